What follows belongs to an exercise in optimizing a design on an open flow for small area; a production flow would make more cautious choices. RTL that was checked went through simulation tests only; none was proved equivalent to the original. The runs stand in the order in which they began. Some may have run side by side, so a run need not build on the results above it, and the first need not be the original design. The series may have gaps, and a smaller design here may also do less where the tests do not look. For run 2, only the layout was checked, not whether the RTL still works. Power is estimated from default activity; no workload was simulated.

[flow/config.mk]
export PLATFORM = sky130hd
export DESIGN_NAME = MIPScore
export DESIGN_NICKNAME = MIPScore
export VERILOG_FILES = /design/flow/design.v
export SDC_FILE = /design/flow/constraint.sdc
export NUM_CORES = 4
export LEC_CHECK = 0
export CAP_MARGIN = 20
export CORE_MARGIN = 2
export CORE_UTILIZATION = 40
export PLACE_DENSITY = 0.6
export SLEW_MARGIN = 20
[flow/constraint.sdc]
create_clock -name core_clock -period 11.0 [get_ports {clk}]
set_input_delay 2.2000 -clock core_clock [delete_from_list [all_inputs] [get_ports {clk}]]
set_output_delay 2.2000 -clock core_clock [all_outputs]
set_load 0.01 [all_outputs]
[flow/design.v]
module Decoder(
	input     [31:0] instr,       
	input            zero,        
	output reg       memtoreg,    
	output reg       memwrite,    
	output reg       dobranch,    
	output reg       alusrcbimm,  
	output reg [4:0] destreg,     
	output reg       regwrite,    
	output reg       dojump,      
	output reg [2:0] alucontrol   
);
	wire [5:0] op = instr[31:26];
	wire [5:0] funct = instr[5:0];
	always @*
	begin
		case (op)
			6'b000000:  
				begin
					regwrite = 1;
					destreg = instr[15:11];
					alusrcbimm = 0;
					dobranch = 0;
					memwrite = 0;
					memtoreg = 0;
					dojump = 0;
					case (funct)
						6'b100001: alucontrol = 3'b101;  
						6'b100011: alucontrol = 3'b001;  
						6'b100100: alucontrol = 3'b111;  
						6'b100101: alucontrol = 3'b110;  
						6'b101011: alucontrol = 3'b000;  
						default:   alucontrol = 3'b010;  
					endcase
				end
			6'b100011,  
			6'b101011:  
				begin
					regwrite = ~op[3];
					destreg = instr[20:16];
					alusrcbimm = 1;
					dobranch = 0;
					memwrite = op[3];
					memtoreg = 1;
					dojump = 0;
					alucontrol = 3'b101;  
				end
			6'b000100:  
				begin
					regwrite = 0;
					destreg = 5'b00000;
					alusrcbimm = 0;
					dobranch = zero;  
					memwrite = 0;
					memtoreg = 0;
					dojump = 0;
					alucontrol = 3'b001;  
				end
			6'b001001:  
				begin
					regwrite = 1;
					destreg = instr[20:16];
					alusrcbimm = 1;
					dobranch = 0;
					memwrite = 0;
					memtoreg = 0;
					dojump = 0;
					alucontrol = 3'b101;  
				end
			6'b000010:  
				begin
					regwrite = 0;
					destreg = 5'b00000;
					alusrcbimm = 0;
					dobranch = 0;
					memwrite = 0;
					memtoreg = 0;
					dojump = 1;
					alucontrol = 3'b010;
				end
			default:  
				begin
					regwrite = 1'b0;
					destreg = 5'b00000;
					alusrcbimm = 1'b0;
					dobranch = 1'b0;
					memwrite = 1'b0;
					memtoreg = 1'b0;
					dojump = 1'b0;
					alucontrol = 3'b010;
				end
		endcase
	end
endmodule
module Datapath(
	input         clk, reset,
	input         memtoreg,
	input         dobranch,
	input         alusrcbimm,
	input  [4:0]  destreg,
	input         regwrite,
	input         jump,
	input  [2:0]  alucontrol,
	output        zero,
	output [31:0] pc,
	input  [31:0] instr,
	output [31:0] aluout,
	output [31:0] writedata,
	input  [31:0] readdata
);
	wire [31:0] signimm;
	wire [31:0] srca, srcb, srcbimm;
	wire [31:0] result;
	ProgramCounter pcenv(clk, reset, dobranch, signimm, jump, instr[25:0], pc);
	SignExtension se(instr[15:0], signimm);
	assign srcbimm = alusrcbimm ? signimm : srcb;
	ArithmeticLogicUnit alu(srca, srcbimm, alucontrol, aluout, zero);
	assign result = memtoreg ? readdata : aluout;
	assign writedata = srcb;
	RegisterFile gpr(clk, regwrite & ~reset, instr[25:21], instr[20:16],
				   destreg, result, srca, srcb);
endmodule
module ProgramCounter(
	input         clk,
	input         reset,
	input         dobranch,
	input  [31:0] branchoffset,
	input         dojump,
	input  [25:0] jumptarget,
	output [31:0] progcounter
);
	reg  [31:0] pc;
	wire [31:0] incpc, branchpc, nextpc;
	Adder pcinc(.a(pc), .b(32'b100), .cin(1'b0), .y(incpc));
	Adder pcbranch(.a(incpc), .b({branchoffset[29:0], 2'b00}), .cin(1'b0), .y(branchpc));
	assign nextpc = dojump   ? {incpc[31:28], jumptarget, 2'b00} :
					dobranch ? branchpc :
							   incpc;
	always @(posedge clk)
	begin
		if (reset) begin  
			pc <= 'h00400000;
		end else begin
			pc <= nextpc;
		end
	end
	assign progcounter = pc;
endmodule
module RegisterFile(
	input         clk,
	input         we3,
	input  [4:0]  ra1, ra2, wa3,
	input  [31:0] wd3,
	output [31:0] rd1, rd2
);
	reg [31:0] registers[31:0];
	always @(posedge clk)
		if (we3) begin
			registers[wa3] <= wd3;
		end
	assign rd1 = (ra1 != 0) ? registers[ra1] : 0;
	assign rd2 = (ra2 != 0) ? registers[ra2] : 0;
endmodule
module Adder(
	input  [31:0] a, b,
	input         cin,
	output [31:0] y,
	output        cout
);
	assign {cout, y} = a + b + cin;
endmodule
module SignExtension(
	input  [15:0] a,
	output [31:0] y
);
	assign y = {{16{a[15]}}, a};
endmodule
module ArithmeticLogicUnit(
	input  [31:0] a, b,
	input  [2:0]  alucontrol,
	output reg [31:0] result,
	output reg        zero
);
always @ *
begin
	case (alucontrol)
		3'b000:  
			result = (a < b) ? 32'd1 : 32'd0;
		3'b001:  
			result = a - b;
		3'b101:  
			result = a + b;
		3'b110:  
			result = a | b;
		3'b111:  
			result = a & b;
		default:
			result = 32'b0;
	endcase
	zero = (alucontrol == 3'b010 || alucontrol == 3'b011 || alucontrol == 3'b100) ? 1'b0 : (result == 32'b0);
end
endmodule
module MIPScore(
	input clk,
	input reset,
	output [31:0] pc,
	input  [31:0] instr,
	output        memwrite,
	output [31:0] aluout, writedata,
	input  [31:0] readdata
);
	wire       memtoreg, alusrcbimm, regwrite, dojump, dobranch, zero;
	wire [4:0] destreg;
	wire [2:0] alucontrol;
	Decoder decoder(instr, zero, memtoreg, memwrite,
					dobranch, alusrcbimm, destreg,
					regwrite, dojump, alucontrol);
	Datapath dp(clk, reset, memtoreg, dobranch,
				alusrcbimm, destreg, regwrite, dojump,
				alucontrol,
				zero, pc, instr,
				aluout, writedata, readdata);
endmodule
[flow/run.sh]
#!/bin/bash
# synth_recipe.tcl (not shown) runs the flow's synth.tcl, then flattens the netlist and writes it again
# the make line also repeats each setting of config.mk as NAME=value (left out here)
make -C /OpenROAD-flow-scripts/flow DESIGN_CONFIG=/design/flow/config.mk WORK_HOME=/design/flow/orfs CLKGATE_MAP_FILE= SYNTH_SCRIPT=/design/flow/synth_recipe.tcl finish
==> flow_results.org, run 1 <==
** Hold path
- Instance count along the most critical hold path :: 3
- The min-delay analysis places its worst path in the category reg -> reg.
- Hold path start :: dp.pcenv.pc[21]
- Worst Hold Path EP :: dp.pcenv.pc[21]

** Critical path
- Cell depth of the worst flop-to-flop path :: 23
- The worst register-to-register path ends at dp.pcenv.pc[31].
- At the worst endpoint, the arrival time is between 8 and 9 ns.
- Worst Setup Start Kind :: input port
- RR Startpoint :: dp.gpr.registers[23][1]
- CP Class :: in -> out
- At the worst endpoint, the required time is approximately 8.8 ns.
- For flop-to-flop paths, the worst setup slack is between 3 and 4 ns.
- Max FO, Critical Path :: 27
- STA classifies the critical path endpoint as an output pin.

** Yosys
- Average size of a mapped cell :: about 16 µm²
- Largest cells by area after synthesis :: sky130_fd_sc_hd__edfxtp_1 54%, sky130_fd_sc_hd__mux4_2 22%, sky130_fd_sc_hd__ha_1 2.8%
- Among all flip-flop cells after synthesis, the most frequent one is sky130_fd_sc_hd__edfxtp_1.
- Cell accounting for the most synthesized area :: sky130_fd_sc_hd__edfxtp_1
- Number of flops mapped to enable cells by yosys :: a little over 1k
- Post-synth ARST share :: 0%
- Counting distinct cell types in the post-synthesis netlist gives between 100 and 150.
- Share of the synthesized area in the top cell type :: a little over half
- The cell area that synthesis handed to floorplanning was roughly 0.056 mm².
- Share of synthesized area occupied by flip-flops and latches :: around 55%
- Yosys warnings :: 4
- Counting flops and latches in the post-synthesis netlist gives about 1.1k.
- Number of cells produced by synthesis :: roughly 3.6k

** Timing
- The hold violation total from the final report came to 0.
- Final critical delay including setup and external delays :: around 11 ns
- After layout, the worst path uses between 90% and 100% of the clock period.
- At the pin with the least slew margin, the transition time is roughly 1.2 ns.
- Max-slew violation total from the final report :: 0
- Final setup TNS :: 0 ns
- Unrepaired setup endpoints after global routing :: no
- Slew headroom :: ~20%
- Setup skew after layout :: around 0.028 ns
- Setup violations remaining at the end of the flow were counted as 0.
- For this run, the top clock speed supported by timing is around 0.094 GHz.

** Clocking
- The number of gates resized after CTS was 0.
- Buffers inserted to repair hold after CTS numbered 0.
- The H-tree was split into 3 levels.
- CTS saw 1054 sinks.
- Clk pin slew, worst setup/hold paths :: 0.06 ns
- Clock Path Buffers :: 3
- The number of clock buffers added by TritonCTS is around 110.
- Clock tree from TritonCTS :: done
- The number of setup buffers added after CTS is 0.
- Clock latency on the worst-skew pair :: ~0.7 ns
- Clock tree root driver cell :: sky130_fd_sc_hd__clkbuf_16

** Placed design
- Number of port buffers :: 160
- Post-detail-place hpwl :: around 120 mm
- Routability congestion estimate :: between 0.9 and 1

** Detailed routing
- The routed layout has about 37k vias.
- The first detailed-routing pass ran for 5 iterations.
- For this run, design rule violations remaining after detail routing come to 0.
- Post-route ant nets :: 0
- Drt total wl :: approximately 190 mm
- In this run, the number of DRC markers left after iteration 0 of detailed routing was ~4.7k.
- In the final routed layout, each cell accounts on average for approximately 33 µm.
- Via-per-instance ratio :: roughly 6.4

** Layout
- FF/Latch Area :: 0.03135 mm²
- Total of fill cells in the finished design :: approximately 12k
- Relative to the synthesized area, the layout overhead comes to 15.08%.
- In the final layout, the multi-input gates occupy roughly 0.024 mm².
- Share of final-layout standard cells stronger than drive strength 1 :: between 20% and 30%
- Cells fill 46.48% of the core in the end.
- At the end of the flow, the number of nets in the layout was 4023.

** Pwr
- The worst-case IR drop observed on VDD is 0.1160 mV.
- For this design the static power due to leakage is roughly 22 nW.
- Power density normalized to cell area :: 154.0 mW/mm²

** Floorplanning
- I/O pin count :: around 160
- Initial Util :: between 40% and 50%
- Die Outline Area :: 0.1443 mm²
- Count of standard-cell rows :: 137
- Floorplan Core Area :: approximately 0.14 mm²
- Die height :: around 380 µm
- Chip width :: approximately 380 µm

** Global route
- The initial antenna violation count is 9.
- Entering global routing, the biggest net connects slightly above 90 pins.
- Global-route wire length before repair :: approximately 270 mm
- Grt ovf :: 0
- The number of global-route vias before repair was approximately 37k.
- GRT Total Usage :: between 20% and 30%

** Status
- The run finished with no timing, DRC or antenna violations.

** Run
- MaxCap Viol Count :: 0
==> metal layers <==
| metal | wire length, µm | up-vias | global-route usage [%] | part of all wire (%) |
|---|---|---|---|---|
| li1 | - | 15240 | - | - |
| met1 | 77810 | 19550 | 37.11 | 41 |
| met2 | 86760 | 1987 | 40.33 | 45 |
| met3 | 20400 | 293 | 5.816 | 11 |
| met4 | 6153 | 6 | 8.267 | 3.2 |
| met5 | 42 | - | 0 | 0.022 |
==> cell usage after synthesis (59+ instances only) <==
master and count:
sky130_fd_sc_hd__ha_1 126, sky130_fd_sc_hd__mux2i_1 135, sky130_fd_sc_hd__edfxtp_1 1024, sky130_fd_sc_hd__inv_1 110, sky130_fd_sc_hd__nor2_1 284, sky130_fd_sc_hd__nand2_1 122
sky130_fd_sc_hd__mux4_2 550, sky130_fd_sc_hd__nor3_1 85, sky130_fd_sc_hd__clkbuf_1 167, sky130_fd_sc_hd__a21oi_1 150, sky130_fd_sc_hd__nand3_1 64, sky130_fd_sc_hd__buf_1 59
==> worst max path at each step <==
stage	from	end	depth (start not counted)
2_1_floorplan	instr[21]	aluout[26]	21
3_3_place_gp	instr[16]	aluout[29]	19
3_5_place_dp	instr[16]	aluout[29]	19
4_1_cts	instr[16]	aluout[29]	19
5_1_grt	instr[16]	aluout[29]	19
6_report	instr[16]	aluout[29]	19
==> cell type report <==
cell class,instances,share of cell area [%]
well taps,1876,3.610
flip-flops and latches,1054,48.22
clock inverters,61,0.6794
repair buffers,368,5.210
clock buffers,151,4.650
multi-input cells,2181,36.97
diodes,2,0.007698
inverters,111,0.6486
==> power by group <==
part	internal [mW]	total, mW	switching, mW
logic	0.672	1.82	1.15
clock network	2.02	3.61	1.59
registers	4.58	4.58	0.00342
==> cells in the final DEF, fill, tap and decap left out, drive strengths merged, types with 9 or more instances in the layout <==
| cell | netlist | layout |
|---|---|---|
| buf | 96 | 217 |
| a211oi | 9 | 9 |
| a221oi | 30 | 30 |
| nor2 | 287 | 287 |
| a22o | 20 | 20 |
| a311o | 13 | 13 |
| clkbuf | 167 | 151 |
| edfxtp | 1024 | 1024 |
| a21o | 32 | 32 |
| nor4 | 15 | 15 |
| nor2b | 27 | 27 |
| nand2b | 11 | 11 |
| o21ai | 52 | 52 |
| nor3 | 86 | 86 |
| nand4 | 13 | 13 |
| o22ai | 29 | 29 |
| a21oi | 151 | 151 |
| clkinv | 1 | 55 |
| a211o | 17 | 17 |
| xor2 | 25 | 25 |
| xnor2 | 42 | 42 |
| o31ai | 16 | 16 |
| and3 | 24 | 24 |
| clkdlybuf4s50 | 0 | 151 |
| ha | 126 | 126 |
| nand3 | 64 | 64 |
| mux2 | 43 | 43 |
| o221ai | 35 | 35 |
| and2 | 13 | 13 |
| mux2i | 135 | 135 |
| o21bai | 9 | 9 |
| or2 | 14 | 14 |
| mux4 | 550 | 550 |
| dfxtp | 30 | 30 |
| or3 | 9 | 9 |
| a31oi | 14 | 14 |
| nand2 | 122 | 122 |
| o211ai | 23 | 23 |
| inv | 110 | 113 |
==> flip-flops by register name (all words and copies together), names as in the netlist <==
signal and count:
dp.pcenv.pc 30, dp.gpr.registers 1024
==> metrics by stage <==
| step | setup slack, ns | instances | cell area, µm² | hold WS, ns | total power [mW] |
|---|---|---|---|---|---|
| final | 0.3885 | 5804 | 65010 | 0.6452 | 10.01 |
| after detailed placement | 0.2012 | 5589 | 61490 | 0.6353 | 6.443 |
| after CTS | 0.1819 | 5801 | 64960 | 0.6507 | 10.01 |
| after global placement | 0.2614 | 5589 | 61480 | 0.6203 | 6.448 |
| after global routing | 0.01076 | 5802 | 65010 | 0.6969 | 10.33 |
| after floorplan | 1.163 | 3609 | 56500 | 0.6512 | 5.728 |
==> worst max-delay path, cell delays in order <==
cell	delay [ns]
sky130_fd_sc_hd__buf_8	0.24
sky130_fd_sc_hd__buf_12	0.32
sky130_fd_sc_hd__buf_4	0.34
sky130_fd_sc_hd__mux4_2	0.55
sky130_fd_sc_hd__mux4_2	0.48
sky130_fd_sc_hd__mux2i_2	0.32
sky130_fd_sc_hd__buf_4	0.22
sky130_fd_sc_hd__nor3_1	0.05
sky130_fd_sc_hd__a21oi_1	0.27
sky130_fd_sc_hd__ha_1	0.38
sky130_fd_sc_hd__nand3_1	0.23
sky130_fd_sc_hd__o31ai_4	0.46
sky130_fd_sc_hd__o31a_2	0.31
sky130_fd_sc_hd__a21oi_1	0.13
sky130_fd_sc_hd__or3_1	0.40
sky130_fd_sc_hd__o41ai_1	0.36
sky130_fd_sc_hd__xnor2_1	0.10
sky130_fd_sc_hd__o211ai_1	0.34
sky130_fd_sc_hd__clkdlybuf4s50_1	0.62
==> cell families (layout without fill, tap and decap cells) <==
family	count (synthesis)	after routing	synth area share, %
AOI/OAI and AO/OA	527	527	6.535
xor gates and xnor gates	67	67	1.039
adders and majority gates	129	129	2.897
buffers and inverters	374	691	2.653
DFF	1054	1054	55.49
muxes	728	728	25.17
other	1	4	0.006638
and+or+nand+nor	728	728	6.205
==> inputs of run 2 (changes only) <==
==> flow/design.v (replaced) <==
module Decoder(
	input     [31:0] instr,
	output           memtoreg,    
	output           memwrite,    
	output           isbeq,       
	output           alusrcbimm,  
	output    [4:0]  destreg,     
	output           regwrite,    
	output           dojump,      
	output           alusub,      
	output    [1:0]  alusel       
);
	wire [5:0] op = instr[31:26];
	wire [5:0] funct = instr[5:0];
	assign memwrite   = op[5] & op[3];
	assign memtoreg   = op[5];
	assign isbeq      = op[2];
	assign dojump     = op[1] & ~op[0];
	assign alusrcbimm = op[0];
	assign regwrite   = (~op[2] & ~op[1]) | (op[5] & ~op[3]);
	assign destreg    = op[0] ? instr[20:16] : instr[15:11];
	assign alusub     = ~op[0] & (funct[1] | op[2]);
	assign alusel[1]  = ~op[0] & funct[2];
	assign alusel[0]  = ~op[0] & (funct[2] ? funct[0] : funct[3]);
endmodule
module Datapath(
	input         clk, reset,
	input         memtoreg,
	input         isbeq,
	input         alusrcbimm,
	input  [4:0]  destreg,
	input         regwrite,
	input         jump,
	input         alusub,
	input  [1:0]  alusel,
	output [31:0] pc,
	input  [31:0] instr,
	output [31:0] aluout,
	output [31:0] writedata,
	input  [31:0] readdata
);
	wire [31:0] srca, srcb, result;
	wire [31:0] signimm = {{16{instr[15]}}, instr[15:0]};
	wire [31:0] opb = alusrcbimm ? signimm : srcb;
	wire [31:0] bx = opb ^ {32{alusub}};
	wire [31:0] p = srca ^ bx;
	wire [31:0] g = srca & bx;
	wire [32:0] c;
	BlockCarry #(.N(32)) ac(.p(p), .g(g), .cin(alusub), .c(c));
	wire [31:0] sum = p ^ c[31:0];
	wire [31:0] lres = g | (p & {32{alusel[0]}});
	assign aluout = alusel[1] ? lres :
	                alusel[0] ? {31'b0, ~c[32]} : sum;
	assign writedata = srcb;
	assign result = memtoreg ? readdata : aluout;
	wire eq = &p;
	reg  [31:2] pcr;
	wire [31:2] pcinc = pcr + 30'd1;
	wire [29:0] bp = pcr ^ signimm[29:0];
	wire [29:0] bg = pcr & signimm[29:0];
	wire [30:0] bc;
	BlockCarry #(.N(30)) bcy(.p(bp), .g(bg), .cin(1'b1), .c(bc));
	wire [31:2] pcbranch = bp ^ bc[29:0];
	wire [31:2] nextpc = jump ? {pcinc[31:28], instr[25:0]} :
	                     (isbeq & eq) ? pcbranch : pcinc;
	always @(posedge clk)
		if (reset) pcr <= 30'h00100000;
		else       pcr <= nextpc;
	assign pc = {pcr, 2'b00};
	wire regwrite2 = ~isbeq & ~jump & ~(memtoreg & instr[29]);
	RegisterFile gpr(.clk(clk), .we(regwrite & ~reset), .we2(regwrite2 & ~reset), .ra1(instr[25:21]),
	                 .ra2(instr[20:16]), .wa(destreg), .wd(result),
	                 .rd1(srca), .rd2(srcb));
endmodule
module BlockCarry #(parameter N = 32) (
	input  [N-1:0] p, g,
	input          cin,
	output [N:0]   c
);
	wire [N-1:0] G, P;
	assign c[0] = cin;
	genvar i;
	generate
		for (i = 0; i < N; i = i + 1) begin : b
			if (i % 4 == 0) begin : s
				assign G[i] = g[i];
				assign P[i] = p[i];
			end else begin : r
				assign G[i] = g[i] | (p[i] & G[i-1]);
				assign P[i] = p[i] & P[i-1];
			end
			assign c[i+1] = G[i] | (P[i] & c[i - i % 4]);
		end
	endgenerate
endmodule
module RegisterFile(
	input         clk,
	input         we,
	input         we2,
	input  [4:0]  ra1, ra2, wa,
	input  [31:0] wd,
	output [31:0] rd1, rd2
);
	reg  [31:0] r [1:31];
	wire [31:0] d [1:31];
	wire [31:1] s1, s2;
	genvar i, b;
	generate
		for (i = 1; i < 32; i = i + 1) begin : g
			wire wen = we & (wa == i);
			wire hold = ~(we2 & (wa == i));
			assign s1[i] = (ra1 == i);
			assign s2[i] = (ra2 == i);
			for (b = 0; b < 32; b = b + 1) begin : h
				RfAo22 u(.a1(r[i][b]), .a2(hold), .b1(wd[b]), .b2(wen), .y(d[i][b]));
			end
			always @(posedge clk)
				r[i] <= d[i];
		end
	endgenerate
	generate
		for (b = 0; b < 32; b = b + 1) begin : m
			wire [30:0] q;
			for (i = 1; i < 32; i = i + 1) begin : c
				assign q[i-1] = r[i][b];
			end
			RfMux31 p1(.q(q), .s(s1), .y(rd1[b]));
			RfMux31 p2(.q(q), .s(s2), .y(rd2[b]));
		end
	endgenerate
endmodule
module RfMux31(
	input  [30:0] q,
	input  [30:0] s,
	output        y
);
	wire [10:0] n;
	genvar k;
	generate
		for (k = 0; k < 10; k = k + 1) begin : a
			RfAoi222 u(.a1(q[3*k]), .a2(s[3*k]), .b1(q[3*k+1]), .b2(s[3*k+1]),
			           .c1(q[3*k+2]), .c2(s[3*k+2]), .y(n[k]));
		end
	endgenerate
	RfNand2 u10(.a(q[30]), .b(s[30]), .y(n[10]));
	wire p0, p1, p2;
	RfNand4 v0(.a(n[0]), .b(n[1]), .c(n[2]), .d(n[3]), .y(p0));
	RfNand4 v1(.a(n[4]), .b(n[5]), .c(n[6]), .d(n[7]), .y(p1));
	RfNand3 v2(.a(n[8]), .b(n[9]), .c(n[10]), .y(p2));
	RfOr3   w(.a(p0), .b(p1), .c(p2), .y(y));
endmodule
module RfAo22(input a1, a2, b1, b2, output y);
	assign y = (a1 & a2) | (b1 & b2);
endmodule
module RfAoi222(input a1, a2, b1, b2, c1, c2, output y);
	assign y = ~((a1 & a2) | (b1 & b2) | (c1 & c2));
endmodule
module RfNand2(input a, b, output y);
	assign y = ~(a & b);
endmodule
module RfNand3(input a, b, c, output y);
	assign y = ~(a & b & c);
endmodule
module RfNand4(input a, b, c, d, output y);
	assign y = ~(a & b & c & d);
endmodule
module RfOr3(input a, b, c, output y);
	assign y = a | b | c;
endmodule
module MIPScore(
	input clk,
	input reset,
	output [31:0] pc,
	input  [31:0] instr,
	output        memwrite,
	output [31:0] aluout, writedata,
	input  [31:0] readdata
);
	wire       memtoreg, alusrcbimm, regwrite, isbeq, dojump, alusub;
	wire [1:0] alusel;
	wire [4:0] destreg;
	Decoder decoder(.instr(instr), .memtoreg(memtoreg), .memwrite(memwrite),
	                .isbeq(isbeq), .alusrcbimm(alusrcbimm), .destreg(destreg),
	                .regwrite(regwrite), .dojump(dojump), .alusub(alusub),
	                .alusel(alusel));
	Datapath dp(.clk(clk), .reset(reset), .memtoreg(memtoreg), .isbeq(isbeq),
	            .alusrcbimm(alusrcbimm), .destreg(destreg), .regwrite(regwrite),
	            .jump(dojump), .alusub(alusub), .alusel(alusel),
	            .pc(pc), .instr(instr), .aluout(aluout),
	            .writedata(writedata), .readdata(readdata));
endmodule
--- a/flow/config.mk
+++ b/flow/config.mk
@@ -7,6 +7,8 @@
 export LEC_CHECK = 0
 export CAP_MARGIN = 20
 export CORE_MARGIN = 2
-export CORE_UTILIZATION = 40
+export CORE_UTILIZATION = 45
+export CTS_BUF_LIST = sky130_fd_sc_hd__clkbuf_8
 export PLACE_DENSITY = 0.6
 export SLEW_MARGIN = 20
+export SYNTH_HIERARCHICAL = 1
==> flow_results.org, run 2 <==
** Status
- Result of the run :: failed layout checks (was finished clean)
- The layout checks failed on setup timing.

** Clocking
- The clock sink count was 1022 (was 1054).
- Clock tree from TritonCTS :: done (unchanged)
- The root buffer cell is sky130_fd_sc_hd__clkbuf_8 (was sky130_fd_sc_hd__clkbuf_16).
- Hold_buf cts :: 0 (unchanged)
- Clock Path Buffers :: 3 (unchanged)
- Number of buffers created by CTS :: 174 (was 112)
- The clock slew at the register clock pins of the worst setup and hold paths is 0.06 ns (about the same).
- Clock latency on the worst-skew pair :: 0.89 ns (was 0.71 ns)
- Total number of H-tree levels :: 4 (was 3)

** Layout
- The most common cell after layout, fill and taps aside was sky130_fd_sc_hd__dfxtp_1 (was sky130_fd_sc_hd__edfxtp_1).
- Registers with the highest flip-flop counts: dp.gpr.r x992, dp.pcr x30 (was dp.gpr.registers x1024, dp.pcenv.pc x30).
- Final Net Count :: 4473 (was 4023)
- The register ranked first by flip-flop count is dp.gpr.r (was dp.gpr.registers).
- Share of final-layout standard cells stronger than drive strength 1 :: 14.43% (was 27.23%)
- Number of flip-flops under the largest register name :: 992 (was 1024)
- Final core area utilization :: 54.41% (was 46.48%)
- Commonest cells after routing, fill and taps aside: 1022 x sky130_fd_sc_hd__dfxtp_1, 992 x sky130_fd_sc_hd__a22o_1, 640 x sky130_fd_sc_hd__a222oi_1 (was 1024 x sky130_fd_sc_hd__edfxtp_1, 550 x sky130_fd_sc_hd__mux4_2, 239 x sky130_fd_sc_hd__nor2_1).
- The signed area change from the synthesized netlist to the final layout was 19.96% (was 15.08%).

** Critical path
- The capturing element type of the critical path is an output pin (unchanged).
- The data required time at the worst endpoint was 8.80 ns (about the same).
- The kind of critical path was in -> out (unchanged).
- The startpoint type of the worst setup path was an input port (unchanged).
- Max FO, Critical Path :: 11 (was 27)
- Arr. time, crit path :: 8.84 ns (was 8.41 ns)

** Floorplanning
- I/O pin count :: 163 (unchanged)
- The x dimension of the die was 316.0 µm (was 379.8 µm).
- Die Outline Area :: 0.09984 mm² (was 0.1443 mm²)
- Floorplan Core Area :: 0.09657 mm² (was 0.1399 mm²)
- Count of standard-cell rows :: 114 (was 137)
- The die outline height came to 316.0 µm (was 379.8 µm).
- The starting density of the core is 45.36% (was 40.39%).

** Yosys
- The synthesized instance count was 3893 (was 3608).
- Cell area after synthesis :: 0.04380 mm² (was 0.05650 mm²)
- Average size of a mapped cell :: 11.25 µm² (was 15.66 µm²)
- Yosys warnings :: 10 (was 4)

** Detailed routing
- Via-per-instance ratio :: 7.713 (was 6.387)
- The average wire length per cell after detail routing is 35.46 µm (was 32.94 µm).
- The count of vias placed by the detailed router was 44.36k (was 37.07k).
- The number of nets still failing antenna checks after routing is 0 (unchanged).
- The total wirelength of the detailed-routed design is 203.9 mm (was 191.2 mm).
- Number of detailed-route iterations in the first pass :: 14 (was 5)
- The residual DRC count came to 0 (unchanged).
- The DRC violation total after the first TritonRoute iteration is 10.01k (was 4733).

** Timing
- The final worst slack came to -0.04373 ns (was 0.3885 ns).
- Hold Violations, Final :: 0 (unchanged)
- Slew headroom :: 15.80% (was 20.55%)
- Unrepaired setup endpoints after global routing: no (unchanged).
- Count of final setup violators :: 1 (was 0)
- The max-slew violation count is 0 (unchanged).
- The ratio of final minimum period to clock period is 100.4% (was 96.47%).
- The minimum period implied by the final worst setup slack was 11.04 ns (was 10.61 ns).
- The transition at the pin with the smallest max-transition slack came to 1.260 ns (was 1.185 ns).
- The timing-limited maximum frequency is 0.09055 GHz (was 0.09424 GHz).
- Setup skew after layout :: 0.03810 ns (was 0.02807 ns)

** Pwr
- The net switching power of the design came to 3.315 mW (was 2.744 mW).
- The total internal power is 7.256 mW (was 7.268 mW).
- Logic gate share of total power :: 20.5% (was 18.2%)
- The power per cell area was 201.2 mW/mm² (was 154.0 mW/mm²).
- Leakage power total :: 20.00 nW (was 22.14 nW)
- The highest ir drop seen on vdd came to 0.1556 mV (was 0.1160 mV).
- Clock Power Share :: 33.1% (was 36.1%)
- Share of total power in sequential cells :: 46.4% (was 45.7%)
- The switching share of total power was 31.36% (was 27.41%).

** Hold path
- The type of the tightest min-delay check is reg -> reg (unchanged).

** Global route
- Via count of the first global-routing pass :: 41.13k (was 36.61k)
- Antenna violations before repair :: 11 (was 9)
- The global-route wire length before repair was 287.4 mm (was 272.3 mm).
- The global routing met3 resource utilization came to 11.58% (was 5.816%).
- Maximum number of pins on one net before global-route repair :: 55 (was 92)
- Global-route met2 utilization :: 53.62% (was 40.33%)
- The global-route layer with the greatest usage was met2 (unchanged).
- Grt ovf :: 0 (unchanged)
- The met1 global-route usage is 52.78% (was 37.11%).
- The combined global-route utilization of all metal layers came to 39.00% (was 26.19%).

** Placed design
- The quantity of I/O buffers inserted on ports was 159 (was 160).
- Routability congestion estimate :: 0.9912 (was 0.9488)
- Worst setup slack after placement :: 0.08816 ns (was 0.2012 ns)
- The HPWL reported at the end of detailed placement is 124.6 mm (was 119.1 mm).

** Run
- MaxCap Viol Count :: 0 (unchanged)
[run 2: power groups by stage]
| stage | sequential (mW) | combinational, mW | clock (mW) |
|---|---|---|---|
| global route | 4.99 | 2.27 | 3.70 |
| detailed placement | 4.95 | 2.09 | 0 |
| floorplan | 4.83 | 1.35 | 0 |
| CTS | 4.88 | 2.10 | 3.52 |
| finish | 4.91 | 2.16 | 3.50 |
| global placement | 4.94 | 2.07 | 0 |
[run 2: what timing repair did]
action,CTS,global route
endpoints found under the setup margin,0,12
setup buffers,0,4
resized for setup,0,10
[run 2: cell type report]
type | instances | area (µm²)
clock inverters | 83 | 515.5
clock buffers | 218 | 3000
inverters | 8 | 30.03
fillers | 8597 | 44020
well taps | 1276 | 1597
repair buffers | 335 | 3143
diodes | 6 | 15.01
multi-input cells | 2803 | 23780
flip-flops and latches | 1022 | 20460
[run 2: stage by stage]
step                hold slack [ns]  power [mW]  instance area [µm²]  setup TNS (ns)  std cells
floorplan                    0.4769       6.179                43810               0       3896
global placement             0.4873       7.003                48610               0       5424
detailed placement           0.4924       7.044                48770               0       5430
CTS                          0.5080       10.51                52280               0       5731
global route                 0.5220       10.95                52530               0       5746
finish                       0.5082       10.57                52540        -0.04373       5751
[run 2: worst max-delay path, stage by stage]
cell	delay, ns
sky130_fd_sc_hd__clkdlybuf4s50_1	0.63
sky130_fd_sc_hd__nand3b_1	0.34
sky130_fd_sc_hd__buf_4	0.22
sky130_fd_sc_hd__buf_12	0.15
sky130_fd_sc_hd__nor2_2	0.88
sky130_fd_sc_hd__a222oi_1	0.17
sky130_fd_sc_hd__nand4_1	0.30
sky130_fd_sc_hd__or3_1	0.20
sky130_fd_sc_hd__mux2i_1	0.10
sky130_fd_sc_hd__xnor2_1	0.17
sky130_fd_sc_hd__ha_1	0.44
sky130_fd_sc_hd__nand2_1	0.08
sky130_fd_sc_hd__nor4_1	0.24
sky130_fd_sc_hd__o21ai_2	0.18
sky130_fd_sc_hd__a31oi_2	0.44
sky130_fd_sc_hd__a32oi_2	0.13
sky130_fd_sc_hd__o31ai_2	0.33
sky130_fd_sc_hd__a31o_2	0.26
sky130_fd_sc_hd__a31o_1	0.33
sky130_fd_sc_hd__o21ai_0	0.13
sky130_fd_sc_hd__a221o_1	0.38
sky130_fd_sc_hd__clkdlybuf4s50_1	0.50
[run 2: path summary, 6_finish.rpt]
path / from / to / slack [ns] / cells after the start
setup / recovery: instr[16] / aluout[0] / -0.04 / 22
hold / removal: dp.gpr.r[31][7] / dp.gpr.r[31][7] / 0.51 / 1
setup reg to reg: dp.gpr.r[16][8] / dp.gpr.r[15][0] / 4.89 / 18
hold reg to reg: dp.gpr.r[31][7] / dp.gpr.r[31][7] / 0.51 / 1
[run 2: layer usage]
layer	up-vias	routed length (µm)
met5	-	236
met4	8	13910
met3	631	28860
met2	3697	81210
met1	21620	79730
li1	18400	-
==> inputs of run 3 (changes only) <==
--- a/flow/design.v
+++ b/flow/design.v
@@ -55,14 +55,14 @@
 	assign result = memtoreg ? readdata : aluout;
 	wire eq = &p;
 	reg  [31:2] pcr;
-	wire [31:2] pcinc = pcr + 30'd1;
-	wire [29:0] bp = pcr ^ signimm[29:0];
-	wire [29:0] bg = pcr & signimm[29:0];
+	wire        taken = isbeq & eq;
+	wire [29:0] boff = signimm[29:0] & {30{taken}};
+	wire [29:0] bp = pcr ^ boff;
+	wire [29:0] bg = pcr & boff;
 	wire [30:0] bc;
 	BlockCarry #(.N(30)) bcy(.p(bp), .g(bg), .cin(1'b1), .c(bc));
-	wire [31:2] pcbranch = bp ^ bc[29:0];
-	wire [31:2] nextpc = jump ? {pcinc[31:28], instr[25:0]} :
-	                     (isbeq & eq) ? pcbranch : pcinc;
+	wire [31:2] pcadd = bp ^ bc[29:0];
+	wire [31:2] nextpc = jump ? {pcadd[31:28], instr[25:0]} : pcadd;
 	always @(posedge clk)
 		if (reset) pcr <= 30'h00100000;
 		else       pcr <= nextpc;
@@ -101,8 +101,7 @@
 	input  [31:0] wd,
 	output [31:0] rd1, rd2
 );
-	reg  [31:0] r [1:31];
-	wire [31:0] d [1:31];
+	wire [31:0] r [1:31];
 	wire [31:1] s1, s2;
 	genvar i, b;
 	generate
@@ -111,11 +110,14 @@
 			wire hold = ~(we2 & (wa == i));
 			assign s1[i] = (ra1 == i);
 			assign s2[i] = (ra2 == i);
+			reg  [31:0] q;
+			wire [31:0] d;
 			for (b = 0; b < 32; b = b + 1) begin : h
-				RfAo22 u(.a1(r[i][b]), .a2(hold), .b1(wd[b]), .b2(wen), .y(d[i][b]));
+				RfAo22 u(.a1(q[b]), .a2(hold), .b1(wd[b]), .b2(wen), .y(d[b]));
 			end
 			always @(posedge clk)
-				r[i] <= d[i];
+				q <= d;
+			assign r[i] = q;
 		end
 	endgenerate
 	generate
==> flow/flow/run.sh (new file) <==
#!/bin/bash
set -euo pipefail
bash standard.sh \
  "CTS_ARGS=-sink_clustering_enable -repair_clock_nets -sink_clustering_size 16 -sink_clustering_max_diameter 60 -buf_list sky130_fd_sc_hd__clkbuf_8 -dont_use_dummy_load" \
  "BUFFER_PORTS_ARGS=-buffer_cell sky130_fd_sc_hd__buf_1" \
  finish > flow_make.log 2>&1
==> flow/standard.sh (new file) <==
#!/bin/bash
# synth_recipe.tcl (not shown) runs the flow's synth.tcl, then flattens the netlist and writes it again
# the make line also repeats each setting of config.mk as NAME=value (left out here)
make -C /OpenROAD-flow-scripts/flow DESIGN_CONFIG=/design/flow/config.mk WORK_HOME=/design/flow/orfs CLKGATE_MAP_FILE= SYNTH_SCRIPT=/design/flow/synth_recipe.tcl "${@:-finish}"
--- a/flow/config.mk
+++ b/flow/config.mk
@@ -7,8 +7,11 @@
 export LEC_CHECK = 0
 export CAP_MARGIN = 20
 export CORE_MARGIN = 2
-export CORE_UTILIZATION = 45
+export CORE_UTILIZATION = 40
 export CTS_BUF_LIST = sky130_fd_sc_hd__clkbuf_8
-export PLACE_DENSITY = 0.6
+export CTS_CLUSTER_DIAMETER = 60
+export CTS_CLUSTER_SIZE = 16
+export PLACE_DENSITY = 0.5
+export SETUP_SLACK_MARGIN = 0.25
 export SLEW_MARGIN = 20
 export SYNTH_HIERARCHICAL = 1
removed: flow/run.sh
==> flow_results.org, run 3 <==
** Timing
- The ratio of final minimum period to clock period came to 95.49% (was 100.4%).
- Setup skew after layout :: 0.08144 ns (was 0.03810 ns)
- Worst Hold Slack :: 0.5112 ns (was 0.5082 ns)
- The max-slew violation count came to 0 (unchanged).
- The final worst slack was 0.4956 ns (was -0.04373 ns).
- Slew headroom :: 18.38% (was 15.80%)
- Transition time at the pin with the least slew margin :: 1.220 ns (was 1.260 ns)
- The timing-limited maximum frequency came to 0.09520 GHz (was 0.09055 GHz).
- Final critical delay including setup and external delays :: 10.50 ns (was 11.04 ns)
- Count of final setup violators :: 0 (was 1)
- Final setup TNS :: 0 ns (was -0.04373 ns)
- Unrepaired setup endpoints after global routing: no (unchanged).
- Hold Violations, Final :: 0 (unchanged)

** Placed design
- Post-detail-place hpwl :: 132.6 mm (was 124.6 mm)
- The setup slack at placement is 0.6642 ns (was 0.08816 ns).
- The quantity of I/O buffers inserted on ports came to 159 (unchanged).
- The placer's final routability congestion estimate is 0.9695 (was 0.9912).

** Detailed routing
- The number of nets still failing antenna checks after routing came to 0 (unchanged).
- The count of vias placed by the detailed router is 42.87k (was 44.36k).
- The DRC violation total after the first TritonRoute iteration came to 8928 (was 10.01k).
- Number of detailed-route iterations in the first pass :: 13 (was 14)
- The via density per instance is 7.600 (was 7.713).
- Drt total wl :: 215.1 mm (was 203.9 mm)
- The residual DRC count was 0 (unchanged).
- The average wire length per cell after detail routing is 38.13 µm (was 35.46 µm).

** Run
- The number of max-capacitance violations reported came to 0 (unchanged).

** Critical path
- Arr. time, crit path :: 8.30 ns (was 8.84 ns)
- The data required time at the worst endpoint was 8.80 ns (about the same).
- Cell chain of the critical path: buf_1 -> or3b_2 -> nor2_4 -> buf_12 -> a222oi_1 -> nand4_1 -> or3_1 -> mux2i_1 -> xnor2_1 -> ha_1 -> a21oi_1 -> o21ai_0 -> nand2_1 -> a31oi_2 -> a32oi_2 -> o31ai_2 -> a31o_2 -> a31o_1 -> nor2b_1 -> o31ai_1 -> nand2_1 -> buf_1 (was clkdlybuf4s50_1 -> nand3b_1 -> buf_4 -> buf_12 -> nor2_2 -> a222oi_1 -> nand4_1 -> or3_1 -> mux2i_1 -> xnor2_1 -> ha_1 -> nand2_1 -> nor4_1 -> o21ai_2 -> a31oi_2 -> a32oi_2 -> o31ai_2 -> a31o_2 -> a31o_1 -> o21ai_0 -> a221o_1 -> clkdlybuf4s50_1).
- Max FO, Critical Path :: 25 (was 11)
- The worst-path cell with the longest stage delay was sky130_fd_sc_hd__or3_1 (was sky130_fd_sc_hd__nor2_2).
- CP Class :: in -> out (unchanged)
- Crit-path leading delay family :: compound AO/OA/AOI/OAI gates (unchanged)
- CP Buf/Inv Count :: 3 (was 4)
- Worst Setup Start Kind :: input port (unchanged)
- The critical path's largest stage delay came to 0.52 ns (was 0.88 ns).
- The capturing element type of the critical path was an output pin (unchanged).

** Pwr
- Power density normalized to cell area :: 187.7 mW/mm² (was 201.2 mW/mm²)
- The leakage power figure came to 18.53 nW (was 20.00 nW).
- The highest ir drop seen on vdd is 0.1324 mV (was 0.1556 mV).
- Final Total Pwr :: 9.237 mW (was 10.57 mW)

** Yosys
- The number of warnings reported in the yosys synthesis log came to 8 (was 10).
- Cell area after synthesis :: 0.04305 mm² (was 0.04380 mm²)
- Number of cells produced by synthesis :: 3843 (was 3893)
- Average size of a mapped cell :: 11.20 µm² (was 11.25 µm²)

** Layout
- The signed area change from the synthesized netlist to the final layout is 14.30% (was 19.96%).
- Commonest cells after routing, fill and taps aside :: 1022 x sky130_fd_sc_hd__dfxtp_1, 992 x sky130_fd_sc_hd__a22o_1, 640 x sky130_fd_sc_hd__a222oi_1 (unchanged)
- The most common cell after layout, fill and taps aside is sky130_fd_sc_hd__dfxtp_1 (unchanged).
- Share of final-layout standard cells stronger than drive strength 1 :: 11.75% (was 14.43%)
- Registers with the highest flip-flop counts :: dp.gpr.g.q x992, dp.pcr x30 (was dp.gpr.r x992, dp.pcr x30)
- Final Net Count :: 4361 (was 4473)
- Final core area utilization :: 46.03% (was 54.41%)
- The register ranked first by flip-flop count is dp.gpr.g.q (was dp.gpr.r).
- Number of flip-flops under the largest register name :: 992 (unchanged)

** Clocking
- Clock latency on the worst-skew pair :: 0.82 ns (was 0.89 ns)
- The number of buffers created by CTS is 99 (was 174).
- Hold_buf cts :: 0 (unchanged)
- The TritonCTS clock tree is done (unchanged).
- The depth of the CTS H-tree was 3 (was 4).
- Clk pin slew, worst setup/hold paths :: 0.07 ns (was 0.06 ns)
- The deepest clock path buffer count came to 3 (unchanged).
- TritonCTS sink count :: 1022 (unchanged)
- Clock tree root driver cell :: sky130_fd_sc_hd__clkbuf_8 (unchanged)

** Hold path
- The type of the tightest min-delay check is reg -> reg (unchanged).

** Global route
- Global-route wire length before repair :: 298.9 mm (was 287.4 mm)
- The initial antenna violation count came to 6 (was 11).
- The number of global-route vias before repair is 39.54k (was 41.13k).
- The combined global-route utilization of all metal layers was 36.98% (was 39.00%).
- The overall overflow remaining after global route is 0 (unchanged).
- Maximum number of pins on one net before global-route repair :: 44 (was 55)

** Floorplanning
- Die height :: 332.1 µm (was 316.0 µm)
- Die Outline Area :: 0.1103 mm² (was 0.09984 mm²)
- The placeable core region came to 0.1069 mm² (was 0.09657 mm²).
- Count of standard-cell rows :: 120 (was 114)
- Initial Util :: 40.27% (was 45.36%)
- Chip width :: 332.1 µm (was 316.0 µm)
- The number of primary I/O pins is 163 (unchanged).

** Status
- Result of the run: finished clean (was failed layout checks).
## run 3: worst reg2reg max path, delay by kind of cell (launching register included)
kind,cells,cell delay (ns)
flip-flops,1,0.33
adder cells (fa/ha/maj),2,0.70
multiplexers,2,0.32
XOR/XNOR,2,0.23
AND/OR/NAND/NOR,6,2.36
buffers and inverters,2,0.46
AO/OA/AOI/OAI,8,1.97
## run 3: path summary, 6_finish.rpt
path                           from           endpoint  slack, ns  cells after the start
setup / recovery          instr[19]          aluout[0]       0.50                     22
hold / removal    dp.gpr.g[31].q[0]  dp.gpr.g[31].q[0]       0.51                      1
setup reg to reg  dp.gpr.g[10].q[1]         dp.pcr[24]       4.52                     22
hold reg to reg   dp.gpr.g[31].q[0]  dp.gpr.g[31].q[0]       0.51                      1
## run 3: metal layers
layer | part of all wire (%) | track usage [%]
met5 | 0.012 | 0
met4 | 6.8 | 23.16
met2 | 40 | 50.91
met3 | 13 | 9.452
met1 | 40 | 51.18
## run 3: cell type report
class,count,area (µm²)
Tap cell,1403,1755
Sequential cell,1022,20460
Clock buffer,99,1363
Fill cell,10120,57700
Antenna cell,6,15.01
Timing Repair Buffer,351,2287
Inverter,44,166.4
Multi-Input combinational cell,2715,23160
## run 3: stage by stage
stage / cells / cell area [µm²]
floorplan: 3846 / 43060
global placement: 5519 / 47480
detailed placement: 5524 / 47610
CTS: 5623 / 48970
global route: 5635 / 49190
finish: 5640 / 49200
## run 3: repair_timing
item,CTS,global route
setup endpoints to repair,0,5
buffers inserted,0,5
resized for setup,0,1
## run 3: where the power goes
part           switching (mW)  internal (mW)  total [mW]
combinational            1.20          0.921        2.12
sequential              0.564           4.42        4.99
clock                    1.34          0.797        2.13
==> inputs of run 4 (changes only) <==
==> flow/run.sh (new file) <==
#!/bin/bash
# synth_recipe.tcl (not shown) runs the flow's synth.tcl, then flattens the netlist and writes it again
# the make line also repeats each setting of config.mk as NAME=value (left out here)
make -C /OpenROAD-flow-scripts/flow DESIGN_CONFIG=/design/flow/config.mk WORK_HOME=/design/flow/orfs CLKGATE_MAP_FILE= SYNTH_SCRIPT=/design/flow/synth_recipe.tcl finish
removed: flow/flow/run.sh
removed: flow/standard.sh
==> flow_results.org, run 4 <==
** Status
- Result of the run :: finished clean (unchanged)

** Critical path
- The combined buffer and inverter count along the critical path is 4 (was 3).
- The data required time at the worst endpoint is 8.80 ns (about the same).
- The worst-path cell with the longest stage delay is sky130_fd_sc_hd__clkdlybuf4s50_1 (was sky130_fd_sc_hd__or3_1).
- Setup slack, reg-to-reg :: 4.16 ns (was 4.52 ns)
- RR Startpoint :: dp.gpr.g[22].q[1] (was dp.gpr.g[10].q[1])
- The capturing element type of the critical path was an output pin (unchanged).
- Max FO, Critical Path :: 12 (was 25)
- The capture point of the worst reg-to-reg path is dp.pcr[24] (unchanged).
- The critical path data arrival time was 8.39 ns (was 8.30 ns).
- The total number of cells along the worst setup path is 21 (was 22).
- The largest delay contributor family on the critical path is compound AO/OA/AOI/OAI gates (unchanged).
- The startpoint type of the worst setup path is an input port (unchanged).
- CP Class :: in -> out (unchanged)
- Cell chain of the critical path :: clkdlybuf4s50_1 -> or3b_2 -> nor2_4 -> a222oi_1 -> nand4_1 -> or3_1 -> ha_1 -> a21oi_2 -> o2bb2ai_2 -> a2111oi_4 -> a31oi_4 -> a32oi_2 -> o31ai_2 -> buf_4 -> a31o_2 -> buf_4 -> a21o_2 -> nor3_1 -> o21ai_1 -> nand2_1 -> clkdlybuf4s50_1 (was buf_1 -> or3b_2 -> nor2_4 -> buf_12 -> a222oi_1 -> nand4_1 -> or3_1 -> mux2i_1 -> xnor2_1 -> ha_1 -> a21oi_1 -> o21ai_0 -> nand2_1 -> a31oi_2 -> a32oi_2 -> o31ai_2 -> a31o_2 -> a31o_1 -> nor2b_1 -> o31ai_1 -> nand2_1 -> buf_1)
- Cell depth of the worst flop-to-flop path :: 21 (was 22)
- The critical path's largest stage delay came to 0.66 ns (was 0.52 ns).

** Detailed routing
- Routed length per placed instance :: 36.68 µm (was 38.13 µm)
- The total wirelength of the detailed-routed design is 211.8 mm (was 215.1 mm).
- Total DRC errors in the routed layout :: 0 (unchanged)
- Number of detailed-route iterations in the first pass :: 14 (was 13)
- Number of DRC violations after detailed-routing iteration 0 :: 8533 (was 8928)
- Detailed-route via count :: 43.14k (was 42.87k)
- Post-route ant nets :: 0 (unchanged)
- Via-per-instance ratio :: 7.470 (was 7.600)

** Clocking
- Total number of H-tree levels :: 3 (unchanged)
- The clock sink count was 1022 (unchanged).
- Clock tree root driver cell :: sky130_fd_sc_hd__clkbuf_8 (unchanged)
- The clock slew at the register clock pins of the worst setup and hold paths was 0.09 ns (was 0.07 ns).
- Clock latency on the worst-skew pair :: 0.83 ns (was 0.82 ns)
- Clock Path Buffers :: 3 (unchanged)
- Hold_buf cts :: 0 (unchanged)
- The TritonCTS clock tree is done (unchanged).
- Number of buffers created by CTS :: 96 (was 99)

** Placed design
- Routability congestion estimate :: 0.9295 (was 0.9695)
- The placed cell count was 5595 (was 5524).
- The HPWL reported at the end of detailed placement was 132.6 mm (about the same).
- Number of port buffers :: 159 (unchanged)

** Hold path
- The type of the tightest min-delay check is reg -> reg (unchanged).
- Hold path start :: dp.gpr.g[31].q[14] (was dp.gpr.g[31].q[0])
- Worst Hold Path EP :: dp.gpr.g[31].q[14] (was dp.gpr.g[31].q[0])
- The worst hold path depth was 1 (unchanged).

** Yosys
- The number of warnings reported in the yosys synthesis log came to 8 (unchanged).
- Number of cells produced by synthesis :: 3843 (unchanged)
- The combined area of all synthesized cells was 0.04305 mm² (unchanged).
- Average size of a mapped cell :: 11.20 µm² (unchanged)

** Floorplanning
- The starting density of the core came to 40.27% (unchanged).
- Count of standard-cell rows :: 120 (unchanged)
- Die Outline Area :: 0.1103 mm² (unchanged)
- Die height :: 332.1 µm (unchanged)
- The x dimension of the die came to 332.1 µm (unchanged).
- I/O pin count :: 163 (unchanged)
- The placeable core region was 0.1069 mm² (unchanged).

** Layout
- The final core utilization came to 48.35% (was 46.03%).
- The area of combinational cells with multiple inputs is 0.02323 mm² (was 0.02316 mm²).
- The area used by sequential logic in the layout is 0.02046 mm² (unchanged).
- Total of fill cells in the finished design :: 9957 (was 10.12k)
- The flip-flop count of the largest register after layout is 992 (unchanged).
- The most common cell after layout, fill and taps aside is sky130_fd_sc_hd__dfxtp_1 (unchanged).
- Registers with the highest flip-flop counts :: dp.gpr.g.q x992, dp.pcr x30 (unchanged)
- Cell Count, Final, Fillers Out :: 5775 (was 5640)
- The count of nets after finishing came to 4430 (was 4361).
- The fraction of layout instances using a drive strength above 1 was 14.67% (was 11.75%).
- Layout-stage area growth over the synthesis result :: 20.06% (was 14.30%)
- Commonest cells after routing, fill and taps aside: 1022 x sky130_fd_sc_hd__dfxtp_1, 992 x sky130_fd_sc_hd__a22o_1, 640 x sky130_fd_sc_hd__a222oi_1 (unchanged).
- Reg with most FFs :: dp.gpr.g.q (unchanged)

** Run
- The number of max-capacitance violations reported was 0 (unchanged).

** Timing
- The max-slew violation count was 0 (unchanged).
- Transition time at the pin with the least slew margin :: 1.206 ns (was 1.220 ns)
- The final count of negative-setup-slack endpoints came to 0 (unchanged).
- The total negative setup slack was 0 ns (unchanged).
- The hold violation total from the final report is 0 (unchanged).
- The minimum period implied by the final worst setup slack came to 10.59 ns (was 10.50 ns).
- The worst slew margin relative to its limit came to 19.31% (was 18.38%).
- The timing-limited maximum frequency came to 0.09442 GHz (was 0.09520 GHz).
- The clock tree skew after final layout came to 0.05597 ns (was 0.08144 ns).
- Unrepaired setup endpoints after global routing :: no (unchanged)
- The ratio of final minimum period to clock period came to 96.28% (was 95.49%).

** Pwr
- The power per cell area was 191.4 mW/mm² (was 187.7 mW/mm²).
- The overall power consumption came to 9.891 mW (was 9.237 mW).
- Max VDD drop :: 0.1130 mV (was 0.1324 mV)
- Cell-internal power :: 6.578 mW (was 6.140 mW)
- The proportion of power drawn by flip-flops and latches is 50.4% (was 54.0%).
- The switching share of total power is 33.49% (was 33.53%).
- Logic gate share of total power :: 23.3% (was 22.9%)
- The net switching power of the design was 3.313 mW (was 3.097 mW).
- The leakage power figure came to 19.71 nW (was 18.53 nW).
- Clock Power Share :: 26.3% (was 23.1%)

** Global route
- The number of global-route vias before repair is 40.56k (was 39.54k).
- Global-route wire length before repair :: 298.8 mm (was 298.9 mm)
- The combined global-route utilization of all metal layers was 36.58% (was 36.98%).
- Grt ovf :: 0 (unchanged)
- The maximum number of pins on one net before global-route repair was 44 (unchanged).
- Antenna violations before repair :: 3 (was 6)
[run 4: changes by cell type in the layout (fill, tap and decap cells not counted), moves of 16 or more]
cell / previous run / this run
sky130_fd_sc_hd__buf_1: 158 / 0
sky130_fd_sc_hd__buf_12: 7 / 26
sky130_fd_sc_hd__inv_6: 0 / 16
sky130_fd_sc_hd__buf_4: 177 / 231
sky130_fd_sc_hd__clkdlybuf4s50_1: 0 / 153
[run 4: through the flow]
step | cell area, µm² | hold slack (ns) | setup slack [ns]
floorplan | 43060 | 0.4769 | 1.934
global placement | 49240 | 0.4883 | 0.09474
detailed placement | 49310 | 0.4927 | 0.1481
CTS | 51400 | 0.5185 | 0.2500
global route | 51680 | 0.5284 | 0.2799
finish | 51680 | 0.5149 | 0.4088
[run 4: timing repair]
item / in CTS / in global routing
resized for setup: 3 / 19
pin swaps: 1 / 8
endpoints found under the setup margin: 4 / 12
buffers inserted: 2 / 2
[run 4: cell type report]
class | count | area share (%)
Clock buffer | 100 | 2.663
Clock inverter | 66 | 1.336
Sequential cell | 1022 | 39.59
Inverter | 44 | 0.3220
Timing Repair Buffer | 423 | 7.749
Multi-Input combinational cell | 2715 | 44.94
Antenna cell | 2 | 0.009683
Tap cell | 1403 | 3.396
[run 4: worst max-delay path by stage]
stage / from / end
6_report: instr[24] / aluout[31]
3_3_place_gp: instr[19] / aluout[31]
4_1_cts: instr[18] / aluout[31]
5_1_grt: instr[24] / aluout[31]
3_5_place_dp: instr[19] / aluout[31]
2_1_floorplan: instr[16] / aluout[31]
[run 4: power by group through the flow]
stage / Sequential [mW] / Clock, mW / Combinational, mW
6_report: 4.98 / 2.60 / 2.31
5_1_grt: 5.08 / 2.77 / 2.43
2_1_floorplan: 4.90 / 0 / 1.35
3_5_place_dp: 5.03 / 0 / 2.24
4_1_cts: 4.96 / 2.63 / 2.24
3_3_place_gp: 5.02 / 0 / 2.22
[run 4: worst reg2reg max path: stages, from the launching register on]
cell	delay, ns
sky130_fd_sc_hd__dfxtp_1	0.34
sky130_fd_sc_hd__a222oi_1	0.49
sky130_fd_sc_hd__nand4_1	0.34
sky130_fd_sc_hd__or3_1	0.57
sky130_fd_sc_hd__mux2i_1	0.22
sky130_fd_sc_hd__xnor2_1	0.11
sky130_fd_sc_hd__ha_1	0.37
sky130_fd_sc_hd__buf_4	0.21
sky130_fd_sc_hd__nand4_1	0.41
sky130_fd_sc_hd__or4_1	0.90
sky130_fd_sc_hd__nor4_1	0.45
sky130_fd_sc_hd__ha_1	0.35
sky130_fd_sc_hd__a211oi_2	0.29
sky130_fd_sc_hd__o21ai_2	0.12
sky130_fd_sc_hd__a32oi_2	0.27
sky130_fd_sc_hd__a2bb2oi_2	0.31
sky130_fd_sc_hd__o21ai_1	0.16
sky130_fd_sc_hd__a21o_1	0.23
sky130_fd_sc_hd__a31o_1	0.23
sky130_fd_sc_hd__xor2_1	0.13
sky130_fd_sc_hd__mux2i_1	0.12
sky130_fd_sc_hd__nor2_1	0.06
[run 4: layer usage]
layer | global-route usage [%] | share of wire, % | vias to the layer above
met2 | 51.92 | 41 | 3070
li1 | - | - | 18060
met1 | 49.73 | 41 | 21460
met5 | 0 | 0 | -
met4 | 21.86 | 6.7 | 0
met3 | 9.382 | 12 | 549
==> inputs of run 5 (changes only) <==
==> flow/config.mk (replaced) <==
export PLATFORM = sky130hd
export DESIGN_NAME = MIPScore
export DESIGN_NICKNAME = MIPScore
export VERILOG_FILES = /design/flow/design.v
export SDC_FILE = /design/flow/constraint.sdc
export NUM_CORES = 4
export LEC_CHECK = 0
export CAP_MARGIN = 5
export CORE_MARGIN = 2
export CORE_UTILIZATION = 40
export CTS_BUF_LIST = sky130_fd_sc_hd__clkbuf_8
export CTS_CLUSTER_DIAMETER = 60
export CTS_CLUSTER_SIZE = 16
export PLACE_DENSITY = 0.5
export SETUP_SLACK_MARGIN = 0.15
export SLEW_MARGIN = 5
export SYNTH_HIERARCHICAL = 1
==> flow_results.org, run 5 <==
** Timing
- The transition at the pin with the smallest max-transition slack is 1.315 ns (was 1.206 ns).
- Unrepaired setup endpoints after global routing: no (unchanged).
- The minimum period implied by the final worst setup slack came to 10.73 ns (was 10.59 ns).
- The total negative setup slack was 0 ns (unchanged).
- Slew headroom :: 12.34% (was 19.31%)
- Post-route setup slack :: 0.2677 ns (was 0.4088 ns)
- The max-slew violation count came to 0 (unchanged).
- Hold Violations, Final :: 0 (unchanged)
- The clock tree skew after final layout came to 0.05322 ns (was 0.05597 ns).
- Final worst path period share :: 97.57% (was 96.28%)
- Count of final setup violators :: 0 (unchanged)
- The timing-limited maximum frequency came to 0.09318 GHz (was 0.09442 GHz).

** Floorplanning
- The row count came to 120 (unchanged).
- I/O pin count :: 163 (unchanged)
- Floorplan Core Area :: 0.1069 mm² (unchanged)
- The die outline height was 332.1 µm (unchanged).
- Die Outline Area :: 0.1103 mm² (unchanged)
- Initial Util :: 40.27% (unchanged)
- Chip width :: 332.1 µm (unchanged)

** Critical path
- The capturing element type of the critical path was an output pin (unchanged).
- The critical path data arrival time is 8.53 ns (was 8.39 ns).
- Worst Setup Start Kind :: input port (unchanged)
- Required time of the worst setup path :: 8.80 ns (about the same)
- The peak fanout along the critical path came to 16 (was 12).
- CP Class :: in -> out (unchanged)

** Layout
- The count of nets after finishing came to 4421 (was 4430).
- Layout-stage area growth over the synthesis result :: 19.66% (was 20.06%)
- Number of flip-flops under the largest register name :: 992 (unchanged)
- Registers with the highest flip-flop counts: dp.gpr.g.q x992, dp.pcr x30 (unchanged).
- Commonest cells after routing, fill and taps aside: 1022 x sky130_fd_sc_hd__dfxtp_1, 992 x sky130_fd_sc_hd__a22o_1, 640 x sky130_fd_sc_hd__a222oi_1 (unchanged).
- Commonest non-fill, non-tap cell in the layout :: sky130_fd_sc_hd__dfxtp_1 (unchanged)
- Share of final-layout standard cells stronger than drive strength 1 :: 14.43% (was 14.67%)
- The post-route cell area is 0.05151 mm² (was 0.05168 mm²).
- Reg with most FFs :: dp.gpr.g.q (unchanged)

** Pwr
- The highest ir drop seen on vdd was 0.1349 mV (was 0.1130 mV).
- The total internal power is 6.599 mW (was 6.578 mW).
- Clock Power Share :: 26.7% (was 26.3%)
- The net switching power of the design was 3.329 mW (was 3.313 mW).
- Leakage power total :: 19.61 nW (was 19.71 nW)
- Logic gate share of total power :: 23.1% (was 23.3%)
- Share of total power in sequential cells :: 50.2% (was 50.4%)
- The power per cell area was 192.7 mW/mm² (was 191.4 mW/mm²).
- The switching share of total power is 33.53% (was 33.49%).

** Clocking
- The number of buffers created by CTS came to 96 (unchanged).
- The root buffer cell is sky130_fd_sc_hd__clkbuf_8 (unchanged).
- Clock Path Buffers :: 3 (unchanged)
- Clk pin slew, worst setup/hold paths :: 0.08 ns (was 0.09 ns)
- The clock sink count was 1022 (unchanged).
- The depth of the CTS H-tree is 3 (unchanged).
- The TritonCTS clock tree was done (unchanged).
- Clock latency on the worst-skew pair :: 0.83 ns (about the same)
- The count of hold-fix buffers inserted at cts came to 0 (unchanged).

** Detailed routing
- Drt total wl :: 212.4 mm (was 211.8 mm)
- Via-per-instance ratio :: 7.495 (was 7.470)
- The number of nets still failing antenna checks after routing is 0 (unchanged).
- Number of detailed-route iterations in the first pass :: 14 (unchanged)
- Detailed-route via count :: 43.28k (was 43.14k)
- Number of DRC violations after detailed-routing iteration 0 :: 8877 (was 8533)
- Total DRC errors in the routed layout :: 0 (unchanged)
- Routed length per placed instance :: 36.79 µm (was 36.68 µm)

** Placed design
- The placer's final routability congestion estimate came to 0.9295 (unchanged).
- The HPWL reported at the end of detailed placement is 132.3 mm (was 132.6 mm).
- The setup slack at placement is 0.07814 ns (was 0.1481 ns).
- The total placed instance area was 0.04924 mm² (was 0.04931 mm²).
- The quantity of I/O buffers inserted on ports was 159 (unchanged).

** Yosys
- The number of warnings reported in the yosys synthesis log was 8 (unchanged).
- Cell area after synthesis :: 0.04305 mm² (unchanged)
- The mean instance size in the synthesized netlist came to 11.20 µm² (unchanged).
- Number of cells produced by synthesis :: 3843 (unchanged)

** Global route
- Via count of the first global-routing pass :: 40.41k (was 40.56k)
- Grt ovf :: 0 (unchanged)
- Antenna violations before repair :: 8 (was 3)
- Global-route wire length before repair :: 299.7 mm (was 298.8 mm)
- Maximum number of pins on one net before global-route repair :: 44 (unchanged)
- GRT Total Usage :: 36.66% (was 36.58%)

** Hold path
- Class of the most critical hold timing path :: reg -> reg (unchanged)

** Run
- MaxCap Viol Count :: 0 (unchanged)

** Status
- Result of the run: finished clean (unchanged).
==> run 5: layer usage <==
| layer | track usage (%) | up-vias | wire (µm) |
|---|---|---|---|
| li1 | - | 18060 | - |
| met3 | 8.869 | 550 | 25440 |
| met5 | 0.4342 | - | 71 |
| met1 | 50.27 | 21490 | 86210 |
| met2 | 52.20 | 3170 | 86860 |
| met4 | 21.16 | 8 | 13860 |
==> run 5: critical path, cell delays in order <==
cell and delay [ns]:
sky130_fd_sc_hd__clkdlybuf4s50_1 0.65, sky130_fd_sc_hd__or3_1 0.48, sky130_fd_sc_hd__nor2_4 0.25, sky130_fd_sc_hd__a222oi_1 0.44, sky130_fd_sc_hd__nand4_1 0.49, sky130_fd_sc_hd__or3_1 0.60, sky130_fd_sc_hd__ha_1 0.37, sky130_fd_sc_hd__a21oi_2 0.20
sky130_fd_sc_hd__o2bb2ai_2 0.11, sky130_fd_sc_hd__a2111oi_4 0.38, sky130_fd_sc_hd__a31oi_4 0.20, sky130_fd_sc_hd__a32oi_2 0.26, sky130_fd_sc_hd__o31ai_2 0.11, sky130_fd_sc_hd__buf_4 0.16, sky130_fd_sc_hd__a31o_2 0.25, sky130_fd_sc_hd__a31o_1 0.22
sky130_fd_sc_hd__nor2b_1 0.11, sky130_fd_sc_hd__o31ai_1 0.07, sky130_fd_sc_hd__buf_4 0.16, sky130_fd_sc_hd__nand2_1 0.21, sky130_fd_sc_hd__clkdlybuf4s50_1 0.60
==> run 5: repair_timing <==
item,4_1_cts,5_1_grt
resized for setup,0,16
pin swaps,1,6
gates cloned,0,0
setup buffers,2,4
endpoints found under the setup margin,2,6
==> run 5: worst paths after layout <==
check / from / endpoint / slack (ns) / cells past startpoint
worst max-delay path: instr[24] / aluout[0] / 0.27 / 21
worst min-delay path: dp.gpr.g[31].q[0] / dp.gpr.g[31].q[0] / 0.52 / 1
worst max register to register: dp.gpr.g[4].q[1] / dp.pcr[24] / 4.25 / 21
worst min register to register: dp.gpr.g[31].q[0] / dp.gpr.g[31].q[0] / 0.52 / 1
==> run 5: power by group through the flow <==
stage / logic (mW) / registers (mW) / clock network, mW
after floorplan: 1.35 / 4.90 / 0
after global placement: 2.22 / 5.02 / 0
after detailed placement: 2.23 / 5.03 / 0
after CTS: 2.24 / 4.96 / 2.68
after global routing: 2.41 / 5.08 / 2.82
final: 2.29 / 4.98 / 2.65
==> run 5: per-stage QoR <==
stage	total power, mW	hold slack (ns)	util (%)	std cells
2_1_floorplan	6.251	0.4769	-	3846
3_3_place_gp	7.240	0.4883	46.06	5592
3_5_place_dp	7.268	0.4924	46.06	5592
4_1_cts	9.877	0.5149	48.07	5766
5_1_grt	10.31	0.5289	48.18	5771
6_report	9.929	0.5157	48.19	5774
==> run 5: layout make-up <==
class / instances / area [µm²]
Antenna cell: 4 / 10.01
Clock buffer: 100 / 1376
Clock inverter: 72 / 753.2
Fill cell: 10010 / 55390
Inverter: 44 / 166.4
Multi-Input combinational cell: 2715 / 23210
Sequential cell: 1022 / 20460
Tap cell: 1403 / 1755
Timing Repair Buffer: 414 / 3786
==> inputs of run 6 (changes only) <==
==> flow/flow/run.sh (new file) <==
#!/bin/bash
set -euo pipefail
bash standard.sh \
  "CTS_ARGS=-sink_clustering_enable -repair_clock_nets -sink_clustering_size 16 -sink_clustering_max_diameter 60 -buf_list sky130_fd_sc_hd__clkbuf_8 -dont_use_dummy_load" \
  "BUFFER_PORTS_ARGS=-buffer_cell sky130_fd_sc_hd__buf_1" \
  finish > flow_make.log 2>&1
==> flow/standard.sh (new file) <==
#!/bin/bash
# synth_recipe.tcl (not shown) runs the flow's synth.tcl, then flattens the netlist and writes it again
# the make line also repeats each setting of config.mk as NAME=value (left out here)
make -C /OpenROAD-flow-scripts/flow DESIGN_CONFIG=/design/flow/config.mk WORK_HOME=/design/flow/orfs CLKGATE_MAP_FILE= SYNTH_SCRIPT=/design/flow/synth_recipe.tcl "${@:-finish}"
removed: flow/run.sh
==> flow_results.org, run 6 <==
** Yosys
- Average size of a mapped cell :: 11.20 µm² (unchanged)
- Number of cells produced by synthesis :: 3843 (unchanged)
- The combined area of all synthesized cells is 0.04305 mm² (unchanged).
- Yosys warnings :: 8 (unchanged)

** Placed design
- Routability congestion estimate :: 0.9695 (was 0.9295)
- Worst setup slack after placement :: 0.7006 ns (was 0.07814 ns)
- Number of port buffers :: 159 (unchanged)
- The total placed instance area was 0.04748 mm² (was 0.04924 mm²).
- Post-detail-place hpwl :: 131.8 mm (was 132.3 mm)

** Critical path
- The internal reg-to-reg setup slack was 4.54 ns (was 4.25 ns).
- The critical path data arrival time was 8.33 ns (was 8.53 ns).
- The startpoint type of the worst setup path is an input port (unchanged).
- CP Launch Point :: instr[19] (was instr[24])
- The timing endpoint of the critical path is aluout[0] (unchanged).
- The peak fanout along the critical path was 25 (was 16).
- The capturing element type of the critical path is an output pin (unchanged).
- RR Startpoint :: dp.gpr.g[4].q[25] (was dp.gpr.g[4].q[1])
- CP Class :: in -> out (unchanged)
- Cell depth of the worst flop-to-flop path :: 21 (unchanged)
- The capture point of the worst reg-to-reg path was dp.pcr[24] (unchanged).
- The data required time at the worst endpoint is 8.80 ns (about the same).

** Global route
- The number of global-route vias before repair was 39.67k (was 40.41k).
- The global-route wire length before repair is 300.2 mm (was 299.7 mm).
- Grt ovf :: 0 (unchanged)
- GRT Total Usage :: 37.07% (was 36.66%)
- The initial antenna violation count came to 8 (unchanged).
- Maximum number of pins on one net before global-route repair :: 44 (unchanged)

** Clocking
- The depth of the CTS H-tree came to 3 (unchanged).
- The clock sink count was 1022 (unchanged).
- The later-pin clock latency in the skew report came to 0.84 ns (was 0.83 ns).
- Clock Path Buffers :: 3 (unchanged)
- The root buffer cell is sky130_fd_sc_hd__clkbuf_8 (unchanged).
- Number of buffers created by CTS :: 98 (was 96)
- Clock tree from TritonCTS :: done (unchanged)
- Clk pin slew, worst setup/hold paths :: 0.05 ns (was 0.08 ns)

** Pwr
- The proportion of power drawn by flip-flops and latches was 54.1% (was 50.2%).
- The power per cell area is 188.5 mW/mm² (was 192.7 mW/mm²).
- The fraction of power consumed by combinational cells came to 22.8% (was 23.1%).
- The leakage power figure came to 18.36 nW (was 19.61 nW).
- The highest ir drop seen on vdd is 0.1022 mV (was 0.1349 mV).
- The power share of the clock group came to 23.0% (was 26.7%).
- Switching power of the nets :: 3.093 mW (was 3.329 mW)
- The total internal power is 6.117 mW (was 6.599 mW).
- Switching part of the total power :: 33.58% (was 33.53%)

** Timing
- Count of final setup violators :: 0 (unchanged)
- Final critical delay including setup and external delays :: 10.53 ns (was 10.73 ns)
- Transition time at the pin with the least slew margin :: 1.282 ns (was 1.315 ns)
- The total negative setup slack came to 0 ns (unchanged).
- Setup skew after layout :: 0.1065 ns (was 0.05322 ns)
- Final worst path period share :: 95.76% (was 97.57%)
- Post-route setup slack :: 0.4659 ns (was 0.2677 ns)
- Max-slew violation total from the final report :: 0 (unchanged)
- Hold Violations, Final :: 0 (unchanged)
- The timing-limited maximum frequency was 0.09493 GHz (was 0.09318 GHz).
- Slew headroom :: 14.26% (was 12.34%)
- Unrepaired setup endpoints after global routing :: no (unchanged)

** Detailed routing
- Via-per-instance ratio :: 7.658 (was 7.495)
- The average wire length per cell after detail routing is 38.30 µm (was 36.79 µm).
- Detailed-route via count :: 43.06k (was 43.28k)
- Total DRC errors in the routed layout :: 0 (unchanged)
- The DRC violation total after the first TritonRoute iteration was 8906 (was 8877).
- Post-route ant nets :: 0 (unchanged)
- The total wirelength of the detailed-routed design was 215.4 mm (was 212.4 mm).
- Number of detailed-route iterations in the first pass :: 14 (unchanged)

** Floorplanning
- The placeable core region came to 0.1069 mm² (unchanged).
- Chip width :: 332.1 µm (unchanged)
- The die outline height came to 332.1 µm (unchanged).
- Initial Util :: 40.27% (unchanged)
- Count of standard-cell rows :: 120 (unchanged)
- The area of the die came to 0.1103 mm² (unchanged).
- I/O pin count :: 163 (unchanged)

** Layout
- Number of flip-flops under the largest register name :: 992 (unchanged)
- The post-route cell area was 0.04886 mm² (was 0.05151 mm²).
- The count of nets after finishing was 4347 (was 4421).
- Commonest non-fill, non-tap cell in the layout :: sky130_fd_sc_hd__dfxtp_1 (unchanged)
- Commonest cells after routing, fill and taps aside: 1022 x sky130_fd_sc_hd__dfxtp_1, 992 x sky130_fd_sc_hd__a22o_1, 640 x sky130_fd_sc_hd__a222oi_1 (unchanged).
- Registers with the highest flip-flop counts :: dp.gpr.g.q x992, dp.pcr x30 (unchanged)
- Share of final-layout standard cells stronger than drive strength 1 :: 11.43% (was 14.43%)
- The register ranked first by flip-flop count was dp.gpr.g.q (unchanged).
- The signed area change from the synthesized netlist to the final layout was 13.51% (was 19.66%).

** Hold path
- The type of the tightest min-delay check was reg -> reg (unchanged).

** Status
- Result of the run :: finished clean (unchanged)

** Run
- MaxCap Viol Count :: 0 (unchanged)
## run 6: critical path, cell delays in order
cell and delay [ns]:
sky130_fd_sc_hd__buf_1 0.36, sky130_fd_sc_hd__or3b_2 0.42, sky130_fd_sc_hd__nor2_4 0.17, sky130_fd_sc_hd__buf_12 0.22, sky130_fd_sc_hd__a222oi_1 0.46, sky130_fd_sc_hd__nand4_1 0.43
sky130_fd_sc_hd__or3_1 0.53, sky130_fd_sc_hd__mux2i_1 0.20, sky130_fd_sc_hd__xnor2_1 0.15, sky130_fd_sc_hd__ha_1 0.49, sky130_fd_sc_hd__a21oi_1 0.13, sky130_fd_sc_hd__o21ai_0 0.23
sky130_fd_sc_hd__nand2_1 0.11, sky130_fd_sc_hd__a31oi_2 0.48, sky130_fd_sc_hd__a32oi_2 0.15, sky130_fd_sc_hd__o31ai_2 0.43, sky130_fd_sc_hd__a31o_2 0.26, sky130_fd_sc_hd__a31o_1 0.15
sky130_fd_sc_hd__nor2b_1 0.04, sky130_fd_sc_hd__o31ai_1 0.33, sky130_fd_sc_hd__nand2_1 0.20, sky130_fd_sc_hd__buf_1 0.18
## run 6: layout make-up
cell class | instances | area (µm²)
Multi-Input combinational cell | 2715 | 23150
Inverter | 44 | 166.4
Tap cell | 1403 | 1755
Clock buffer | 98 | 1349
Fill cell | 10210 | 58040
Sequential cell | 1022 | 20460
Timing Repair Buffer | 338 | 1979
Antenna cell | 3 | 7.507
## run 6: through the flow
stage / cells / util, % / total power, mW / hold slack [ns]
floorplan: 3846 / - / 6.251 / 0.4769
global route: 5621 / 45.70 / 9.547 / 0.5281
finish: 5623 / 45.71 / 9.210 / 0.5111
CTS: 5617 / 45.68 / 9.141 / 0.5111
global placement: 5519 / 44.42 / 7.052 / 0.4879
detailed placement: 5519 / 44.42 / 7.080 / 0.4924
## run 6: how the worst min path moves through the flow
stage,startpoint,cells after the start,slack [ns],end
3_5_place_dp,dp.gpr.g[25].q[29],1,0.49,dp.gpr.g[25].q[29]
5_1_grt,dp.gpr.g[26].q[8],1,0.53,dp.gpr.g[26].q[8]
2_1_floorplan,dp.gpr.g[10].q[0],1,0.48,dp.gpr.g[10].q[0]
4_1_cts,dp.gpr.g[1].q[9],1,0.51,dp.gpr.g[1].q[9]
3_3_place_gp,dp.gpr.g[19].q[26],1,0.49,dp.gpr.g[19].q[26]
6_report,dp.gpr.g[1].q[9],1,0.51,dp.gpr.g[1].q[9]
## run 6: routing by layer
layer,track usage [%],up-vias,share of wire (%)
met1,51.75,21310,41
met3,8.985,586,13
met2,51.98,3361,40
met5,0,-,0.0056
met4,20.77,2,6.2
li1,-,17800,-
## run 6: power by group through the flow
stage / Sequential [mW] / Clock [mW] / Combinational, mW
final: 4.99 / 2.12 / 2.10
after global routing: 5.08 / 2.26 / 2.21
after CTS: 4.96 / 2.13 / 2.05
after detailed placement: 5.03 / 0 / 2.05
after global placement: 5.03 / 0 / 2.03
after floorplan: 4.90 / 0 / 1.35
## run 6: repair_timing
item,4_1_cts,5_1_grt
gates resized for setup,0,0
buffers inserted,0,3
endpoints found under the setup margin,0,1
hold buffers,0,0
==> inputs of run 7 (changes only) <==
==> flow/flow/run.sh (replaced) <==
#!/bin/bash
set -euo pipefail
bash standard.sh \
  "CTS_ARGS=-sink_clustering_enable -repair_clock_nets -sink_clustering_size 16 -sink_clustering_max_diameter 80 -buf_list sky130_fd_sc_hd__clkbuf_8 -dont_use_dummy_load" \
  "BUFFER_PORTS_ARGS=-buffer_cell sky130_fd_sc_hd__buf_1" \
  finish > flow_make.log 2>&1
--- a/flow/config.mk
+++ b/flow/config.mk
@@ -7,11 +7,11 @@
 export LEC_CHECK = 0
 export CAP_MARGIN = 5
 export CORE_MARGIN = 2
-export CORE_UTILIZATION = 40
+export CORE_UTILIZATION = 48
 export CTS_BUF_LIST = sky130_fd_sc_hd__clkbuf_8
-export CTS_CLUSTER_DIAMETER = 60
+export CTS_CLUSTER_DIAMETER = 80
 export CTS_CLUSTER_SIZE = 16
-export PLACE_DENSITY = 0.5
+export PLACE_DENSITY = 0.6
 export SETUP_SLACK_MARGIN = 0.15
 export SLEW_MARGIN = 5
 export SYNTH_HIERARCHICAL = 1
==> flow_results.org, run 7 <==
** Timing
- Post-route setup slack :: 0.2863 ns (was 0.4659 ns)
- The hold violation total from the final report is 0 (unchanged).
- The worst slew margin relative to its limit is 14.45% (was 14.26%).
- Unrepaired setup endpoints after global routing: no (unchanged).
- Max Fclk :: 0.09334 GHz (was 0.09493 GHz)
- Final setup TNS :: 0 ns (unchanged)
- Max-slew violation total from the final report :: 0 (unchanged)
- The final count of negative-setup-slack endpoints was 0 (unchanged).
- Transition time at the pin with the least slew margin :: 1.280 ns (was 1.282 ns)
- The worst hold margin was 0.5178 ns (was 0.5111 ns).
- The minimum period implied by the final worst setup slack came to 10.71 ns (was 10.53 ns).
- Final worst path period share :: 97.40% (was 95.76%)
- The clock tree skew after final layout was 0.06292 ns (was 0.1065 ns).

** Layout
- Layout-stage area growth over the synthesis result :: 11.40% (was 13.51%)
- The post-route cell area came to 0.04795 mm² (was 0.04886 mm²).
- Registers with the highest flip-flop counts: dp.gpr.g.q x992, dp.pcr x30 (unchanged).
- Final core area utilization :: 54.10% (was 45.71%)
- FF/Latch Area :: 0.02046 mm² (unchanged)
- Total of fill cells in the finished design :: 7968 (was 10.21k)
- The most common cell after layout, fill and taps aside is sky130_fd_sc_hd__dfxtp_1 (unchanged).
- The final cell count without fillers came to 5341 (was 5623).
- Final Net Count :: 4302 (was 4347)
- Commonest cells after routing, fill and taps aside :: 1022 x sky130_fd_sc_hd__dfxtp_1, 992 x sky130_fd_sc_hd__a22o_1, 640 x sky130_fd_sc_hd__a222oi_1 (unchanged)
- Reg with most FFs :: dp.gpr.g.q (unchanged)
- The flip-flop count of the largest register after layout came to 992 (unchanged).
- Multi-input gate area :: 0.02302 mm² (was 0.02315 mm²)
- The fraction of layout instances using a drive strength above 1 came to 10.33% (was 11.43%).

** Status
- Result of the run: finished clean (unchanged).

** Clocking
- The clock slew at the register clock pins of the worst setup and hold paths was 0.10 ns (was 0.05 ns).
- The clock sink count was 1022 (unchanged).
- The deepest clock path buffer count is 3 (unchanged).
- Number of buffers created by CTS :: 74 (was 98)
- Clock tree from TritonCTS :: done (unchanged)
- Hold_buf cts :: 0 (unchanged)
- The later-pin clock latency in the skew report is 0.77 ns (was 0.84 ns).
- Clock tree root driver cell :: sky130_fd_sc_hd__clkbuf_8 (unchanged)
- The depth of the CTS H-tree is 3 (unchanged).

** Critical path
- Setup crit end kind :: output pin (unchanged)
- The number of cell instances on the worst register-to-register path came to 20 (was 21).
- Setup slack, reg-to-reg :: 4.03 ns (was 4.54 ns)
- Max FO, Critical Path :: 23 (was 25)
- The capture point of the worst reg-to-reg path was dp.pcr[24] (unchanged).
- The reg-to-reg startpoint was dp.gpr.g[13].q[24] (was dp.gpr.g[4].q[25]).
- The startpoint type of the worst setup path is an input port (unchanged).
- The data required time at the worst endpoint is 8.80 ns (about the same).
- CP Class :: in -> out (unchanged)
- The critical path data arrival time was 8.51 ns (was 8.33 ns).

** Detailed routing
- Routed length per placed instance :: 37.14 µm (was 38.30 µm)
- The count of vias placed by the detailed router is 42.67k (was 43.06k).
- Total DRC errors in the routed layout :: 0 (unchanged)
- Post-route ant nets :: 0 (unchanged)
- Number of detailed-route iterations in the first pass :: 14 (unchanged)
- The via density per instance came to 7.989 (was 7.658).
- The DRC violation total after the first TritonRoute iteration is 8877 (was 8906).
- Drt total wl :: 198.4 mm (was 215.4 mm)

** Pwr
- The net switching power of the design was 2.971 mW (was 3.093 mW).
- The overall power consumption is 8.893 mW (was 9.210 mW).
- The leakage power figure came to 18.06 nW (was 18.36 nW).
- Clock Power Share :: 20.8% (was 23.0%)
- The power per cell area came to 185.4 mW/mm² (was 188.5 mW/mm²).
- The switching share of total power came to 33.40% (was 33.58%).
- The highest ir drop seen on vdd came to 0.1173 mV (was 0.1022 mV).
- The proportion of power drawn by flip-flops and latches was 56.0% (was 54.1%).
- Cell-internal power :: 5.922 mW (was 6.117 mW)
- The fraction of power consumed by combinational cells was 23.1% (was 22.8%).

** Placed design
- Routability congestion estimate :: 0.9827 (was 0.9695)
- Area post-placement :: 0.04690 mm² (was 0.04748 mm²)
- Worst setup slack after placement :: 0.5554 ns (was 0.7006 ns)
- The quantity of I/O buffers inserted on ports is 159 (unchanged).
- Post-detail-place hpwl :: 120.3 mm (was 131.8 mm)
- The placed cell count is 5261 (was 5519).

** Yosys
- Yosys warnings :: 8 (unchanged)
- The combined area of all synthesized cells is 0.04305 mm² (unchanged).
- The mean instance size in the synthesized netlist was 11.20 µm² (unchanged).
- The synthesized instance count is 3843 (unchanged).

** Global route
- The met1 global-route usage came to 55.01% (was 51.75%).
- The maximum number of pins on one net before global-route repair was 44 (unchanged).
- Met3 demand-to-capacity share in global routing :: 13.30% (was 8.985%)
- The met2 track utilization from global routing came to 57.12% (was 51.98%).
- Antenna violations before repair :: 6 (was 8)
- The overall overflow remaining after global route is 0 (unchanged).
- The global-route wire length before repair came to 278.6 mm (was 300.2 mm).
- The combined global-route utilization of all metal layers came to 41.14% (was 37.07%).
- Top Usage Layer GRT :: met2 (unchanged)
- The number of global-route vias before repair was 39.10k (was 39.67k).

** Run
- MaxCap Viol Count :: 0 (unchanged)

** Floorplanning
- I/O pin count :: 163 (unchanged)
- The x dimension of the die came to 303.5 µm (was 332.1 µm).
- Die Outline Area :: 0.09210 mm² (was 0.1103 mm²)
- Count of standard-cell rows :: 109 (was 120)
- Floorplan Core Area :: 0.08865 mm² (was 0.1069 mm²)
- The die outline height was 303.5 µm (was 332.1 µm).
- Initial Util :: 48.56% (was 40.27%)

** Hold path
- Instance count along the most critical hold path :: 1 (unchanged)
- Class of the most critical hold timing path :: reg -> reg (unchanged)
- The sink of the worst hold path was dp.gpr.g[31].q[26] (was dp.gpr.g[1].q[9]).
- The startpoint of the lowest-slack hold path was dp.gpr.g[31].q[26] (was dp.gpr.g[1].q[9]).
## run 7: critical path, stage by stage
cell,delay (ns)
sky130_fd_sc_hd__buf_1,0.34
sky130_fd_sc_hd__or3b_2,0.58
sky130_fd_sc_hd__nor2_4,0.84
sky130_fd_sc_hd__a222oi_1,0.24
sky130_fd_sc_hd__nand4_1,0.44
sky130_fd_sc_hd__or3_1,0.23
sky130_fd_sc_hd__mux2i_1,0.11
sky130_fd_sc_hd__xnor2_1,0.15
sky130_fd_sc_hd__ha_1,0.43
sky130_fd_sc_hd__nand3_1,0.18
sky130_fd_sc_hd__nor4_1,0.27
sky130_fd_sc_hd__o21ai_0,0.23
sky130_fd_sc_hd__a31oi_4,0.43
sky130_fd_sc_hd__a32oi_2,0.15
sky130_fd_sc_hd__o31ai_2,0.49
sky130_fd_sc_hd__a31o_2,0.27
sky130_fd_sc_hd__a31o_1,0.15
sky130_fd_sc_hd__nor2b_1,0.04
sky130_fd_sc_hd__o31ai_1,0.20
sky130_fd_sc_hd__buf_4,0.18
sky130_fd_sc_hd__nand2_1,0.15
sky130_fd_sc_hd__buf_1,0.18
## run 7: power by group through the flow
stage / Combinational [mW] / Sequential [mW] / Clock (mW)
finish: 2.06 / 4.98 / 1.85
global route: 2.16 / 5.07 / 1.99
CTS: 1.99 / 4.95 / 1.86
detailed placement: 1.99 / 5.03 / 0
global placement: 1.96 / 5.02 / 0
floorplan: 1.35 / 4.90 / 0
## run 7: metal layers
metal	wire length (µm)	share of wire (%)
met1	76780	39
met2	78940	40
met3	28480	14
met4	14150	7.1
met5	13	0.0066
## run 7: area by class of cell
type / count / area share (%)
Antenna cell: 4 / 0.02087
Clock buffer: 74 / 2.124
Inverter: 44 / 0.3444
Multi-Input combinational cell: 2715 / 48.01
Sequential cell: 1022 / 42.66
Tap cell: 1165 / 3.040
Timing Repair Buffer: 317 / 3.799
## run 7: worst max path at each step
stage	cells past startpoint	from	slack (ns)	endpoint
after global placement	23	instr[17]	0.61	aluout[0]
after CTS	23	instr[17]	0.53	aluout[0]
after global routing	23	instr[19]	0.22	aluout[31]
after detailed placement	23	instr[17]	0.56	aluout[0]
final	22	instr[16]	0.29	aluout[0]
after floorplan	18	instr[16]	1.93	aluout[31]
## run 7: what timing repair did
| item | CTS | global route |
|---|---|---|
| endpoints found under the hold margin | 0 | 0 |
| setup endpoints to repair | 0 | 3 |
| resized for setup | 0 | 2 |
| buffers inserted | 0 | 2 |
==> inputs of run 8 (changes only) <==
--- a/flow/config.mk
+++ b/flow/config.mk
@@ -7,11 +7,11 @@
 export LEC_CHECK = 0
 export CAP_MARGIN = 5
 export CORE_MARGIN = 2
-export CORE_UTILIZATION = 48
+export CORE_UTILIZATION = 52
 export CTS_BUF_LIST = sky130_fd_sc_hd__clkbuf_8
 export CTS_CLUSTER_DIAMETER = 80
 export CTS_CLUSTER_SIZE = 16
-export PLACE_DENSITY = 0.6
+export PLACE_DENSITY = 0.62
 export SETUP_SLACK_MARGIN = 0.15
 export SLEW_MARGIN = 5
 export SYNTH_HIERARCHICAL = 1
==> flow_results.org, run 8 <==
** Layout
- The register ranked first by flip-flop count is dp.gpr.g.q (unchanged).
- Registers with the highest flip-flop counts :: dp.gpr.g.q x992, dp.pcr x30 (unchanged)
- Layout-stage area growth over the synthesis result :: 10.93% (was 11.40%)
- The most common cell after layout, fill and taps aside is sky130_fd_sc_hd__dfxtp_1 (unchanged).
- Number of flip-flops under the largest register name :: 992 (unchanged)
- Commonest cells after routing, fill and taps aside: 1022 x sky130_fd_sc_hd__dfxtp_1, 992 x sky130_fd_sc_hd__a22o_1, 640 x sky130_fd_sc_hd__a222oi_1 (unchanged).
- Share of final-layout standard cells stronger than drive strength 1 :: 10.08% (was 10.33%)
- The fill cell total of the finished layout is 6897 (was 7968).
- Final Net Count :: 4308 (was 4302)

** Detailed routing
- The via density per instance came to 8.326 (was 7.989).
- The residual DRC count is 0 (unchanged).
- The count of vias placed by the detailed router was 43.77k (was 42.67k).
- The length of the first detailed-routing pass in iterations is 13 (was 14).
- The number of nets still failing antenna checks after routing is 0 (unchanged).
- Routed length per placed instance :: 38.08 µm (was 37.14 µm)
- Number of DRC violations after detailed-routing iteration 0 :: 9173 (was 8877)
- Drt total wl :: 200.2 mm (was 198.4 mm)

** Clocking
- The TritonCTS clock tree is done (unchanged).
- TritonCTS sink count :: 1022 (unchanged)
- The root buffer cell was sky130_fd_sc_hd__clkbuf_8 (unchanged).
- The deepest clock path buffer count was 3 (unchanged).
- The number of buffers created by CTS is 75 (was 74).
- Clk pin slew, worst setup/hold paths :: 0.08 ns (was 0.10 ns)
- The later-pin clock latency in the skew report came to 0.75 ns (was 0.77 ns).
- The count of hold-fix buffers inserted at cts came to 0 (unchanged).
- Total number of H-tree levels :: 3 (unchanged)

** Floorplanning
- The row count came to 105 (was 109).
- The starting density of the core came to 52.51% (was 48.56%).
- Floorplan Core Area :: 0.08198 mm² (was 0.08865 mm²)
- The number of primary I/O pins was 163 (unchanged).
- Die Outline Area :: 0.08510 mm² (was 0.09210 mm²)
- The x dimension of the die came to 291.7 µm (was 303.5 µm).
- Die height :: 291.7 µm (was 303.5 µm)

** Global route
- Global-route wire length before repair :: 286.7 mm (was 278.6 mm)
- Via count of the first global-routing pass :: 42.03k (was 39.10k)
- The combined global-route utilization of all metal layers was 44.95% (was 41.14%).
- Maximum number of pins on one net before global-route repair :: 48 (was 44)
- The initial antenna violation count came to 11 (was 6).
- The overall overflow remaining after global route is 0 (unchanged).

** Timing
- The final worst slack came to 0.2668 ns (was 0.2863 ns).
- The hold violation total from the final report was 0 (unchanged).
- Setup skew after layout :: 0.09880 ns (was 0.06292 ns)
- Max Fclk :: 0.09317 GHz (was 0.09334 GHz)
- The transition at the pin with the smallest max-transition slack came to 1.384 ns (was 1.280 ns).
- Count of final setup violators :: 0 (unchanged)
- The total negative setup slack came to 0 ns (unchanged).
- Unrepaired setup endpoints after global routing :: no (unchanged)
- The ratio of final minimum period to clock period is 97.57% (was 97.40%).
- Max-slew violation total from the final report :: 0 (unchanged)
- The worst slew margin relative to its limit came to 7.504% (was 14.45%).
- The minimum period implied by the final worst setup slack was 10.73 ns (was 10.71 ns).

** Critical path
- Slowest-stage cell, CP :: sky130_fd_sc_hd__nor2_4 (unchanged)
- RR Startpoint :: dp.gpr.g[22].q[1] (was dp.gpr.g[13].q[24])
- Worst r2r dst :: dp.pcr[24] (unchanged)
- End point of the critical path :: aluout[0] (unchanged)
- The most common cell type on the critical path was sky130_fd_sc_hd__buf_1 (unchanged).
- The peak fanout along the critical path is 19 (was 23).
- The number of cell instances on the worst register-to-register path was 21 (was 20).
- The critical path's largest stage delay was 0.80 ns (was 0.84 ns).
- Cell chain of the critical path :: buf_1 -> nand3b_1 -> nor2_4 -> buf_4 -> a222oi_1 -> nand4_1 -> or3_1 -> mux2i_1 -> xnor2_1 -> ha_1 -> and4_1 -> o21ai_0 -> a31oi_2 -> a32oi_2 -> o31ai_2 -> a31o_2 -> a31o_1 -> nor2b_1 -> o31ai_1 -> nand2_1 -> buf_1 (was buf_1 -> or3b_2 -> nor2_4 -> a222oi_1 -> nand4_1 -> or3_1 -> mux2i_1 -> xnor2_1 -> ha_1 -> nand3_1 -> nor4_1 -> o21ai_0 -> a31oi_4 -> a32oi_2 -> o31ai_2 -> a31o_2 -> a31o_1 -> nor2b_1 -> o31ai_1 -> buf_4 -> nand2_1 -> buf_1)
- Arr. time, crit path :: 8.53 ns (was 8.51 ns)
- The startpoint type of the worst setup path is an input port (unchanged).
- Setup crit end kind :: output pin (unchanged)
- Required time of the worst setup path :: 8.80 ns (about the same)
- The internal reg-to-reg setup slack was 3.91 ns (was 4.03 ns).
- CP Launch Point :: instr[16] (unchanged)
- The kind of critical path was in -> out (unchanged).

** Placed design
- Number of port buffers :: 159 (unchanged)
- Worst setup slack after placement :: 0.6326 ns (was 0.5554 ns)
- Routability congestion estimate :: 1.042 (was 0.9827)
- The HPWL reported at the end of detailed placement was 124.7 mm (was 120.3 mm).

** Pwr
- Max VDD drop :: 0.1183 mV (was 0.1173 mV)
- Power density normalized to cell area :: 186.4 mW/mm² (was 185.4 mW/mm²)
- The leakage power figure is 18.03 nW (was 18.06 nW).
- Final Total Pwr :: 8.902 mW (was 8.893 mW)

** Yosys
- Average size of a mapped cell :: 11.20 µm² (unchanged)
- The synthesized instance count is 3843 (unchanged).
- Cell area after synthesis :: 0.04305 mm² (unchanged)
- Yosys warnings :: 8 (unchanged)

** Status
- Result of the run: finished clean (unchanged).

** Run
- MaxCap Viol Count :: 0 (unchanged)

** Hold path
- Class of the most critical hold timing path :: reg -> reg (unchanged)
- The worst hold path depth was 1 (unchanged).
[run 8: cell types whose count changed in the layout (fill, tap and decap cells not counted), sizes merged]
cell,change
clkbuf,+1
buf,+5
diode,+5
[run 8: power breakdown]
group          leakage (nW)  total, mW  internal (mW)  switching [mW]
combinational          9.09       2.08          0.904            1.18
clock                 0.539       1.83          0.614            1.21
sequential             8.40       4.99           4.42           0.573
total                  18.0       8.90           5.94            2.96
[run 8: cell type report]
| cell class | count | area [µm²] | area share [%] |
|---|---|---|---|
| Antenna cell | 9 | 22.52 | 0.04716 |
| Inverter | 44 | 165.2 | 0.3459 |
| Multi-Input combinational cell | 2715 | 22890 | 47.93 |
| Sequential cell | 1022 | 20460 | 42.84 |
| Clock buffer | 75 | 1032 | 2.162 |
| Tap cell | 1070 | 1339 | 2.804 |
| Timing Repair Buffer | 322 | 1847 | 3.867 |
[run 8: what timing repair did]
item	in CTS	in global routing
buffers inserted	0	0
endpoints found under the hold margin	0	0
resized for setup	0	2
setup endpoints to repair	0	1
[run 8: layer usage]
layer / global-route usage, % / up-vias / share of wire (%)
met5: 0 / - / 0.020
met1: 57.57 / 21220 / 36
met4: 29.12 / 6 / 7.4
met2: 64.45 / 4034 / 41
met3: 15.18 / 787 / 16
li1: - / 17730 / -
[run 8: worst min path at each step]
stage                         endpoint  slack, ns               start
floorplan            dp.gpr.g[10].q[0]       0.48   dp.gpr.g[10].q[0]
global placement     dp.gpr.g[13].q[5]       0.49   dp.gpr.g[13].q[5]
detailed placement    dp.gpr.g[7].q[3]       0.49    dp.gpr.g[7].q[3]
CTS                 dp.gpr.g[31].q[28]       0.51  dp.gpr.g[31].q[28]
global route        dp.gpr.g[31].q[27]       0.53  dp.gpr.g[31].q[27]
finish              dp.gpr.g[31].q[23]       0.52  dp.gpr.g[31].q[23]
[run 8: worst max-delay path, delay by kind of cell]
kind,cells,cell delay (ns)
fa+ha+maj,1,0.31
xor+xnor,1,0.18
simple gates,7,2.34
mux,1,0.12
buf+inv,3,0.95
compound gates,8,2.40
[run 8: metrics by stage]
step | hold slack, ns | instances | cell area, µm² | util, %
6_report | 0.5186 | 5257 | 47750 | 58.25
5_1_grt | 0.5276 | 5253 | 47740 | 58.24
4_1_cts | 0.5141 | 5248 | 47720 | 58.21
3_5_place_dp | 0.4946 | 5173 | 46680 | 56.95
3_3_place_gp | 0.4872 | 5173 | 46680 | 56.95
2_1_floorplan | 0.4769 | 3846 | 43060 | -

==> port drivers added, routing unchanged <==
In the flow no input, the clock included, has a driving cell. The finished layouts below were timed again as built, in two steps.
Step 1, drivers: a clkbuf_16 drives clk and a buf_2 each remaining input, both assumed.
Step 2 times the ports against the registers' clock, not the clock port: input delays grow and output delays shrink by t, the midpoint of the rising clock arrivals with the driver on.
Three values: ideal, step 1, step 2; two values: the first two.
| run | t, ns | setup slack, ns | worst setup path after step 2 | worst slew at a driven data input, ns | cell pins on the clock port's net |
|---|---|---|---|---|---|
| run 1 | 0.769 | 0.389 / 0.314 / 0.314 | input to output | 0.10 | 1 |
| run 2 | 0.937 | -0.044 / -0.070 / -0.070 | input to output | 0.06 | 1 |
| run 3 | 0.856 | 0.496 / 0.471 / 0.471 | input to output | 0.04 | 1 |
| run 4 | 0.871 | 0.409 / 0.380 / 0.380 | input to output | 0.05 | 1 |
| run 5 | 0.880 | 0.268 / 0.237 / 0.237 | input to output | 0.05 | 1 |
| run 6 | 0.859 | 0.466 / 0.439 / 0.439 | input to output | 0.04 | 1 |
| run 7 | 0.803 | 0.286 / 0.257 / 0.257 | input to output | 0.04 | 1 |
| run 8 | 0.777 | 0.267 / 0.243 / 0.243 | input to output | 0.06 | 1 |
The setup slack of run 1, which loses most, moves by -0.075 ns with the drivers and by -0.075 ns with both steps.
